Source: an optimization exercise on an open RTL-to-GDS flow (aim: small area). Production flows keep margins and buffers that such runs may drop. Function was checked by simulation only, so behaviour that the tests miss may differ from the original. Runs are listed by start time; runs that overlapped did not see each other's results, and the first one shown may already differ from the original design. Some runs may be left out. An edit can pass the tests and still lose a function that they never use. No driver is modelled on the clock port, so clock power and skew are understated where the tree is cut down; a real chip needs a root buffer or a tree. Power and IR drop assume default switching activity.

File: flow/run.sh
#!/bin/bash
# synth_recipe.tcl (not shown) runs the flow's synth.tcl, then flattens the netlist and writes it again
# the make line also repeats each setting of config.mk as NAME=value (left out here)
make -C /OpenROAD-flow-scripts/flow DESIGN_CONFIG=/design/flow/config.mk WORK_HOME=/design/flow/orfs CLKGATE_MAP_FILE= SYNTH_SCRIPT=/design/flow/synth_recipe.tcl finish
File: flow/design.v
`timescale 1ns / 1ps
`default_nettype none
module PWM(
	input wire clk,  
	input wire rst,
	input wire data,
	input wire select,  
	input wire PWM_valid_I,
	output reg PWM_signal,
	output reg PWM_TOP   
    );
localparam Full_time = 	125;
integer counter_value;
reg select_flag;
reg data_gravada;
reg select_delay;
always @ (posedge clk) begin    
    if (rst)
        select_delay <= 0;
    else
        select_delay <= select;  
end
wire select_Rising = select && !select_delay;
always@ (posedge clk)  
begin
	if (rst)
	begin
		PWM_signal <= 0;
		PWM_TOP <= 0;
		counter_value <= 0;
		select_flag <= 0;
		data_gravada <= 0;
	end
	else
	begin
	if (PWM_valid_I== 1)
		begin
			data_gravada <= data;
			PWM_TOP <= 0;
		end
	if (select_Rising)
	begin
		PWM_signal <= 1;
		select_flag <= 1;
	end
	if (select_flag == 1)  
	begin
		if (data_gravada == 0)
			begin
				if (counter_value == 24)
				PWM_signal <= 0;
			end
		if (counter_value == 60)   
			begin
				PWM_signal <= 0;
			end
		if (counter_value == Full_time)
			begin
				PWM_TOP <= 1;  
				counter_value <= 0;
				if (select == 0 )  
					begin
						select_flag <= 0;
						PWM_signal <= 0;
					end
				else
				begin
				PWM_signal <= 1;
				end
			end
		else
			begin
				counter_value <= counter_value +1;
			end
	end
	end
end
endmodule
`default_nettype wire
`timescale 1ns / 1ps
module Controlador(
	input wire clk,
	input wire rst,
	input wire [7:0] entrada_dados,
	input wire ready,     
	input wire controlador_valid,
	output reg saida_dados,
	output reg write_pwm,
	output reg C_valid_O
    );
reg print_flag;
reg timer_flag;	  
integer state;   
integer counter_50us;
integer bit_counter;
integer coluna;
reg c_ready_delay;
always @ (posedge clk) begin    
    if (rst)
        c_ready_delay <= 0;
    else
        c_ready_delay <= ready;  
end
wire c_ready_Rising = ready && !c_ready_delay;
always@ (posedge clk)
begin
	if (rst)
	begin
		print_flag = 1;
		timer_flag = 0;
		state = 3;
		counter_50us = 0;
		bit_counter = 0;
		coluna = 0;
		saida_dados <= 0;
		write_pwm <= 0;
		C_valid_O <= 0;
	end
	else
	begin
	if (c_ready_Rising)  
	begin
	state = 3;  
	end
	if (print_flag == 1)
	begin
		if (state == 1)
		begin
			C_valid_O <= 0;
			state = 0;
		end
		if (state == 2)
		begin
			if ( controlador_valid == 1)  
			begin
				saida_dados <= entrada_dados [coluna];  
				bit_counter = bit_counter + 1;
				C_valid_O <= 1;  
				state = 1;
			end
		end
		if (state == 3)
		begin
			if (timer_flag == 0)  
			write_pwm <= 1;  
			begin
				state = 2;
			end
		end
		if (bit_counter == 400)
			begin
				bit_counter = 0;
				timer_flag = 1;
				coluna = coluna + 1;
			if (coluna == 8)
				begin
				coluna = 0;
				end
			end
	end
	if (timer_flag == 1)  
		begin
		counter_50us = counter_50us + 1;
		write_pwm <= 0;
		if (counter_50us == 2500)  
			begin
			counter_50us = 0;
			timer_flag = 0;
			print_flag = 1;
			state = 3;
			end
		end
	end
end
endmodule
`timescale 1ns / 1ps
module TOP_1(
	input wire clk,
	input wire rst,
	input wire [7:0] entrada_dados,
	input wire dados_valid,
	output wire PWM_signal,
	output wire dados_lidos
	);
	wire entrada_PWM;
	wire ready;
	wire PWM_select;
	wire C_valid_PWM;
	assign dados_lidos = C_valid_PWM;
	PWM uut_PWM (
		.clk(clk),
		.rst(rst),
		.data(entrada_PWM),
		.select(PWM_select),
		.PWM_valid_I(C_valid_PWM),
		.PWM_signal(PWM_signal),
		.PWM_TOP(ready)
	);
	Controlador uut_controlador (
		.clk(clk),
		.rst(rst),
		.entrada_dados(entrada_dados),
		.ready(ready),
		.controlador_valid(dados_valid),
		.C_valid_O(C_valid_PWM),
		.write_pwm(PWM_select),
		.saida_dados(entrada_PWM)
	);
endmodule
File: flow/config.mk
export PLATFORM = sky130hd
export DESIGN_NAME = TOP_1
export DESIGN_NICKNAME = TOP_1
export VERILOG_FILES = /design/flow/design.v
export SDC_FILE = /design/flow/constraint.sdc
export NUM_CORES = 4
export LEC_CHECK = 0
export CAP_MARGIN = 20
export CORE_MARGIN = 2
export CORE_UTILIZATION = 40
export SLEW_MARGIN = 20
File: flow/constraint.sdc
create_clock -name core_clock -period 10.0 [get_ports {clk}]
set_input_delay 2.0000 -clock core_clock [delete_from_list [all_inputs] [get_ports {clk}]]
set_output_delay 2.0000 -clock core_clock [all_outputs]
set_load 0.01 [all_outputs]
==> results of run 1 <==
worst max-delay path by stage:
| stage | to | slack [ns] | depth (start not counted) | from |
|---|---|---|---|---|
| 3_3_place_gp | uut_controlador.coluna[22] | 3.39 | 11 | dados_valid |
| 5_1_grt | uut_controlador.coluna[7] | 3.26 | 11 | dados_valid |
| 6_report | uut_controlador.coluna[22] | 3.59 | 11 | dados_valid |
| 4_1_cts | uut_controlador.coluna[22] | 3.66 | 11 | dados_valid |
| 3_5_place_dp | uut_controlador.coluna[22] | 3.23 | 11 | dados_valid |
| 2_1_floorplan | uut_controlador.coluna[10] | 4.84 | 12 | dados_valid |
per-stage QoR:
step                power (W)  utilization [%]
global placement     0.000840             41.3
finish                0.00150             43.6
CTS                   0.00152             43.6
global route          0.00156             43.6
detailed placement   0.000842             41.3
floorplan            0.000818                -
flip-flops by register name, indices dropped and copies added (netlist names), 32 cells and up:
signal	cells
uut_controlador.counter_50us	32
uut_controlador.state	32
uut_PWM.counter_value	32
uut_controlador.bit_counter	32
uut_controlador.coluna	32
metal layers:
metal | wire [um] | GRT usage, %
met1 | 12500 | 26.6
met2 | 10800 | 28.5
met3 | 940 | 3.03
met4 | 248 | 5.26
met5 | 0 | 0
critical path, stage by stage:
cell,delay [ns]
clkdlybuf4s50_1,0.69
nand4_1,0.32
or4_1,0.76
nor4_1,0.38
xnor2_1,0.19
o211ai_1,0.14
or4b_2,0.66
and4bb_2,0.31
buf_4,0.49
nand2_1,0.45
o32ai_1,0.34
cell type report:
class / count / area, um2 / area share, %
well taps: 330 / 413 / 3.77
clock buffers: 17 / 425 / 3.88
repair buffers: 22 / 196 / 1.79
clock inverters: 15 / 163 / 1.48
flip-flops and latches: 170 / 3400 / 31.1
inverters: 24 / 90.1 / 0.822
multi-input cells: 971 / 6270 / 57.2
power groups by stage:
stage | Clock [W] | Combinational [W] | Sequential [W]
3_3_place_gp | 0 | 0.0000974 | 0.000743
6_report | 0.000675 | 0.0000992 | 0.000729
3_5_place_dp | 0 | 0.0000989 | 0.000744
4_1_cts | 0.000689 | 0.0000991 | 0.000728
2_1_floorplan | 0 | 0.0000967 | 0.000721
5_1_grt | 0.000716 | 0.000112 | 0.000734
synth_stat cells, drive strengths merged, types with 5 or more instances:
cell type,n
clkbuf,74
o311ai,8
dfxtp,170
ha,6
o2111ai,5
nand2b,6
nor2b,16
a31o,10
o211ai,10
nand2,100
xor2,39
mux2i,18
a311oi,6
nor2,139
o31ai,7
and3,27
a31oi,17
or3,15
nor4,55
nand3,77
and4,17
o2bb2ai,6
nor3b,9
or4,26
nand4,63
or2,8
xnor2,51
and2,15
a211oi,9
buf,36
inv,23
a21oi,23
nor4bb,29
a32o,12
a211o,5
o21ai,20
nor3,54
cells by family (layout without fill, tap and decap cells):
family / Yosys count / count (layout) / share of synthesized area, %
muxes: 23 / 23 / 2.54
and+or+nand+nor: 671 / 671 / 36.5
adders and majority gates: 6 / 6 / 0.736
buffers and inverters: 134 / 78 / 5.53
DFF: 170 / 170 / 33.3
xor gates and xnor gates: 90 / 90 / 7.72
AOI/OAI and AO/OA: 181 / 181 / 13.6
==> flow_summary.json, run 1 <==
{
  "status": "timing/DRC/antenna clean",
  "drive_gt1_share_pct": 7.22,
  "rsz0062_at_grt": "false",
  "timing.fmax_ghz": 0.156,
  "finalNonFillerCells": 1549,
  "post_cts_resized": 0,
  "switchingPower_w": 0.000405,
  "fillCellCount": 2559,
  "layout_common_cells": "dfxtp_1, nor2_1, nand2_1, nand3_1, nand4_1",
  "grt_pass1_vias": 8302,
  "grt_overflow_total": 0,
  "finalClockSkew_ns": 0.0116,
  "hold_end": "uut_controlador.state[31]",
  "tritoncts": "yes",
  "min_path_type": "reg2reg",
  "grt_usage_pct": 18.5,
  "power.density_nw_per_um2": 137,
  "vias_per_cell": 5.93,
  "initial_core_util_pct": 40.6,
  "vias": 9189,
  "synth_cell_type_count": 79,
  "antenna_cells": 0,
  "area_growth_syn_to_layout_pct": 7.38,
  "pre_cts_ws_ns": 3.23,
  "cts-root-buf": "clkbuf_16",
  "syn_area_um2": 10200,
  "hold_path_depth": 1,
  "maxCapViolations": 0,
  "cts_hold_buf": 0,
  "drv_slew": 0,
  "dieArea_um2": 26800,
  "row_count": 58,
  "firstDrtPassIters": 7,
  "core_um2": 25100,
  "syn-num-nets": 1292,
  "finalCritPeriodShare_pct": 64.1,
  "synth_edf_count": 0,
  "grt_pass1_wl_um": 41300,
  "totalWireLength_um": 24500,
  "cts_made_buffers": 17,
  "rr_worst_depth": 10,
  "holdWs_ns": 0.467,
  "syn_inst": 1275,
  "r2r-start": "uut_controlador.state[12]",
  "min_period_ns": 6.41,
  "power.share.sequential_pct": 48.5,
  "irDropWorstVdd_mv": 0.0755,
  "crit_path_end_kind": "register",
  "fin_nets": 1223,
  "postLayoutCellArea_um2": 11000,
  "ys_warn_count": 2,
  "place_congestion": 0.854,
  "clk_pin_slew_ns": 0.07,
  "tightest_slew_ns": 1.04,
  "worstSetupPathType": "in2reg",
  "synth_top_area_share_pct": 33.3,
  "r2r_end": "uut_controlador.coluna[22]",
  "crit_arrival_ns": 6.74,
  "synth.ff_latch_count": 170,
  "ys.flop_type": "dfxtp_1",
  "p_int_w": 0.00110,
  "required_ns": 10.33,
  "grt_start_max_net_pins": 113,
  "drc": 0,
  "drt_iter0_markers": 684,
  "swShare_pct": 27.0,
  "worstSetupStartpointType": "input port",
  "ys_async_sr_fraction_pct": 0,
  "final_common_cell": "dfxtp_1",
  "synth_area_leaders": "dfxtp_1, nor2_1, xnor2_1",
  "dp_cells": 1517,
  "clkSinkCount": 170,
  "ant_nets": 0,
  "routedWlPerCell_um": 15.8,
  "final_hold_viol_count": 0,
  "die_h_um": 164,
  "cp_max_fo": 53,
  "yosysTopAreaCell": "dfxtp_1",
  "min_from": "uut_controlador.state[31]",
  "hpwl_um": 16100,
  "p_leak_nw": 3.54,
  "worstSkewPairLatency_ns": 0.43,
  "syn_avg_cell_area_um2": 8.00,
  "antenna_found_initial": 0,
  "num_io_pins": 13,
  "clockBufferDepth": 2,
  "maxSlewHeadroom_pct": 31.0,
  "die_w_um": 164,
  "numPortBuffers": 12,
  "yosysSeqAreaShare_pct": 33.3,
  "reg2reg_slack_ns": 5.10,
  "clkPwrFrac_pct": 44.9,
  "p_comb_share_pct": 6.6,
  "finalSetupViolCount": 0,
  "placed_cell_area_um2": 10400,
  "post_cts_buffers": 0,
  "fin_tns_setup_ns": 0,
  "fin_ws_ns": 3.59,
  "htreeDepth": 4
}
==> run 2: changes to the inputs <==
--- a/flow/design.v
+++ b/flow/design.v
@@ -10,7 +10,7 @@
 	output reg PWM_TOP   
     );
 localparam Full_time = 	125;
-integer counter_value;
+reg [6:0] counter_value;
 reg select_flag;
 reg data_gravada;
 reg select_delay;
@@ -90,10 +90,10 @@
     );
 reg print_flag;
 reg timer_flag;	  
-integer state;   
-integer counter_50us;
-integer bit_counter;
-integer coluna;
+reg [1:0] state;   
+reg [11:0] counter_50us;
+reg [8:0] bit_counter;
+reg [2:0] coluna;
 reg c_ready_delay;
 always @ (posedge clk) begin    
     if (rst)
==> flow_summary.json, run 2 <==
{
  "totalWireLength_um": 4070,
  "fin_nets": 279,
  "tritoncts": "yes",
  "yosysTopAreaCell": "dfxtp_1",
  "p_leak_nw": 0.876,
  "vias_per_cell": 5.12,
  "pre_cts_ws_ns": 5.31,
  "grt_pass1_wl_um": 7290,
  "fin_ws_ns": 5.64,
  "core_um2": 5440,
  "power.density_nw_per_um2": 137,
  "synth_cell_type_count": 48,
  "drt_iter0_markers": 82,
  "final_common_cell": "dfxtp_1",
  "synth_area_leaders": "dfxtp_1, nor2_1, xnor2_1",
  "firstDrtPassIters": 4,
  "initial_core_util_pct": 40.7,
  "vias": 1714,
  "num_io_pins": 13,
  "cts_hold_buf": 0,
  "routedWlPerCell_um": 12.2,
  "finalClockSkew_ns": 0.00790,
  "syn_inst": 252,
  "ys_warn_count": 2,
  "min_path_type": "reg2reg",
  "synthMuxAreaShare_pct": 5.71,
  "postLayoutCellArea_um2": 2470,
  "die_h_um": 78.4,
  "cp_num_buf_inv": 1,
  "final_hold_viol_count": 0,
  "place_congestion": 0.752,
  "yosysSeqAreaShare_pct": 38.9,
  "post_cts_resized": 0,
  "grt_start_max_net_pins": 23,
  "dieArea_um2": 6140,
  "synth_compound_area_share_pct": 14.2,
  "min_from": "uut_PWM.PWM_TOP",
  "synth.ff_latch_count": 43,
  "required_ns": 10.20,
  "worst_path_dominant_cell_family": "compound AO/OA/AOI/OAI gates",
  "htreeDepth": 2,
  "synth_top_family_by_area": "simple AND/OR/NAND/NOR gates",
  "switchingPower_w": 0.0000811,
  "fillCellCount": 553,
  "clockBufferDepth": 2,
  "p_comb_share_pct": 9.6,
  "placed_cell_area_um2": 2370,
  "power.share.sequential_pct": 54.6,
  "drv_slew": 0,
  "p_int_w": 0.000258,
  "synth_top_area_share_pct": 38.9,
  "crit_arrival_ns": 4.56,
  "crit_chain": "clkdlybuf4s50_1, nand2_1, nor4_1, or3b_2, a221oi_4, a211oi_1, o21ai_0, o31ai_1",
  "status": "timing/DRC/antenna clean",
  "synth.most_common_cell": "dfxtp_1",
  "clkPwrFrac_pct": 35.8,
  "syn-num-nets": 269,
  "grt_overflow_total": 0,
  "layout_common_cells": "dfxtp_1, nor2_1, nand2_1, clkdlybuf4s50_1, a21oi_1",
  "grt_pass1_vias": 1620,
  "die_w_um": 78.4,
  "irDropWorstVdd_mv": 0.0538,
  "finalSetupViolCount": 0,
  "cp_max_fo": 9,
  "crit_path_end_kind": "register",
  "swShare_pct": 23.9,
  "cts-root-buf": "clkbuf_8",
  "maxSlewHeadroom_pct": 37.7,
  "synth_common_cells": "dfxtp_1, nor2_1, nand2_1, a21oi_1",
  "maxCapViolations": 0,
  "min_period_ns": 4.36,
  "timing.fmax_ghz": 0.229,
  "post_cts_buffers": 0,
  "cts_made_buffers": 5,
  "drc": 0,
  "max_stage_delay_ns": 0.80,
  "hpwl_um": 2910,
  "grt_usage_pct": 14.9,
  "tightest_slew_ns": 0.928,
  "ys.flop_type": "dfxtp_1",
  "clkSinkCount": 43,
  "worstSetupStartpointType": "input port",
  "synth_fa_ha_area_share_pct": 3.39,
  "crit_path_start": "dados_valid",
  "synth_edf_count": 0,
  "finalCritPeriodShare_pct": 43.6,
  "syn_area_um2": 2210,
  "row_count": 27,
  "r2r-start": "uut_controlador.bit_counter[0]",
  "fin_tns_setup_ns": 0,
  "largest_reg_flops": 12,
  "cp_slowest_cell": "a211oi_1",
  "clk_pin_slew_ns": 0.08,
  "syn_avg_cell_area_um2": 8.78,
  "antenna_cells": 0,
  "synth-xor-area-share_pct": 7.12,
  "area_growth_syn_to_layout_pct": 11.5,
  "ant_nets": 0,
  "ys_async_sr_fraction_pct": 0,
  "utilization_pct": 45.4,
  "worstSetupPathType": "in2reg",
  "numPortBuffers": 12,
  "drive_gt1_share_pct": 7.98,
  "worstSkewPairLatency_ns": 0.29,
  "antenna_found_initial": 0,
  "yosys.area_share.simple_pct": 26.5,
  "rsz0062_at_grt": "false"
}
==> run 2: layout make-up <==
type	count	area, um2	share of cell area (%)
inverters	10	37.5	1.52
repair buffers	12	120	4.87
flip-flops and latches	43	861	34.9
well taps	72	90.1	3.65
clock buffers	8	100	4.05
multi-input cells	190	1260	51.0
==> run 2: cells by family after synthesis <==
family,after synthesis
simple gates,112
buf+inv,19
mux,10
flops,43
fa+ha+maj,6
compound gates,44
xor+xnor,18
==> run 2: metrics by stage <==
step	total power [W]	cells	hold slack [ns]
after floorplan	0.000211	252	0.452
after global placement	0.000222	327	0.469
after detailed placement	0.000222	327	0.472
after CTS	0.000346	335	0.479
after global routing	0.000357	335	0.502
final	0.000339	335	0.478
==> run 2: metal layers <==
layer | wire length, um | part of all wire, % | GRT usage [%] | vias up
met5 | 0 | 0 | 0 | -
met4 | 70 | 1.7 | 6.67 | 0
met3 | 154 | 3.8 | 3.22 | 6
met2 | 1770 | 43 | 23.9 | 22
met1 | 2080 | 51 | 19.2 | 781
li1 | - | - | - | 905
==> run 2: power groups by stage <==
| stage | sequential [W] | combinational (W) | clock (W) |
|---|---|---|---|
| floorplan | 0.000187 | 0.0000235 | 0 |
| finish | 0.000185 | 0.0000326 | 0.000121 |
| CTS | 0.000185 | 0.0000331 | 0.000127 |
| detailed placement | 0.000189 | 0.0000330 | 0 |
| global placement | 0.000190 | 0.0000329 | 0 |
| global route | 0.000187 | 0.0000372 | 0.000133 |
==> run 2: worst paths after layout <==
check	slack, ns	cells after the start	to
setup / recovery	5.64	8	uut_controlador.counter_50us[7]
hold / removal	0.48	1	uut_controlador.c_ready_delay
setup reg to reg	7.32	8	uut_controlador.counter_50us[7]
hold reg to reg	0.48	1	uut_controlador.c_ready_delay
==> run 2: worst register-to-register path: stages, from the launching register on <==
cell and delay, ns:
dfxtp_1 0.45, ha_1 0.21, nand4b_1 0.09, nor4_1 0.39, or3b_2 0.24, a221oi_4 0.08
a211oi_1 0.80, o21ai_0 0.23, o31ai_1 0.11
==> run 3: changes to the inputs <==
==> flow/design.v (replaced) <==
`timescale 1ns / 1ps
`default_nettype none
module TOP_1(
	input wire clk,
	input wire rst,
	input wire [7:0] entrada_dados,
	input wire dados_valid,
	output wire PWM_signal,
	output wire dados_lidos
	);
	reg        ps;       
	reg        pt;       
	reg        crd;      
	reg        sf;       
	reg        dg;       
	reg  [6:0] cv;       
	reg        sd;       
	reg        cvo;      
	reg        q;        
	reg        b;
	reg [11:0] x;
	reg  [2:0] col;
	assign PWM_signal  = ps;
	assign dados_lidos = cvo;
	wire tf   = x[11] | x[10];           
	wire wp   = !tf & !b;                
	wire d3   = !tf & b;                 
	wire c125 = &cv[6:2] & cv[0];        
	wire c60  = !cv[6] & (&cv[5:2]) & !cv[1] & !cv[0];
	wire c24  = !cv[6] & !cv[5] & cv[4] & cv[3] & !cv[2] & !cv[1] & !cv[0];
	wire wrap = sf & c125;
	wire rR   = pt & !crd;
	wire s3   = d3 | rR;
	wire s2   = !s3 & q;
	wire s1   = !s3 & !q & cvo;
	wire take = s2 & dados_valid;
	wire gend = x[11] & x[10] & x[8] & x[7] & x[6] & x[1];   
	wire last = !tf & (&x[8:0]);                              
	wire [11:0] xinc = x + {11'd0, take | tf};
	always @(posedge clk) begin
		crd <= pt;
		if (take)
			sd <= entrada_dados[col];
		q <= s3 | (s2 & !dados_valid);
		if (rst) begin
			ps  <= 0;
			pt  <= 0;
			sf  <= 0;
			dg  <= 0;
			cv  <= 0;
			cvo <= 0;
			b   <= 1;
			x   <= 12'd624;
			col <= 0;
		end else begin
			if (cvo)
				dg <= sd;
			if (wrap)
				pt <= 1;
			else if (cvo)
				pt <= 0;
			sf <= wrap ? wp : (sf | wp);
			if (!sf || c125)
				ps <= wp;
			else if ((c24 && !dg) || c60)
				ps <= 0;
			cv <= (sf && !c125) ? cv + 7'd1 : 7'd0;
			if (s1)
				cvo <= 0;
			else if (take)
				cvo <= 1;
			b <= tf & (gend | b | take);
			if (gend)
				x <= 12'd624 | {11'd0, b | take};
			else
				x <= xinc;
			if (take && last)
				col <= col + 3'd1;
		end
	end
endmodule
`default_nettype wire
==> flow_summary.json, run 3 <==
{
  "drt_iter0_markers": 38,
  "row_count": 21,
  "final_common_cell": "dfxtp_1",
  "vias": 1037,
  "clk_pin_slew_ns": 0.10,
  "post_cts_resized": 0,
  "syn_inst": 143,
  "syn-num-nets": 159,
  "fin_nets": 174,
  "cts_made_buffers": 5,
  "numPortBuffers": 12,
  "core_um2": 3280,
  "totalWireLength_um": 2380,
  "area_growth_syn_to_layout_pct": 18.1,
  "p_leak_nw": 0.579,
  "largest_reg_flops": 12,
  "finalCritPeriodShare_pct": 37.2,
  "switchingPower_w": 0.0000525,
  "status": "timing/DRC/antenna clean",
  "ys_async_sr_fraction_pct": 0,
  "hpwl_um": 1770,
  "tritoncts": "yes",
  "yosysSeqAreaShare_pct": 46.9,
  "place_congestion": 0.838,
  "post_cts_buffers": 0,
  "htreeDepth": 2,
  "postLayoutCellArea_um2": 1590,
  "pre_cts_ws_ns": 5.92,
  "synth_edf_count": 1,
  "grt_usage_pct": 15.0,
  "yosysTopAreaCell": "dfxtp_1",
  "finalSetupViolCount": 0,
  "synth_cell_type_count": 32,
  "routedWlPerCell_um": 11.6,
  "layout_common_cells": "dfxtp_1, nor2_1, clkdlybuf4s50_1, nand2_1, xor2_1",
  "synth_top_area_share_pct": 44.7,
  "num_io_pins": 13,
  "timing.fmax_ghz": 0.268,
  "r2r_end": "x[8]",
  "hold_path_depth": 0,
  "final_hold_viol_count": 0,
  "firstDrtPassIters": 4,
  "ant_nets": 0,
  "syn_area_um2": 1340,
  "power.share.sequential_pct": 54.5,
  "crit_path_end_kind": "register",
  "p_int_w": 0.000184,
  "worstSkewPairLatency_ns": 0.34,
  "cts_hold_buf": 0,
  "initial_core_util_pct": 40.9,
  "vias_per_cell": 5.06,
  "irDropWorstVdd_mv": 0.119,
  "r2r-start": "x[10]",
  "cp_max_fo": 8,
  "crit_arrival_ns": 3.97,
  "placed_cell_area_um2": 1510,
  "rr_worst_depth": 9,
  "min_from": "pt",
  "holdWs_ns": 0.374,
  "synth_area_leaders": "dfxtp_1, nor2_1, xor2_1",
  "synth_common_cells": "dfxtp_1, nor2_1, nand2_1, xor2_1",
  "ys.flop_type": "dfxtp_1",
  "syn_avg_cell_area_um2": 9.40,
  "antenna_cells": 0,
  "cts-root-buf": "clkbuf_4",
  "grt_start_max_net_pins": 14,
  "required_ns": 10.24,
  "drc": 0,
  "clkPwrFrac_pct": 39.5,
  "dieArea_um2": 3840,
  "finalClockSkew_ns": 0.00555,
  "tightest_slew_ns": 0.472,
  "die_h_um": 62.0,
  "worstSetupStartpointType": "input port",
  "clkSinkCount": 31,
  "p_comb_share_pct": 6.1,
  "grt_overflow_total": 0,
  "grt_pass1_wl_um": 4110,
  "synth.most_common_cell": "dfxtp_1",
  "power.density_nw_per_um2": 149,
  "min_period_ns": 3.72,
  "ys_warn_count": 1,
  "min_path_type": "reg2reg",
  "hold_end": "crd",
  "maxSlewHeadroom_pct": 68.5,
  "drv_slew": 0,
  "fin_ws_ns": 6.28,
  "synth.ff_latch_count": 31,
  "drive_gt1_share_pct": 11.3,
  "antenna_found_initial": 0,
  "grt_pass1_vias": 996,
  "clockBufferDepth": 2,
  "swShare_pct": 22.2,
  "worstSetupPathType": "in2reg",
  "reg2reg_slack_ns": 7.91,
  "rsz0062_at_grt": "false",
  "maxCapViolations": 0,
  "die_w_um": 62.0,
  "fin_tns_setup_ns": 0
}
-- run 3: changes by cell type in the layout (fill, tap and decap cells not counted), sizes merged, moves of 5 or more --
cell,delta
dfxtp,-13
nand2,-11
nor2,-8
mux2i,-6
nor2b,-6
o31ai,-6
a21oi,-5
inv,-5
xnor2,-5
-- run 3: worst max-delay path by stage --
stage	end	start	slack, ns	cells after the start
final	x[8]	dados_valid	6.28	10
after floorplan	x[8]	dados_valid	6.59	9
after global routing	x[8]	dados_valid	6.11	10
after CTS	x[8]	dados_valid	6.29	10
after detailed placement	x[8]	dados_valid	5.92	10
after global placement	x[8]	dados_valid	6.00	10
-- run 3: worst max-delay path: stages --
cell	delay, ns
clkdlybuf4s50_1	0.50
nand2_1	0.08
a211o_4	0.30
nand2_1	0.10
ha_1	0.18
ha_1	0.21
and4_1	0.28
nand4_1	0.12
xor2_1	0.14
nor2_1	0.05
-- run 3: area by class of cell --
type | instances | area [um2]
multi-input combinational | 103 | 678
fill | 333 | 1700
sequential | 31 | 631
tap | 46 | 57.6
clock buffer | 7 | 76.3
timing repair buffer | 12 | 120
inverter | 5 | 18.8
clock inverter | 1 | 5.00
-- run 3: power groups by stage --
stage	clock network (W)	registers, W	logic [W]
floorplan	0	0.000132	0.00000773
global placement	0	0.000132	0.0000142
detailed placement	0	0.000132	0.0000144
CTS	0.0000975	0.000129	0.0000145
finish	0.0000933	0.000129	0.0000143
global route	0.000102	0.000129	0.0000164
-- run 3: kinds of logic after synthesis --
group	synth area share, %
buf+inv	2.61
fa+ha+maj	4.66
mux	4.93
compound gates	10.2
xor+xnor	8.47
flops	46.9
simple gates	22.2
-- run 3: stage by stage --
stage               total power (W)  instances  util [%]
finish                     0.000236        205      48.3
global placement           0.000146        197      45.8
detailed placement         0.000146        197      45.8
CTS                        0.000241        205      48.3
floorplan                  0.000139        143         -
global route               0.000248        205      48.3
-- run 3: metal layers --
layer / GRT usage (%) / up-vias / share of wire (%)
met5: 0 / - / 0
met4: 6.38 / 0 / 2.1
met3: 6.83 / 5 / 4.1
met2: 23.8 / 8 / 46
met1: 17.3 / 490 / 48
li1: - / 534 / -
==> run 4: changes to the inputs <==
--- a/flow/design.v
+++ b/flow/design.v
@@ -25,9 +25,9 @@
 	wire tf   = x[11] | x[10];           
 	wire wp   = !tf & !b;                
 	wire d3   = !tf & b;                 
-	wire c125 = &cv[6:2] & cv[0];        
-	wire c60  = !cv[6] & (&cv[5:2]) & !cv[1] & !cv[0];
-	wire c24  = !cv[6] & !cv[5] & cv[4] & cv[3] & !cv[2] & !cv[1] & !cv[0];
+	wire c125 = (cv == 7'b0100000);
+	wire c60  = (cv == 7'b0101111);
+	wire c24  = (cv == 7'b1010111);
 	wire wrap = sf & c125;
 	wire rR   = pt & !crd;
 	wire s3   = d3 | rR;
@@ -42,15 +42,18 @@
 		if (take)
 			sd <= entrada_dados[col];
 		q <= s3 | (s2 & !dados_valid);
+		cv <= (sf && !c125) ? {cv[5:0], !(cv[6] ^ cv[5])} : 7'd0;
+		if (rst || gend)
+			x <= 12'd624 | {11'd0, (b | take) & !rst};
+		else
+			x <= xinc;
 		if (rst) begin
 			ps  <= 0;
 			pt  <= 0;
 			sf  <= 0;
 			dg  <= 0;
-			cv  <= 0;
 			cvo <= 0;
 			b   <= 1;
-			x   <= 12'd624;
 			col <= 0;
 		end else begin
 			if (cvo)
@@ -64,16 +67,11 @@
 				ps <= wp;
 			else if ((c24 && !dg) || c60)
 				ps <= 0;
-			cv <= (sf && !c125) ? cv + 7'd1 : 7'd0;
 			if (s1)
 				cvo <= 0;
 			else if (take)
 				cvo <= 1;
 			b <= tf & (gend | b | take);
-			if (gend)
-				x <= 12'd624 | {11'd0, b | take};
-			else
-				x <= xinc;
 			if (take && last)
 				col <= col + 3'd1;
 		end
--- a/flow/config.mk
+++ b/flow/config.mk
@@ -6,6 +6,7 @@
 export NUM_CORES = 4
 export LEC_CHECK = 0
 export CAP_MARGIN = 20
-export CORE_MARGIN = 2
-export CORE_UTILIZATION = 40
+export CORE_AREA = 2 2 58 58
+export CTS_BUF_LIST = sky130_fd_sc_hd__clkbuf_4
+export DIE_AREA = 0 0 60 60
 export SLEW_MARGIN = 20
==> flow_summary.json, run 4 <==
{
  "status": "timing/DRC/antenna clean",
  "min_path_type": "reg2reg",
  "dp_cells": 184,
  "ys_warn_count": 1,
  "vias_per_cell": 4.97,
  "required_ns": 10.23,
  "fillCellCount": 300,
  "crit_arrival_ns": 4.00,
  "synth-xor-area-share_pct": 6.13,
  "cp_num_buf_inv": 1,
  "grt_pass1_vias": 894,
  "syn_area_um2": 1280,
  "synth_common_cells": "dfxtp_1, nor2_1, and2_1, nand2_1, xor2_1",
  "antenna_found_initial": 0,
  "initial_core_util_pct": 42.4,
  "irDropWorstVdd_mv": 0.0685,
  "row_count": 20,
  "drt_iter0_markers": 33,
  "clockBufferDepth": 2,
  "reg2reg_slack_ns": 7.86,
  "drv_slew": 0,
  "synth_edf_count": 1,
  "vias": 955,
  "synth_compound_area_share_pct": 11.0,
  "worstSetupStartpointType": "input port",
  "post_cts_buffers": 0,
  "yosysSeqAreaShare_pct": 49.1,
  "maxSlewHeadroom_pct": 70.9,
  "synth_fa_ha_area_share_pct": 3.89,
  "firstDrtPassIters": 2,
  "layout_common_cells": "dfxtp_1, nor2_1, clkdlybuf4s50_1, and2_1",
  "routedWlPerCell_um": 11.8,
  "finalSetupViolCount": 0,
  "synth.most_common_cell": "dfxtp_1",
  "yosys.area_share.simple_pct": 22.7,
  "finalClockSkew_ns": 0.00737,
  "cts-root-buf": "clkbuf_4",
  "clk_pin_slew_ns": 0.10,
  "rsz0062_at_grt": "false",
  "power.density_nw_per_um2": 141,
  "synth_top_family_by_area": "simple AND/OR/NAND/NOR gates",
  "crit_chain": "clkdlybuf4s50_1, nand2_1, a211o_4, nand2_1, ha_1, ha_1, and4_1, nand4_1, xor2_1, nor2_1",
  "drive_gt1_share_pct": 10.1,
  "syn_avg_cell_area_um2": 9.88,
  "grt_start_max_net_pins": 13,
  "finalCritPeriodShare_pct": 37.7,
  "final_hold_viol_count": 0,
  "syn_inst": 130,
  "drc": 0,
  "num_io_pins": 13,
  "clkSinkCount": 31,
  "cp_slowest_cell": "clkdlybuf4s50_1",
  "fin_tns_setup_ns": 0,
  "tritoncts": "yes",
  "ys_async_sr_fraction_pct": 0,
  "syn-num-nets": 145,
  "synth_cell_type_count": 38,
  "worst_path_dominant_cell_family": "simple AND/OR/NAND/NOR gates",
  "cts_hold_buf": 0,
  "numPortBuffers": 12,
  "antenna_cells": 0,
  "synth_top_area_share_pct": 46.7,
  "pre_cts_ws_ns": 5.86,
  "worstSetupPathType": "in2reg",
  "grt_overflow_total": 0,
  "die_h_um": 60,
  "cp_max_fo": 8,
  "die_w_um": 60,
  "max_stage_delay_ns": 0.50,
  "area_growth_syn_to_layout_pct": 17.1,
  "final_common_cell": "dfxtp_1",
  "place_congestion": 0.781,
  "min_period_ns": 3.77,
  "tightest_slew_ns": 0.432,
  "utilization_pct": 49.7,
  "maxCapViolations": 0,
  "hpwl_um": 1630,
  "fin_ws_ns": 6.23,
  "yosysTopAreaCell": "dfxtp_1",
  "post_cts_resized": 0,
  "timing.fmax_ghz": 0.265,
  "ys.flop_type": "dfxtp_1",
  "synthMuxAreaShare_pct": 5.16,
  "htreeDepth": 2,
  "synth_area_leaders": "dfxtp_1, xor2_1, nor2_1",
  "p_leak_nw": 0.549,
  "largest_reg_flops": 12,
  "grt_pass1_wl_um": 3780,
  "crit_path_end_kind": "register",
  "ant_nets": 0,
  "cts_made_buffers": 5,
  "core_um2": 3030,
  "dieArea_um2": 3600,
  "finalNonFillerCells": 192,
  "fin_nets": 162,
  "synth.ff_latch_count": 31,
  "grt_usage_pct": 14.6,
  "worstSkewPairLatency_ns": 0.33,
  "totalWireLength_um": 2260
}
-- run 4: layer usage --
metal	up-vias	share of wire, %	wire length [um]	global-route usage [%]
met4	0	1.9	43	6.67
met1	449	48	1070	18.0
met5	-	0	0	0
met2	8	47	1060	21.7
met3	5	3.6	81	6.49
li1	493	-	-	-
-- run 4: worst register-to-register path, delay by kind of cell (launching register included) --
family	cells	cell delay [ns]
compound gates	1	0.38
xor+xnor	1	0.15
fa+ha+maj	2	0.42
flops	1	0.43
simple gates	5	0.65
-- run 4: final cells by class --
| type | count | area, um2 | area share [%] |
|---|---|---|---|
| well taps | 44 | 55.1 | 3.66 |
| flip-flops and latches | 31 | 631 | 41.9 |
| clock inverters | 3 | 15.0 | 0.998 |
| repair buffers | 12 | 120 | 7.98 |
| multi-input cells | 92 | 628 | 41.7 |
| clock buffers | 5 | 37.5 | 2.49 |
| inverters | 5 | 18.8 | 1.25 |
-- run 4: final timing paths --
path / start / end / cells after the start
worst min register to register: pt / crd / 0
worst max-delay path: dados_valid / x[8] / 10
worst max register to register: x[10] / x[8] / 9
worst min-delay path: pt / crd / 0
-- run 4: cells by family after synthesis --
logic type               count (synthesis)
multiplexers                             4
AO/OA/AOI/OAI                           21
XOR/XNOR                                 9
adder cells (fa/ha/maj)                  4
AND/OR/NAND/NOR                         54
flip-flops                              31
buffers and inverters                    7
-- run 4: per-stage QoR --
step | total power [W] | cell area (um2) | hold slack (ns)
2_1_floorplan | 0.000139 | 1280 | 0.344
3_3_place_gp | 0.000146 | 1450 | 0.356
3_5_place_dp | 0.000146 | 1450 | 0.363
4_1_cts | 0.000216 | 1510 | 0.372
5_1_grt | 0.000224 | 1510 | 0.384
6_report | 0.000213 | 1510 | 0.374
-- run 4: power breakdown --
group          switching (W)  total (W)  internal [W]
combinational     0.00000560  0.0000137    0.00000812
clock              0.0000442  0.0000699     0.0000257
sequential        0.00000237   0.000129      0.000127
==> run 5: changes to the inputs <==
==> flow/flow/run.sh (new file) <==
#!/bin/bash
# Layout: the standard flow (standard.sh), with two changes:
#  - port buffers are sky130_fd_sc_hd__buf_1 (one per input and output port, as standard);
#  - clock tree built from clkbuf_4 without dummy balancing loads.
# make's output goes to standard_flow.log; each ORFS step logs to orfs/logs/.
set -euo pipefail
bash standard.sh \
  "BUFFER_PORTS_ARGS=-buffer_cell sky130_fd_sc_hd__buf_1" \
  "CTS_ARGS=-sink_clustering_enable -repair_clock_nets -dont_use_dummy_load -buf_list sky130_fd_sc_hd__clkbuf_4" \
  finish > standard_flow.log 2>&1
==> flow/standard.sh (new file) <==
#!/bin/bash
# synth_recipe.tcl (not shown) runs the flow's synth.tcl, then flattens the netlist and writes it again
# the make line also repeats each setting of config.mk as NAME=value (left out here)
make -C /OpenROAD-flow-scripts/flow DESIGN_CONFIG=/design/flow/config.mk WORK_HOME=/design/flow/orfs CLKGATE_MAP_FILE= SYNTH_SCRIPT=/design/flow/synth_recipe.tcl "${@:-finish}"
removed: flow/run.sh
==> flow_summary.json, run 5 <==
{
  "ys_warn_count": 1,
  "die_h_um": 60,
  "fin_nets": 162,
  "cts_hold_buf": 0,
  "p_leak_nw": 0.513,
  "pre_cts_ws_ns": 6.26,
  "min_period_ns": 3.40,
  "totalWireLength_um": 2280,
  "yosysTopAreaCell": "dfxtp_1",
  "worstSkewPairLatency_ns": 0.32,
  "power.share.sequential_pct": 64.8,
  "crit_path_end_kind": "register",
  "initial_core_util_pct": 42.4,
  "cp_max_fo": 8,
  "antenna_found_initial": 0,
  "die_w_um": 60,
  "grt_pass1_wl_um": 3820,
  "largest_reg_flops": 12,
  "drive_gt1_share_pct": 9.66,
  "synth.most_common_cell": "dfxtp_1",
  "syn_inst": 130,
  "dieArea_um2": 3600,
  "final_common_cell": "dfxtp_1",
  "p_comb_share_pct": 5.3,
  "ys.flop_type": "dfxtp_1",
  "status": "timing/DRC/antenna clean",
  "synth_common_cells": "dfxtp_1, nor2_1, and2_1, nand2_1, xor2_1",
  "cts_made_buffers": 5,
  "firstDrtPassIters": 4,
  "layout_common_cells": "dfxtp_1, nor2_1, buf_1, and2_1",
  "switchingPower_w": 0.0000441,
  "area_growth_syn_to_layout_pct": 10.1,
  "grt_start_max_net_pins": 13,
  "final_hold_viol_count": 0,
  "synth.ff_latch_count": 31,
  "finalCritPeriodShare_pct": 34.0,
  "fin_ws_ns": 6.60,
  "vias": 956,
  "clk_pin_slew_ns": 0.09,
  "cts-root-buf": "clkbuf_4",
  "routedWlPerCell_um": 12.0,
  "place_congestion": 0.777,
  "maxSlewHeadroom_pct": 64.9,
  "synth_cell_type_count": 38,
  "yosysSeqAreaShare_pct": 49.1,
  "clockBufferDepth": 2,
  "numPortBuffers": 12,
  "syn-num-nets": 145,
  "tightest_slew_ns": 0.526,
  "antenna_cells": 0,
  "ys_async_sr_fraction_pct": 0,
  "worstSetupPathType": "in2reg",
  "min_path_type": "reg2reg",
  "maxCapViolations": 0,
  "synth_top_area_share_pct": 46.7,
  "hpwl_um": 1710,
  "multiInputGateArea_um2": 628,
  "fin_tns_setup_ns": 0,
  "ant_nets": 0,
  "drv_slew": 0,
  "fillCellCount": 308,
  "post_cts_buffers": 0,
  "power.density_nw_per_um2": 141,
  "synth_edf_count": 1,
  "syn_avg_cell_area_um2": 9.88,
  "clkPwrFrac_pct": 29.9,
  "grt_usage_pct": 14.5,
  "finalClockSkew_ns": 0.0150,
  "rsz0062_at_grt": "false",
  "crit_arrival_ns": 3.61,
  "worstSetupStartpointType": "input port",
  "register_area_um2": 631,
  "synth_area_leaders": "dfxtp_1, xor2_1, nor2_1",
  "finalSetupViolCount": 0,
  "timing.fmax_ghz": 0.294,
  "syn_area_um2": 1280,
  "post_cts_resized": 0,
  "tritoncts": "yes",
  "grt_pass1_vias": 920,
  "drc": 0,
  "row_count": 20,
  "clkSinkCount": 31,
  "required_ns": 10.21,
  "p_int_w": 0.000155,
  "drt_iter0_markers": 59,
  "swShare_pct": 22.1,
  "num_io_pins": 13,
  "vias_per_cell": 5.06,
  "irDropWorstVdd_mv": 0.0643,
  "core_um2": 3030,
  "grt_overflow_total": 0,
  "htreeDepth": 2
}
run 5: final cells by class:
type / instances / area share, %
flip-flops and latches: 31 / 44.6
multi-input cells: 92 / 44.4
well taps: 44 / 3.89
repair buffers: 12 / 3.18
clock buffers: 5 / 2.65
inverters: 5 / 1.33
run 5: final timing paths:
kind	from	end	slack (ns)	depth (start not counted)
setup / recovery	dados_valid	x[8]	6.60	10
hold / removal	pt	crd	0.37	0
setup reg to reg	x[10]	x[8]	7.86	9
hold reg to reg	pt	crd	0.37	0
run 5: kinds of logic after synthesis:
group           after synthesis  synth area share [%]
fa+ha+maj                     4                  3.89
mux                           4                  5.16
flops                        31                  49.1
compound gates               21                  11.0
xor+xnor                      9                  6.13
simple gates                 54                  22.7
buf+inv                       7                  2.05
run 5: per-stage QoR:
step | utilization [%] | std cells | instance area [um2] | hold slack, ns | total power, W
after global routing | 46.7 | 189 | 1420 | 0.398 | 0.000209
after global placement | 45.5 | 184 | 1380 | 0.357 | 0.000142
final | 46.7 | 189 | 1420 | 0.373 | 0.000199
after floorplan | - | 130 | 1280 | 0.344 | 0.000139
after CTS | 46.7 | 189 | 1420 | 0.375 | 0.000202
after detailed placement | 45.5 | 184 | 1380 | 0.360 | 0.000143
run 5: power by group through the flow:
| stage | sequential, W | clock [W] | combinational, W |
|---|---|---|---|
| 3_3_place_gp | 0.000132 | 0 | 0.0000103 |
| 5_1_grt | 0.000130 | 0.0000675 | 0.0000120 |
| 6_report | 0.000129 | 0.0000595 | 0.0000106 |
| 4_1_cts | 0.000129 | 0.0000624 | 0.0000107 |
| 3_5_place_dp | 0.000132 | 0 | 0.0000107 |
| 2_1_floorplan | 0.000132 | 0 | 0.00000726 |
run 5: critical path, cell delays in order:
cell,delay [ns]
buf_1,0.11
nand2_1,0.08
a211o_4,0.30
nand2_1,0.10
ha_1,0.21
ha_1,0.21
and4_1,0.26
nand4_1,0.13
xor2_1,0.16
nor2_1,0.05
run 5: per-layer routing:
metal | vias up | global-route usage (%) | wire [um]
met1 | 456 | 18.1 | 1090
met4 | 0 | 5.71 | 17
met5 | - | 0 | 0
li1 | 491 | - | -
met2 | 7 | 22.2 | 1100
met3 | 2 | 5.84 | 76
==> run 6: changes to the inputs <==
--- a/flow/design.v
+++ b/flow/design.v
@@ -25,9 +25,9 @@
 	wire tf   = x[11] | x[10];           
 	wire wp   = !tf & !b;                
 	wire d3   = !tf & b;                 
-	wire c125 = (cv == 7'b0100000);
-	wire c60  = (cv == 7'b0101111);
-	wire c24  = (cv == 7'b1010111);
+	wire c125 = (cv == 7'b1110000);
+	wire c60  = (cv == 7'b0111000);
+	wire c24  = (cv == 7'b0111100);
 	wire wrap = sf & c125;
 	wire rR   = pt & !crd;
 	wire s3   = d3 | rR;
@@ -35,14 +35,19 @@
 	wire s1   = !s3 & !q & cvo;
 	wire take = s2 & dados_valid;
 	wire gend = x[11] & x[10] & x[8] & x[7] & x[6] & x[1];   
-	wire last = !tf & (&x[8:0]);                              
-	wire [11:0] xinc = x + {11'd0, take | tf};
+	wire [12:0] xc;
+	assign xc[0] = take | tf;
+	genvar gi;
+	generate for (gi = 0; gi < 12; gi = gi + 1) begin : g_inc
+		assign xc[gi+1] = xc[gi] & x[gi];
+	end endgenerate
+	wire [11:0] xinc = x ^ xc[11:0];
 	always @(posedge clk) begin
 		crd <= pt;
 		if (take)
 			sd <= entrada_dados[col];
-		q <= s3 | (s2 & !dados_valid);
-		cv <= (sf && !c125) ? {cv[5:0], !(cv[6] ^ cv[5])} : 7'd0;
+		q <= s3 | (q & !dados_valid);
+		cv <= (sf && !c125) ? {cv[5:0], (cv[6] ^ cv[5])} : 7'd64;
 		if (rst || gend)
 			x <= 12'd624 | {11'd0, (b | take) & !rst};
 		else
@@ -62,7 +67,7 @@
 				pt <= 1;
 			else if (cvo)
 				pt <= 0;
-			sf <= wrap ? wp : (sf | wp);
+			sf <= wp | (sf & !c125);
 			if (!sf || c125)
 				ps <= wp;
 			else if ((c24 && !dg) || c60)
@@ -72,7 +77,7 @@
 			else if (take)
 				cvo <= 1;
 			b <= tf & (gend | b | take);
-			if (take && last)
+			if (xc[10] && !tf)   
 				col <= col + 3'd1;
 		end
 	end
==> flow/flow/run.sh (replaced) <==
#!/bin/bash
# Layout: the standard flow (standard.sh, standard synthesis), with:
#  - port buffers of sky130_fd_sc_hd__buf_1 (one per input and output port, as standard);
#  - clock tree synthesis without dummy balancing loads, and a POST_CTS hook
#    (flow/post_cts.tcl) that drives all flip-flops from the tree's root buffer
#    (a clkbuf_16) and gives each logic cell the smallest drive of its family.
# make's output goes to standard_flow.log; each ORFS step logs to orfs/logs/.
set -euo pipefail
here=$(pwd)
bash standard.sh \
  "BUFFER_PORTS_ARGS=-buffer_cell sky130_fd_sc_hd__buf_1" \
  "CTS_ARGS=-sink_clustering_enable -repair_clock_nets -dont_use_dummy_load -buf_list sky130_fd_sc_hd__clkbuf_4" \
  "POST_CTS_TCL=$here/flow/post_cts.tcl" \
  finish > standard_flow.log 2>&1
==> flow/flow/post_cts.tcl (new file) <==
# POST_CTS hook: drive all flip-flops from one clock buffer, and use the
# smallest drive strength of each logic cell (the clock period has ample slack).
set block [ord::get_db_block]
set db [ord::get_db]

# --- clock: the tree is port -> root buffer -> leaf buffers -> flip-flops
set clknet [[$block findBTerm clk] getNet]
set root ""
foreach it [$clknet getITerms] { if {[$it isInputSignal]} { set root [$it getInst] } }
set rootout ""
foreach it [$root getITerms] { if {[$it isOutputSignal]} { set rootout [$it getNet] } }
set leaves {}
foreach it [$rootout getITerms] {
  set inst [$it getInst]
  if {$inst ne $root && [string match "*clkbuf*" [[$inst getMaster] getName]]} { lappend leaves $inst }
}
foreach leaf $leaves {
  set lout ""
  foreach it [$leaf getITerms] { if {[$it isOutputSignal]} { set lout [$it getNet] } }
  foreach it [$lout getITerms] {
    if {[$it getInst] eq $leaf} continue
    $it disconnect
    $it connect $rootout
  }
  puts "post_cts: removed clock buffer [$leaf getName]"
  odb::dbInst_destroy $leaf
  odb::dbNet_destroy $lout
}
$root swapMaster [$db findMaster sky130_fd_sc_hd__clkbuf_16]
puts "post_cts: clock root [$root getName] is [[$root getMaster] getName]"

# --- logic cells: smallest-area master of the same family (name without _N)
set smallest [dict create]
foreach lib [$db getLibs] {
  foreach m [$lib getMasters] {
    set n [$m getName]
    if {![regexp {^(sky130_fd_sc_hd__[a-z0-9]+)_[0-9]+$} $n -> fam]} continue
    if {[lsearch -exact $::env(DONT_USE_CELLS) $n] >= 0} continue
    set a [expr {[$m getWidth] * [$m getHeight]}]
    if {![dict exists $smallest $fam] || $a < [lindex [dict get $smallest $fam] 1]} { dict set smallest $fam [list $m $a] }
  }
}
foreach inst [$block getInsts] {
  set m [$inst getMaster]
  set n [$m getName]
  if {[$m getType] ne "CORE"} continue
  if {[$m isSequential]} continue
  if {[string match "*clkbuf*" $n] || [string match "*tap*" $n]} continue
  if {![regexp {^(sky130_fd_sc_hd__[a-z0-9]+)_[0-9]+$} $n -> fam]} continue
  if {![dict exists $smallest $fam]} continue
  set sm [lindex [dict get $smallest $fam] 0]
  if {$sm ne $m && [lindex [dict get $smallest $fam] 1] < [$m getWidth] * [$m getHeight]} {
    puts "post_cts: [$inst getName] $n -> [$sm getName]"
    $inst swapMaster $sm
  }
}
detailed_placement
check_placement -verbose
==> flow_summary.json, run 6 <==
{
  "die_h_um": 60,
  "gr-usage-met3_pct": 1.95,
  "firstDrtPassIters": 6,
  "crit_arrival_ns": 4.71,
  "vias_per_cell": 4.94,
  "gr-max-usage-layer": "met1",
  "grtUsageMet2_pct": 22.7,
  "place_congestion": 0.715,
  "synth_edf_count": 1,
  "grt_pass1_wl_um": 3280,
  "worstSetupStartpointType": "input port",
  "final_hold_viol_count": 0,
  "crit_path_start": "dados_valid",
  "cp_num_buf_inv": 1,
  "final_common_cell": "dfxtp_1",
  "totalWireLength_um": 2010,
  "yosysTopAreaCell": "dfxtp_1",
  "cpMostUsedCell": "ha_1",
  "fin_tns_setup_ns": 0,
  "antenna_found_initial": 0,
  "drc": 0,
  "ys_warn_count": 1,
  "min_from": "pt",
  "min_period_ns": 4.67,
  "multiInputGateArea_um2": 578,
  "irDropWorstVdd_mv": 0.0656,
  "core_um2": 3030,
  "grt_usage_pct": 15.2,
  "dp_cells": 169,
  "maxCapViolations": 0,
  "drive_gt1_share_pct": 3.17,
  "ys_async_sr_fraction_pct": 0,
  "syn_area_um2": 1240,
  "synth.ff_latch_count": 31,
  "gr-usage-met1_pct": 22.8,
  "worstSetupPathType": "in2reg",
  "vias": 840,
  "cp_max_fo": 4,
  "pre_cts_ws_ns": 5.15,
  "min_path_type": "reg2reg",
  "initial_core_util_pct": 41.0,
  "maxSlewHeadroom_pct": 54.5,
  "worstSkewPairLatency_ns": 0.17,
  "fin_nets": 151,
  "tightest_slew_ns": 0.683,
  "row_count": 20,
  "ys.flop_type": "dfxtp_1",
  "synth_cell_type_count": 30,
  "finalSetupViolCount": 0,
  "crit_chain": "buf_1, and3_1, nand2b_1, ha_1, ha_1, ha_1, ha_1, ha_1, ha_1, ha_1, ha_1, ha_1, ha_1, ha_1, xnor2_1, nor3_1",
  "max_stage_delay_ns": 0.22,
  "dieArea_um2": 3600,
  "worst_path_dominant_cell_family": "adder cells",
  "area_growth_syn_to_layout_pct": 8.48,
  "finalClockSkew_ns": 0.00294,
  "ant_nets": 0,
  "utilization_pct": 44.4,
  "finalCritPeriodShare_pct": 46.7,
  "die_w_um": 60,
  "clk_pin_slew_ns": 0.11,
  "finalNonFillerCells": 170,
  "syn-num-nets": 137,
  "routedWlPerCell_um": 11.8,
  "grt_start_max_net_pins": 32,
  "fin_ws_ns": 5.33,
  "drv_slew": 0,
  "p_leak_nw": 0.552,
  "antenna_cells": 0,
  "synth_area_leaders": "dfxtp_1, ha_1, and2_1",
  "syn_avg_cell_area_um2": 10.9,
  "rsz0062_at_grt": "false",
  "timing.fmax_ghz": 0.214,
  "fillCellCount": 298,
  "crit_path_end_kind": "register",
  "grt_pass1_vias": 739,
  "status": "timing/DRC/antenna clean",
  "synth_top_area_share_pct": 48.4,
  "power.density_nw_per_um2": 140,
  "synth_common_cells": "dfxtp_1, ha_1, nor2_1, and2_1, nand2_1",
  "yosysSeqAreaShare_pct": 50.9,
  "syn_inst": 114,
  "r2r-start": "x[11]",
  "clkSinkCount": 31,
  "layout_common_cells": "dfxtp_1, nor2_1, ha_1, buf_1, and2_1",
  "synth.most_common_cell": "dfxtp_1",
  "drt_iter0_markers": 106,
  "largest_reg_flops": 12,
  "grt_overflow_total": 0,
  "cp_slowest_cell": "ha_1",
  "required_ns": 10.04,
  "num_io_pins": 13,
  "numPortBuffers": 12,
  "holdWs_ns": 0.373,
  "register_area_um2": 631,
  "hpwl_um": 1480
}
[run 6: cell types whose count changed after synthesis, moves of 3 or more]
cell / delta
ha_1: +8
or3_1: +5
xor2_1: -5
nand3_1: -4
and4_1: -3
nor2_1: -3
o21ai_0: -3
[run 6: cell type report]
type                    instances  share of cell area, %
clock buffers                   1                   1.86
flip-flops and latches         31                   46.9
repair buffers                 12                   3.35
multi-input cells              79                   43.0
well taps                      44                   4.09
inverters                       3                  0.837
[run 6: through the flow]
step	cell area, um2	total power [W]
after floorplan	1240	0.000139
after global placement	1340	0.000142
after detailed placement	1340	0.000143
after global routing	1350	0.000199
final	1350	0.000188
[run 6: cells by family (layout without fill, tap and decap cells)]
kind of cell / Yosys count / in the layout / share of synthesized area (%)
mux: 5 / 5 / 6.76
simple gates: 46 / 46 / 19.8
xor+xnor: 4 / 4 / 2.83
buf+inv: 4 / 16 / 1.21
compound gates: 12 / 12 / 6.46
flops: 31 / 31 / 50.9
fa+ha+maj: 12 / 12 / 12.1
[run 6: power by group]
part	total, W	internal (W)	switching [W]
Clock	0.0000479	0.0000186	0.0000293
Sequential	0.000129	0.000127	0.00000226
Combinational	0.0000107	0.00000508	0.00000560
Total	0.000188	0.000151	0.0000372
[run 6: routing by layer]
layer / vias up / wire (um)
li1: 418 / -
met1: 406 / 907
met2: 14 / 1010
met3: 2 / 60
met4: 0 / 29
met5: - / 0
[run 6: final timing paths]
path                end  cells after the start  slack, ns
setup reg to reg  x[11]                     17       6.27
hold / removal      crd                      0       0.37
hold reg to reg     crd                      0       0.37
setup / recovery  x[11]                     16       5.33
==> run 7: changes to the inputs <==
--- a/flow/design.v
+++ b/flow/design.v
@@ -44,8 +44,7 @@
 	wire [11:0] xinc = x ^ xc[11:0];
 	always @(posedge clk) begin
 		crd <= pt;
-		if (take)
-			sd <= entrada_dados[col];
+		sd <= entrada_dados[col];
 		q <= s3 | (q & !dados_valid);
 		cv <= (sf && !c125) ? {cv[5:0], (cv[6] ^ cv[5])} : 7'd64;
 		if (rst || gend)
@@ -61,7 +60,7 @@
 			b   <= 1;
 			col <= 0;
 		end else begin
-			if (cvo)
+			if (cvo && !q)       
 				dg <= sd;
 			if (wrap)
 				pt <= 1;
==> flow_summary.json, run 7 <==
{
  "status": "timing/DRC/antenna clean",
  "synth_cell_type_count": 28,
  "ant_nets": 0,
  "worstSkewPairLatency_ns": 0.17,
  "drive_gt1_share_pct": 3.17,
  "final_common_cell": "dfxtp_1",
  "grt_usage_pct": 15.2,
  "placed_cell_area_um2": 1310,
  "die_w_um": 60,
  "initial_core_util_pct": 40.2,
  "fillCellCount": 304,
  "worstSetupStartpointType": "input port",
  "row_count": 20,
  "required_ns": 10.04,
  "ys_warn_count": 1,
  "fin_tns_setup_ns": 0,
  "crit_arrival_ns": 4.52,
  "drv_slew": 0,
  "syn_inst": 114,
  "vias": 851,
  "clk_pin_slew_ns": 0.11,
  "drc": 0,
  "antenna_found_initial": 0,
  "finalSetupViolCount": 0,
  "largest_reg_flops": 12,
  "numPortBuffers": 12,
  "grt_overflow_total": 0,
  "layout_common_cells": "dfxtp_1, nor2_1, ha_1, buf_1, and2_1",
  "firstDrtPassIters": 7,
  "synth_edf_count": 0,
  "worstSetupPathType": "in2reg",
  "grt_start_max_net_pins": 32,
  "min_path_type": "reg2reg",
  "finalCritPeriodShare_pct": 44.8,
  "area_growth_syn_to_layout_pct": 9.35,
  "grt_pass1_vias": 751,
  "die_h_um": 60,
  "p_leak_nw": 0.540,
  "antenna_cells": 0,
  "core_um2": 3030,
  "postLayoutCellArea_um2": 1330,
  "irDropWorstVdd_mv": 0.0748,
  "totalWireLength_um": 1920,
  "synth_top_area_share_pct": 51.0,
  "syn-num-nets": 137,
  "cp_max_fo": 4,
  "yosysSeqAreaShare_pct": 51.0,
  "rsz0062_at_grt": "false",
  "hpwl_um": 1400,
  "min_period_ns": 4.48,
  "dieArea_um2": 3600,
  "vias_per_cell": 5.01,
  "synth.ff_latch_count": 31,
  "grt_pass1_wl_um": 3330,
  "register_area_um2": 621,
  "yosysTopAreaCell": "dfxtp_1",
  "maxCapViolations": 0,
  "power.density_nw_per_um2": 141,
  "crit_path_end_kind": "register",
  "syn_avg_cell_area_um2": 10.7,
  "routedWlPerCell_um": 11.3,
  "tightest_slew_ns": 0.691,
  "ys_async_sr_fraction_pct": 0,
  "timing.fmax_ghz": 0.223,
  "synth_area_leaders": "dfxtp_1, ha_1, and2_1",
  "drt_iter0_markers": 89,
  "fin_nets": 151,
  "place_congestion": 0.701,
  "holdWs_ns": 0.383,
  "num_io_pins": 13,
  "final_hold_viol_count": 0,
  "synth_common_cells": "dfxtp_1, ha_1, nor2_1, and2_1, a21oi_1",
  "maxSlewHeadroom_pct": 53.9,
  "ys.flop_type": "dfxtp_1",
  "finalClockSkew_ns": 0.00659,
  "multiInputGateArea_um2": 574,
  "clkSinkCount": 31,
  "synth.most_common_cell": "dfxtp_1",
  "syn_area_um2": 1220
}
[run 7: cell types whose count changed in the layout (fill, tap and decap cells not counted)]
cell | previous run | this run
and3_1 | 2 | 1
o21ai_0 | 1 | 2
nand3_1 | 2 | 3
o31ai_1 | 0 | 1
a21oi_1 | 6 | 7
nand2b_1 | 2 | 1
dfxtp_1 | 30 | 31
nor2_1 | 13 | 12
edfxtp_1 | 1 | 0
mux2i_1 | 2 | 1
[run 7: final cells by class]
class	count	area share, %
sequential	31	46.6
clock buffer	1	1.88
multi-input combinational	79	43.1
inverter	3	0.846
tap	44	4.14
timing repair buffer	12	3.38
[run 7: kinds of logic after synthesis]
group / Yosys count / synth area share (%)
compound gates: 15 / 7.71
mux: 4 / 6.06
buf+inv: 4 / 1.23
flops: 31 / 51.0
fa+ha+maj: 12 / 12.3
xor+xnor: 4 / 2.88
simple gates: 44 / 18.8
[run 7: power by group]
part	total [W]	internal [W]	switching [W]
Clock	0.0000494	0.0000187	0.0000307
Combinational	0.0000100	0.00000478	0.00000525
Sequential	0.000129	0.000126	0.00000227
[run 7: per-stage QoR]
| stage | setup slack (ns) | power, W | instances | utilization (%) |
|---|---|---|---|---|
| final | 5.52 | 0.000188 | 170 | 44.0 |
| after global placement | 5.33 | 0.000141 | 169 | 43.4 |
| after floorplan | 5.61 | 0.000138 | 114 | - |
| after global routing | 5.28 | 0.000197 | 170 | 44.0 |
| after detailed placement | 5.31 | 0.000141 | 169 | 43.4 |
[run 7: critical path, cell delays in order]
cell,delay [ns]
buf_1,0.09
nand2_1,0.09
o31ai_1,0.07
ha_1,0.21
ha_1,0.18
ha_1,0.18
ha_1,0.18
ha_1,0.19
ha_1,0.18
ha_1,0.18
ha_1,0.18
ha_1,0.19
ha_1,0.22
ha_1,0.20
xnor2_1,0.13
nor3_1,0.05
[run 7: layer usage]
layer / wire length, um / vias up / track usage [%]
met3: 153 / 2 / 3.03
met1: 833 / 393 / 24.0
met5: 0 / - / 0
met4: 8 / 0 / 3.49
li1: - / 421 / -
met2: 922 / 35 / 21.0
[run 7: path summary, 6_finish.rpt]
| kind | from | endpoint | slack [ns] | cells past startpoint |
|---|---|---|---|---|
| worst max-delay path | dados_valid | x[11] | 5.52 | 16 |
| worst min-delay path | pt | crd | 0.38 | 0 |
| worst min register to register | pt | crd | 0.38 | 0 |
| worst max register to register | x[11] | x[11] | 6.73 | 15 |
==> run 8: changes to the inputs <==
--- a/flow/design.v
+++ b/flow/design.v
@@ -11,7 +11,6 @@
 	reg        ps;       
 	reg        pt;       
 	reg        crd;      
-	reg        sf;       
 	reg        dg;       
 	reg  [6:0] cv;       
 	reg        sd;       
@@ -28,6 +27,7 @@
 	wire c125 = (cv == 7'b1110000);
 	wire c60  = (cv == 7'b0111000);
 	wire c24  = (cv == 7'b0111100);
+	wire sf   = |cv;                     
 	wire wrap = sf & c125;
 	wire rR   = pt & !crd;
 	wire s3   = d3 | rR;
@@ -46,7 +46,10 @@
 		crd <= pt;
 		sd <= entrada_dados[col];
 		q <= s3 | (q & !dados_valid);
-		cv <= (sf && !c125) ? {cv[5:0], (cv[6] ^ cv[5])} : 7'd64;
+		if (sf && !c125 && !rst)
+			cv <= {cv[5:0], (cv[6] ^ cv[5])};
+		else
+			cv <= {wp && !rst, 6'd0};
 		if (rst || gend)
 			x <= 12'd624 | {11'd0, (b | take) & !rst};
 		else
@@ -54,7 +57,6 @@
 		if (rst) begin
 			ps  <= 0;
 			pt  <= 0;
-			sf  <= 0;
 			dg  <= 0;
 			cvo <= 0;
 			b   <= 1;
@@ -66,7 +68,6 @@
 				pt <= 1;
 			else if (cvo)
 				pt <= 0;
-			sf <= wp | (sf & !c125);
 			if (!sf || c125)
 				ps <= wp;
 			else if ((c24 && !dg) || c60)
==> flow_summary.json, run 8 <==
{
  "yosysTopAreaCell": "dfxtp_1",
  "totalWireLength_um": 1850,
  "ys_async_sr_fraction_pct": 0,
  "synthMuxAreaShare_pct": 6.11,
  "fin_tns_setup_ns": 0,
  "synth_cell_type_count": 35,
  "ys_warn_count": 1,
  "tightest_slew_ns": 0.944,
  "num_io_pins": 13,
  "initial_core_util_pct": 39.9,
  "hpwl_um": 1370,
  "grt_start_max_net_pins": 31,
  "status": "timing/DRC/antenna clean",
  "drv_slew": 0,
  "synth_edf_count": 0,
  "ys.flop_type": "dfxtp_1",
  "vias": 823,
  "cpMostUsedCell": "ha_1",
  "syn-num-nets": 134,
  "finalSetupViolCount": 0,
  "drive_gt1_share_pct": 3.28,
  "grt_pass1_vias": 746,
  "die_w_um": 60,
  "dieArea_um2": 3600,
  "rsz0062_at_grt": "false",
  "synth_top_area_share_pct": 49.7,
  "yosys.area_share.simple_pct": 19.4,
  "row_count": 20,
  "synth_top_family_by_area": "simple AND/OR/NAND/NOR gates",
  "timing.fmax_ghz": 0.221,
  "final_hold_viol_count": 0,
  "finalPower_w": 0.000181,
  "synth_compound_area_share_pct": 8.39,
  "drc": 0,
  "firstDrtPassIters": 5,
  "pre_cts_ws_ns": 5.28,
  "worst_path_dominant_cell_family": "adder cells",
  "syn_area_um2": 1210,
  "min_path_type": "reg2reg",
  "numPortBuffers": 12,
  "fillCellCount": 303,
  "synth-xor-area-share_pct": 2.90,
  "antenna_cells": 0,
  "cp_num_buf_inv": 1,
  "maxSlewHeadroom_pct": 37.1,
  "synth_area_leaders": "dfxtp_1, ha_1, mux4_1",
  "irDropWorstVdd_mv": 0.0548,
  "grt_overflow_total": 0,
  "power.share.sequential_pct": 68.2,
  "core_um2": 3030,
  "worstSkewPairLatency_ns": 0.17,
  "final_common_cell": "dfxtp_1",
  "required_ns": 10.02,
  "largest_reg_flops": 12,
  "syn_avg_cell_area_um2": 10.9,
  "clkSinkCount": 30,
  "worstSetupStartpointType": "input port",
  "vias_per_cell": 4.96,
  "power.density_nw_per_um2": 139,
  "max_stage_delay_ns": 0.23,
  "synth.ff_latch_count": 30,
  "min_period_ns": 4.52,
  "crit_chain": "buf_1, nand2_1, o31ai_1, ha_1, ha_1, ha_1, ha_1, ha_1, ha_1, ha_1, ha_1, ha_1, ha_1, ha_1, xnor2_1, nor3_1",
  "grt_usage_pct": 13.9,
  "fin_ws_ns": 5.48,
  "drt_iter0_markers": 70,
  "utilization_pct": 43.3,
  "synth_fa_ha_area_share_pct": 12.4,
  "syn_inst": 111,
  "maxCapViolations": 0,
  "p_comb_share_pct": 5.9,
  "swShare_pct": 19.8,
  "fin_nets": 147,
  "ant_nets": 0,
  "synth.most_common_cell": "dfxtp_1",
  "yosysSeqAreaShare_pct": 49.7,
  "p_leak_nw": 0.525,
  "clk_pin_slew_ns": 0.11,
  "cp_max_fo": 4,
  "routedWlPerCell_um": 11.1,
  "crit_arrival_ns": 4.54,
  "clkPwrFrac_pct": 25.9,
  "p_int_w": 0.000146,
  "grt_pass1_wl_um": 3180,
  "synth_common_cells": "dfxtp_1, ha_1, nor2_1, and2_1, nor2b_1",
  "worstSetupPathType": "in2reg",
  "area_growth_syn_to_layout_pct": 8.50,
  "cp_slowest_cell": "ha_1",
  "place_congestion": 0.765,
  "switchingPower_w": 0.0000359,
  "finalCritPeriodShare_pct": 45.2,
  "finalClockSkew_ns": 0.00683,
  "layout_common_cells": "dfxtp_1, ha_1, buf_1, nor2_1",
  "antenna_found_initial": 0,
  "die_h_um": 60,
  "crit_path_end_kind": "register"
}
==> run 8: routing by layer <==
metal,vias to the layer above,share of wire (%),wire length (um),global-route usage [%]
met4,0,0,0,0
li1,415,-,-,-
met1,391,47,865,19.7
met2,17,48,885,23.8
met3,0,5.1,94,1.95
met5,-,0,0,0
==> run 8: cell families (layout without fill, tap and decap cells) <==
logic type | count (synthesis) | count (layout)
DFF | 30 | 30
buffers and inverters | 3 | 14
muxes | 4 | 4
adders and majority gates | 12 | 12
AOI/OAI and AO/OA | 16 | 16
and+or+nand+nor | 42 | 42
xor gates and xnor gates | 4 | 4
==> run 8: power by group through the flow <==
stage	clock network [W]	registers [W]	logic, W
after global routing	0.0000539	0.000124	0.0000121
final	0.0000470	0.000124	0.0000107
after global placement	0	0.000126	0.0000106
after floorplan	0	0.000126	0.00000733
after detailed placement	0	0.000127	0.0000109
==> run 8: path summary, 6_finish.rpt <==
| kind | from | end | slack [ns] | cells after the start |
|---|---|---|---|---|
| setup / recovery | dados_valid | x[11] | 5.48 | 16 |
| hold / removal | pt | crd | 0.36 | 0 |
| setup reg to reg | x[11] | x[11] | 6.70 | 15 |
| hold reg to reg | pt | crd | 0.36 | 0 |
==> run 8: metrics by stage <==
stage	hold WS, ns	std cells	area, um2
2_1_floorplan	0.337	111	1210
3_3_place_gp	0.348	165	1300
3_5_place_dp	0.356	165	1300
5_1_grt	0.387	166	1310
6_report	0.364	166	1310
==> run 8: final cells by class <==
cell class	instances	area, um2	share of cell area [%]
timing repair buffer	12	45.0	3.44
inverter	1	3.75	0.287
sequential	30	601	45.8
tap	44	55.1	4.20
multi-input combinational	78	581	44.3
clock buffer	1	25.0	1.91
==> run 9: changes to the inputs <==
--- a/flow/flow/run.sh
+++ b/flow/flow/run.sh
@@ -3,7 +3,7 @@
 #  - port buffers of sky130_fd_sc_hd__buf_1 (one per input and output port, as standard);
 #  - clock tree synthesis without dummy balancing loads, and a POST_CTS hook
 #    (flow/post_cts.tcl) that drives all flip-flops from the tree's root buffer
-#    (a clkbuf_16) and gives each logic cell the smallest drive of its family.
+#    (a buf_12) and gives each logic cell the smallest drive of its family.
 # make's output goes to standard_flow.log; each ORFS step logs to orfs/logs/.
 set -euo pipefail
 here=$(pwd)
--- a/flow/flow/post_cts.tcl
+++ b/flow/flow/post_cts.tcl
@@ -1,4 +1,4 @@
-# POST_CTS hook: drive all flip-flops from one clock buffer, and use the
+# POST_CTS hook: drive all flip-flops from one clock buffer (a buf_12), and use the
 # smallest drive strength of each logic cell (the clock period has ample slack).
 set block [ord::get_db_block]
 set db [ord::get_db]
@@ -26,7 +26,7 @@
   odb::dbInst_destroy $leaf
   odb::dbNet_destroy $lout
 }
-$root swapMaster [$db findMaster sky130_fd_sc_hd__clkbuf_16]
+$root swapMaster [$db findMaster sky130_fd_sc_hd__buf_12]
 puts "post_cts: clock root [$root getName] is [[$root getMaster] getName]"
 
 # --- logic cells: smallest-area master of the same family (name without _N)
@@ -44,7 +44,7 @@
   set m [$inst getMaster]
   set n [$m getName]
   if {[$m getType] ne "CORE"} continue
-  if {[$m isSequential]} continue
+  if {[$m isSequential] || $inst eq $root} continue
   if {[string match "*clkbuf*" $n] || [string match "*tap*" $n]} continue
   if {![regexp {^(sky130_fd_sc_hd__[a-z0-9]+)_[0-9]+$} $n -> fam]} continue
   if {![dict exists $smallest $fam]} continue
==> flow_summary.json, run 9 <==
{
  "synth_top_area_share_pct": 49.7,
  "grt_start_max_net_pins": 31,
  "die_w_um": 60,
  "row_count": 20,
  "finalNonFillerCells": 166,
  "totalWireLength_um": 1850,
  "rsz0062_at_grt": "false",
  "drive_gt1_share_pct": 3.28,
  "worstSetupStartpointType": "input port",
  "yosysTopAreaCell": "dfxtp_1",
  "die_h_um": 60,
  "numPortBuffers": 12,
  "layout_common_cells": "dfxtp_1, ha_1, buf_1, nor2_1",
  "final_hold_viol_count": 0,
  "finalCritPeriodShare_pct": 45.4,
  "largest_reg_flops": 12,
  "worstSkewPairLatency_ns": 0.14,
  "final_common_cell": "dfxtp_1",
  "tightest_slew_ns": 0.947,
  "syn_area_um2": 1210,
  "grt_pass1_wl_um": 3180,
  "synth.most_common_cell": "dfxtp_1",
  "cpMostUsedCell": "ha_1",
  "worstSetupPathType": "in2reg",
  "timing.fmax_ghz": 0.220,
  "crit_chain": "buf_1, nand2_1, o31ai_1, ha_1, ha_1, ha_1, ha_1, ha_1, ha_1, ha_1, ha_1, ha_1, ha_1, ha_1, xnor2_1, nor3_1",
  "drv_slew": 0,
  "antenna_cells": 0,
  "worst_path_dominant_cell_family": "adder cells",
  "ys_async_sr_fraction_pct": 0,
  "max_stage_delay_ns": 0.23,
  "fin_nets": 147,
  "finalSetupViolCount": 0,
  "cp_slowest_cell": "ha_1",
  "min_path_type": "reg2reg",
  "p_leak_nw": 0.522,
  "clk_pin_slew_ns": 0.11,
  "antenna_found_initial": 0,
  "crit_path_end_kind": "register",
  "syn_avg_cell_area_um2": 10.9,
  "maxSlewHeadroom_pct": 36.8,
  "required_ns": 10.00,
  "place_congestion": 0.765,
  "grt_overflow_total": 0,
  "area_growth_syn_to_layout_pct": 8.08,
  "synth_area_leaders": "dfxtp_1, ha_1, mux4_1",
  "reg2reg_slack_ns": 6.70,
  "dieArea_um2": 3600,
  "syn-num-nets": 134,
  "cp_max_fo": 4,
  "min_period_ns": 4.54,
  "grt_usage_pct": 13.9,
  "hpwl_um": 1370,
  "status": "timing/DRC/antenna clean",
  "fin_tns_setup_ns": 0,
  "drc": 0,
  "ant_nets": 0,
  "initial_core_util_pct": 39.9,
  "routedWlPerCell_um": 11.1,
  "crit_arrival_ns": 4.54,
  "syn_inst": 111,
  "grt_pass1_vias": 746,
  "pre_cts_ws_ns": 5.28,
  "irDropWorstVdd_mv": 0.0483,
  "synth_cell_type_count": 35,
  "dp_cells": 165,
  "core_um2": 3030,
  "drt_iter0_markers": 64,
  "postLayoutCellArea_um2": 1310,
  "firstDrtPassIters": 5,
  "yosysSeqAreaShare_pct": 49.7,
  "synth.ff_latch_count": 30,
  "clkSinkCount": 30,
  "finalClockSkew_ns": 0.00623,
  "vias": 822,
  "vias_per_cell": 4.95,
  "fin_ws_ns": 5.46,
  "synth_common_cells": "dfxtp_1, ha_1, nor2_1, and2_1, nor2b_1",
  "synth_edf_count": 0,
  "maxCapViolations": 0,
  "placed_cell_area_um2": 1300,
  "utilization_pct": 43.1,
  "ys_warn_count": 1,
  "num_io_pins": 13,
  "ys.flop_type": "dfxtp_1",
  "cp_num_buf_inv": 1,
  "power.density_nw_per_um2": 137
}
## run 9: changes by cell type in the layout (fill, tap and decap cells not counted), sizes merged
cell,change
buf,+1
clkbuf,-1
## run 9: worst reg2reg max path: cells and delay by family, from the launching register on
kind            cells  cell delay (ns)
compound gates      1             0.14
xor+xnor            1             0.14
fa+ha+maj          11             2.10
flops               1             0.35
simple gates        2             0.43
## run 9: logic make-up after synthesis
kind of cell | count (synthesis) | share of synthesized area (%)
AOI/OAI and AO/OA | 16 | 8.39
adders and majority gates | 12 | 12.4
DFF | 30 | 49.7
muxes | 4 | 6.11
xor gates and xnor gates | 4 | 2.90
and+or+nand+nor | 42 | 19.4
buffers and inverters | 3 | 1.04
## run 9: metal layers
layer  part of all wire [%]  track usage (%)
met5                      0                0
met4                      0                0
met3                    4.8             1.95
met2                     48             23.8
met1                     47             19.7
## run 9: final timing paths
path | start | endpoint | depth (start not counted)
worst max-delay path | dados_valid | x[11] | 16
worst min-delay path | pt | crd | 0
worst max register to register | x[11] | x[11] | 15
worst min register to register | pt | crd | 0
## run 9: final cells by class
cell class / instances / area [um2]
clock buffer: 1 / 20.0
fill: 303 / 1720
inverter: 1 / 3.75
multi-input combinational: 78 / 581
sequential: 30 / 601
tap: 44 / 55.1
timing repair buffer: 12 / 45.0
## run 9: metrics by stage
step	hold slack, ns	power [W]
6_report	0.364	0.000179
5_1_grt	0.388	0.000188
3_5_place_dp	0.356	0.000137
3_3_place_gp	0.348	0.000137
2_1_floorplan	0.337	0.000134
## run 9: report_power, final
group	internal [W]	switching (W)	leakage (nW)
combinational	0.00000500	0.00000570	0.268
clock	0.0000164	0.0000284	0.00940
sequential	0.000122	0.00000174	0.244
total	0.000143	0.0000359	0.522
==> run 10: changes to the inputs <==
--- a/flow/design.v
+++ b/flow/design.v
@@ -24,9 +24,9 @@
 	wire tf   = x[11] | x[10];           
 	wire wp   = !tf & !b;                
 	wire d3   = !tf & b;                 
-	wire c125 = (cv == 7'b1110000);
-	wire c60  = (cv == 7'b0111000);
-	wire c24  = (cv == 7'b0111100);
+	wire c125 = (cv == 7'b1100000);
+	wire c60  = (cv == 7'b1110001);
+	wire c24  = (cv == 7'b1111001);
 	wire sf   = |cv;                     
 	wire wrap = sf & c125;
 	wire rR   = pt & !crd;
@@ -49,7 +49,7 @@
 		if (sf && !c125 && !rst)
 			cv <= {cv[5:0], (cv[6] ^ cv[5])};
 		else
-			cv <= {wp && !rst, 6'd0};
+			cv <= {6'd0, wp && !rst};
 		if (rst || gend)
 			x <= 12'd624 | {11'd0, (b | take) & !rst};
 		else
==> flow_summary.json, run 10 <==
{
  "numPortBuffers": 12,
  "ys_warn_count": 1,
  "ys_async_sr_fraction_pct": 0,
  "min_period_ns": 4.54,
  "worstSetupPathType": "in2reg",
  "crit_path_start": "dados_valid",
  "finalPower_w": 0.000180,
  "syn-num-nets": 135,
  "clkPwrFrac_pct": 25.4,
  "synth_edf_count": 0,
  "required_ns": 10.00,
  "syn_inst": 112,
  "synth_top_area_share_pct": 50.1,
  "routedWlPerCell_um": 12.1,
  "irDropWorstVdd_mv": 0.0813,
  "utilization_pct": 42.8,
  "p_leak_nw": 0.516,
  "grt_usage_pct": 14.8,
  "p_int_w": 0.000143,
  "dp_cells": 166,
  "area_growth_syn_to_layout_pct": 8.04,
  "yosysTopAreaCell": "dfxtp_1",
  "ant_nets": 0,
  "vias_per_cell": 4.92,
  "grt_pass1_vias": 778,
  "initial_core_util_pct": 39.6,
  "num_io_pins": 13,
  "swShare_pct": 20.6,
  "critPathCapture": "x[11]",
  "finalNonFillerCells": 167,
  "largest_reg_flops": 12,
  "finalSetupViolCount": 0,
  "finalClockSkew_ns": 0.00249,
  "crit_path_end_kind": "register",
  "die_w_um": 60,
  "place_congestion": 0.733,
  "min_path_type": "reg2reg",
  "hpwl_um": 1500,
  "fin_tns_setup_ns": 0,
  "dieArea_um2": 3600,
  "finalCritPeriodShare_pct": 45.4,
  "fin_nets": 148,
  "final_hold_viol_count": 0,
  "maxSlewHeadroom_pct": 38.5,
  "pre_cts_ws_ns": 5.28,
  "r2r_end": "x[11]",
  "rsz0062_at_grt": "false",
  "totalWireLength_um": 2030,
  "maxCapViolations": 0,
  "worstSkewPairLatency_ns": 0.14,
  "worstSetupStartpointType": "input port",
  "syn_area_um2": 1200,
  "cp_max_fo": 4,
  "synth_common_cells": "dfxtp_1, ha_1, nor2_1, nand2_1",
  "r2r-start": "x[11]",
  "grt_start_max_net_pins": 31,
  "drv_slew": 0,
  "drc": 0,
  "drt_iter0_markers": 114,
  "drive_gt1_share_pct": 3.25,
  "tightest_slew_ns": 0.923,
  "syn_avg_cell_area_um2": 10.7,
  "clk_pin_slew_ns": 0.11,
  "core_um2": 3030,
  "synth_area_leaders": "dfxtp_1, ha_1, mux4_2",
  "power.share.sequential_pct": 68.7,
  "antenna_found_initial": 0,
  "clkSinkCount": 30,
  "timing.fmax_ghz": 0.220,
  "die_h_um": 60,
  "synth_cell_type_count": 30,
  "status": "timing/DRC/antenna clean",
  "hold_path_depth": 0,
  "switchingPower_w": 0.0000371,
  "row_count": 20,
  "rr_worst_depth": 15,
  "p_comb_share_pct": 5.9,
  "vias": 821,
  "grt_pass1_wl_um": 3330,
  "synth.most_common_cell": "dfxtp_1",
  "synth.ff_latch_count": 30,
  "ys.flop_type": "dfxtp_1",
  "crit_arrival_ns": 4.55,
  "firstDrtPassIters": 4,
  "power.density_nw_per_um2": 139,
  "grt_overflow_total": 0,
  "reg2reg_slack_ns": 6.70,
  "fin_ws_ns": 5.46,
  "antenna_cells": 0,
  "final_common_cell": "dfxtp_1",
  "yosysSeqAreaShare_pct": 50.1,
  "layout_common_cells": "dfxtp_1, ha_1, buf_1, nor2_1, nand2_1"
}
run 10: per-layer routing:
| metal | GRT usage, % | routed length (um) |
|---|---|---|
| met4 | 3.81 | 35 |
| met1 | 19.2 | 889 |
| met2 | 25.6 | 1000 |
| met5 | 0 | 0 |
| met3 | 1.95 | 98 |
run 10: final cells by class:
cell class	instances	area (um2)
Tap cell	44	55.1
Timing Repair Buffer	12	45.0
Multi-Input combinational cell	78	567
Inverter	2	7.51
Sequential cell	30	601
Fill cell	288	1730
Clock buffer	1	20.0
run 10: stage by stage:
step | hold WS, ns | area, um2
after floorplan | 0.344 | 1200
final | 0.379 | 1290
after global routing | 0.387 | 1290
after detailed placement | 0.357 | 1290
after global placement | 0.355 | 1290
run 10: cell families after synthesis:
group	after synthesis	synth area share, %
flops	30	50.1
compound gates	13	6.89
xor+xnor	4	2.92
mux	4	5.53
simple gates	45	20.7
buf+inv	4	1.36
fa+ha+maj	12	12.5
run 10: power groups by stage:
stage	registers, W	clock network [W]	logic [W]
2_1_floorplan	0.000127	0	0.00000776
3_3_place_gp	0.000127	0	0.0000111
3_5_place_dp	0.000127	0	0.0000117
5_1_grt	0.000124	0.0000505	0.0000122
6_report	0.000124	0.0000457	0.0000106
run 10: worst min-delay path by stage:
| stage | start | to | slack, ns |
|---|---|---|---|
| 2_1_floorplan | pt | crd | 0.34 |
| 3_3_place_gp | pt | crd | 0.36 |
| 3_5_place_dp | pt | crd | 0.36 |
| 5_1_grt | pt | crd | 0.39 |
| 6_report | pt | crd | 0.38 |
run 10: critical path: stages:
cell	delay, ns
buf_1	0.09
nand2_1	0.09
o31ai_1	0.08
ha_1	0.21
ha_1	0.18
ha_1	0.18
ha_1	0.17
ha_1	0.17
ha_1	0.18
ha_1	0.20
ha_1	0.19
ha_1	0.18
ha_1	0.24
ha_1	0.21
xnor2_1	0.13
nor3_1	0.05

## port drivers added, routing unchanged
In the flow no input, the clock included, has a driving cell. The finished layouts below were timed again as built, in two steps.
Step 1 assumes that a clkbuf_16 drives the clock port and a buf_2 every other input.
Step 2 adds t to the input delays and takes it off the output delays; t is the mean of the earliest and latest rising clock arrival at the registers after step 1. Input paths then give back, and output paths get back, about the clock's delay inside the block.
a / b / c = no drivers / after step 1 / after step 2; a / b = the first two.
run	t, ns	setup WS [ns]	clock arrival spread, ns	cell pins on the clock port's net
run 1	0.475	3.595 / 3.607 / 3.131	0.012 / 0.011	1
run 2	0.317	5.637 / 5.636 / 5.319	0.008 / 0.008	1
run 3	0.359	6.275 / 6.273 / 5.914	0.005 / 0.006	1
run 4	0.347	6.225 / 6.225 / 5.878	0.007 / 0.008	1
run 5	0.331	6.599 / 6.593 / 6.262	0.015 / 0.015	1
run 6	0.197	5.326 / 5.336 / 5.139	0.004 / 0.004	1
run 7	0.199	5.521 / 5.531 / 5.333	0.007 / 0.007	1
run 8	0.189	5.481 / 5.485 / 5.296	0.007 / 0.007	1
run 9	0.166	5.456 / 5.462 / 5.296	0.007 / 0.006	1
run 10	0.170	5.456 / 5.459 / 5.289	0.002 / 0.002	1
After both steps every run listed still meets setup and hold. The setup slack of run 1, which loses most, moves by +0.012 ns with the drivers and by -0.464 ns with both steps.
